This design comes from an exercise in tuning for small area on the open sky130 flow, not from production work. Where RTL was checked, it was by simulation tests only, not by an equivalence proof against the original. The runs stand in the order in which they began. Some may have run side by side, so a run need not build on the results above it, and the first need not be the original design. Some runs may be left out. An edit can pass the tests and still lose a function that they never use. For runs 2 to 6, only the layout was checked, not whether the RTL still works. In runs 9, 11 to 15 and 17 the design's own scripts or RTL, not TritonCTS, make the clock network. The clock port is modelled as an ideal driver, which makes a skipped or thinned clock tree look cheaper than it is; a real chip needs a root buffer or a tree.

--- flow/run.sh ---
#!/bin/bash
# synth_recipe.tcl (not shown) runs the flow's synth.tcl, then flattens the netlist and writes it again
# the make line also repeats each setting of config.mk as NAME=value (left out here)
make -C /OpenROAD-flow-scripts/flow DESIGN_CONFIG=/design/flow/config.mk WORK_HOME=/design/flow/orfs CLKGATE_MAP_FILE= SYNTH_SCRIPT=/design/flow/synth_recipe.tcl finish
--- flow/design.v ---
`timescale 1ns / 1ps
module uart (
    input        clk,
    input        reset,
    input        br_tick,
    output       tx,
    output [7:0] rx_data,
    output       rx_done,
    input        rx
);
    reg [7:0] p;
    reg [7:0] rd;
    wire r_idle = (p == 8'd0);
    assign rx_done = (p == 8'd160);
    assign rx_data = rd;
    wire r_sample = br_tick & (p[3:0] == 4'hf) & (p[7:4] != 4'd0) & (p[7:4] != 4'd9);
    always @(posedge clk, posedge reset) begin
        if (reset) begin
            p <= 8'd0;
        end else if (r_idle | rx_done) begin
            p <= rx ? 8'd0 : 8'd8;
        end else if (br_tick) begin
            p <= p + 8'd1;
        end
    end
    always @(posedge clk) begin
        if ((r_idle | rx_done) & ~rx) rd <= 8'd0;
        else if (r_sample) rd <= {rx, rd[7:1]};
    end
    localparam T_DONE = 8'd160, T_IDLE = 8'd161, T_LOAD = 8'd255;
    reg [7:0] q;
    reg [7:0] td;
    wire t_frame = (q < 8'd160);
    wire t_shift = br_tick & (q[3:0] == 4'hf) & (q[7:4] != 4'd0) & (q[7:4] != 4'd9);
    always @(posedge clk, posedge reset) begin
        if (reset) begin
            q <= T_IDLE;
        end else if (q == T_IDLE) begin
            if (rx_done) q <= T_LOAD;
        end else if (q == T_LOAD) begin
            q <= 8'd0;
        end else if (q == T_DONE) begin
            q <= T_IDLE;
        end else if (br_tick) begin
            q <= q + 8'd1;
        end
    end
    always @(posedge clk) begin
        if (q == T_LOAD) td <= rd;
        else if (t_shift) td <= {1'b0, td[7:1]};
    end
    assign tx = (q[7:4] == 4'd0) ? 1'b0 : t_frame ? (q[7:4] == 4'd9 ? 1'b1 : td[0]) : 1'b1;
endmodule
`timescale 1ns / 1ps
module top_counter_up_down (
    input        clk,
    input        reset,
    output [3:0] fndCom,
    output [7:0] fndFont,
    output       tx,
    input        rx
);
    wire        br_tick, scan_tick;
    wire [7:0]  rx_data;
    wire        rx_done;
    wire        en, clear, mode;
    wire [15:0] bcd;
    tick_gen U_TickGen (
        .clk      (clk),
        .reset    (reset),
        .br_tick  (br_tick),
        .scan_tick(scan_tick)
    );
    uart U_uart (
        .clk    (clk),
        .reset  (reset),
        .br_tick(br_tick),
        .tx     (tx),
        .rx_data(rx_data),
        .rx_done(rx_done),
        .rx     (rx)
    );
    control_unit U_ControlUnit (
        .clk    (clk),
        .reset  (reset),
        .rx_data(rx_data),
        .rx_done(rx_done),
        .en     (en),
        .clear  (clear),
        .mode   (mode)
    );
    counter_bcd U_Counter (
        .clk  (clk),
        .reset(reset),
        .en   (en),
        .clear(clear),
        .mode (mode),
        .bcd  (bcd)
    );
    fndController U_FndController (
        .clk      (clk),
        .reset    (reset),
        .scan_tick(scan_tick),
        .bcd      (bcd),
        .fndCom   (fndCom),
        .fndFont  (fndFont)
    );
endmodule
module control_unit (
    input            clk,
    input            reset,
    input      [7:0] rx_data,
    input            rx_done,
    output           en,
    output           clear,
    output reg       mode
);
    localparam STOP = 2'd0, RUN = 2'd1, CLEAR = 2'd2;
    reg [1:0] state;
    wire hi  = (rx_data[7:6] == 2'b01);
    wire is_r = hi && (rx_data[4:0] == 5'b10010);
    wire is_c = hi && (rx_data[4:0] == 5'b00011);
    wire is_m = hi && (rx_data[4:0] == 5'b01101);
    assign en    = (state == RUN);
    assign clear = (state == CLEAR);
    always @(posedge clk, posedge reset) begin
        if (reset) begin
            state <= STOP;
            mode  <= 1'b0;
        end else begin
            if (rx_done && is_m) mode <= ~mode;
            case (state)
                STOP: begin
                    if (rx_done && is_r) state <= RUN;
                    else if (rx_done && is_c) state <= CLEAR;
                end
                RUN: if (rx_done && is_r) state <= STOP;
                default: state <= STOP;
            endcase
        end
    end
endmodule
module counter_bcd (
    input             clk,
    input             reset,
    input             en,
    input             clear,
    input             mode,
    output reg [15:0] bcd
);
    reg [4:0] div;
    wire tick = (div == 5'd25);
    always @(posedge clk, posedge reset) begin
        if (reset) begin
            div <= 5'd0;
        end else if (clear) begin
            div <= 5'd0;
        end else if (en) begin
            div <= tick ? 5'd1 : div + 5'd1;
        end
    end
    wire step = en & tick;
    wire [3:0] d0 = bcd[3:0], d1 = bcd[7:4], d2 = bcd[11:8], d3 = bcd[15:12];
    wire l0 = mode ? (d0 == 4'd0) : (d0 == 4'd9);
    wire l1 = mode ? (d1 == 4'd0) : (d1 == 4'd9);
    wire l2 = mode ? (d2 == 4'd0) : (d2 == 4'd9);
    function [3:0] nxt(input [3:0] d, input dn);
        if (dn) nxt = (d == 4'd0) ? 4'd9 : d - 4'd1;
        else    nxt = (d == 4'd9) ? 4'd0 : d + 4'd1;
    endfunction
    always @(posedge clk, posedge reset) begin
        if (reset) begin
            bcd <= 16'd0;
        end else if (clear) begin
            bcd <= 16'd0;
        end else if (step) begin
            bcd[3:0] <= nxt(d0, mode);
            if (l0) bcd[7:4] <= nxt(d1, mode);
            if (l0 & l1) bcd[11:8] <= nxt(d2, mode);
            if (l0 & l1 & l2) bcd[15:12] <= nxt(d3, mode);
        end
    end
endmodule
`timescale 1ns / 1ps
module tick_gen (
    input  clk,
    input  reset,
    output br_tick,
    output scan_tick
);
    reg [3:0] c;
    always @(posedge clk, posedge reset) begin
        if (reset) c <= 4'd15;
        else if (c == 4'd9) c <= 4'd0;
        else if (c == 4'd15) c <= 4'd1;
        else c <= c + 4'd1;
    end
    assign scan_tick = (c == 4'd0);
    assign br_tick   = (c == 4'd0) | (c == 4'd5);
endmodule
module fndController (
    input         clk,
    input         reset,
    input         scan_tick,
    input  [15:0] bcd,
    output [ 3:0] fndCom,
    output [ 7:0] fndFont
);
    reg [1:0] sel;
    always @(posedge clk, posedge reset) begin
        if (reset) sel <= 2'd0;
        else if (scan_tick) sel <= sel + 2'd1;
    end
    assign fndCom = ~(4'b0001 << sel);
    reg [3:0] dig;
    always @(*) begin
        case (sel)
            2'd0: dig = bcd[3:0];
            2'd1: dig = bcd[7:4];
            2'd2: dig = bcd[11:8];
            default: dig = bcd[15:12];
        endcase
    end
    wire w = dig[3], x = dig[2], y = dig[1], z = dig[0];
    wire a_off = (~w & ~x & ~y & z) | (x & ~y & ~z);
    wire b_off = x & (y ^ z);
    wire c_off = ~x & y & ~z;
    wire d_off = a_off | (x & y & z);
    wire e_off = z | (x & ~y);
    wire f_off = (y & z) | (~w & ~x & (y | z));
    wire g_off = (~w & ~x & ~y) | (x & y & z);
    wire ones_lt5 = ~bcd[3] & ~(bcd[2] & (bcd[1] | bcd[0]));
    wire dp = ~((sel == 2'd1) & ones_lt5);
    assign fndFont = {dp, g_off, f_off, e_off, d_off, c_off, b_off, a_off};
endmodule
--- flow/config.mk ---
export PLATFORM = sky130hd
export DESIGN_NAME = top_counter_up_down
export DESIGN_NICKNAME = top_counter_up_down
export VERILOG_FILES = /design/flow/design.v
export SDC_FILE = /design/flow/constraint.sdc
export NUM_CORES = 4
export LEC_CHECK = 0
export CAP_MARGIN = 20
export CORE_MARGIN = 2
export CORE_UTILIZATION = 40
export SLEW_MARGIN = 20
--- flow/constraint.sdc ---
create_clock -name core_clock -period 90.0 [get_ports {clk}]
set_input_delay 18.0000 -clock core_clock [delete_from_list [all_inputs] [get_ports {clk}]]
set_output_delay 18.0000 -clock core_clock [all_outputs]
set_load 0.01 [all_outputs]
==> parameters.txt, run 1 <==
Parameter                              Value

Timing
  RSZ-0062 raised after global routing    no
  Post-route clock period utilization    23.06%
  Max Clk Rate    48.18 MHz
  Final number of hold-violating endpoints    0
  Worst clock skew on the final layout    10.94 ps
  Pins over their slew limit    0
  Fin crit period    20760 ps
  Tightest slew margin relative to the limit    29.25%
  Transition time at the pin with the least slew margin    1052 ps
  Setup TNS after final layout    0 ps
  Final setup violation count    0

Global routing
  Total global-route track usage    15.43%
  Largest net degree at the start of global routing    47
  Number of global-route vias before repair    2981
  Number of antenna violations at the first check in global routing    0
  Global-route wire length before repair    13.97 mm
  Total global routing overflow    0

Logic synthesis
  Post-synthesis instance area    0.004058 mm²
  Number of flip-flops and latches in the synthesized netlist    62
  Top flip-flop cell by instance count after synthesis    dfrtp_1
  Number of enable flip-flop cells after synthesis    8
  Syn_nets    464
  Dominant cells by area after synthesis    dfrtp_1, ha_1, edfxtp_1
  Cell count after synthesis    440
  Cell type with the highest aggregate area in the netlist    dfrtp_1
  Avg Synthesized Cell Area    9.222 µm²
  Top post-synthesis cells by count    dfrtp_1, nor2_1, inv_1, a21oi_1, o21ai_0
  Async set-or-reset flop fraction in the synthesized netlist    74.19%
  Seq/Total Area, Yosys    38.45%
  Area share of the largest cell type after synthesis    24.05%
  Synth unique cells    66
  Number of warnings printed during yosys synthesis    5

Setup path
  Arrival time at the worst endpoint    2760 ps
  Data required time at the worst endpoint    72000 ps
  Worst r2r path cells    5
  CP endpoint kind    primary output
  CP startpoint kind    flop
  Endpoint of the most critical register-to-register path    U_Counter.bcd[13]
  Start-to-end type of the worst setup path    flop to primary output
  Top fanout value on the critical path    5
  Reg2Reg Launch Point    U_ControlUnit.mode
  Flop-to-flop setup slack    87080 ps

Clock tree
  PostCTS Resize Cnt    0
  Buffer type at the clock tree root    clkbuf_8
  Clock insertion delay at the later pin of the skew report    340 ps
  CTS tree    built
  CTS Buf Count    9
  Clk buf depth    2
  Clock Sinks    62
  # hold bufs at CTS    0
  Clock-pin slew on the worst setup and hold paths    70 ps
  # H-tree levels    3
  Post-CTS Setup Bufs    0

Route
  Starting DRT DRC Count    154
  Vias after detailed routing    3113
  Via density per instance    5.461
  Antenna Violating Nets Remaining    0
  TritonRoute pass-1 iters    5
  Final routed wire length divided by cell count    13.99 µm
  WL final    7.974 mm
  Total DRC errors in the routed layout    0

Min path
  Origin of the worst min-delay path    U_uart.rd[7]
  Worst Hold Endpoint    U_uart.rd[7]
  Worst Hold Path Cells    2
  Type of the most critical hold path    flop to flop

Die
  Floorplan Core Area    0.009819 mm²
  Initial Utilization    41.32%
  # rows    36
  Horizontal die dimension    104.7 µm
  Die Height    104.7 µm
  Boundary Pins    16
  Die Footprint    0.01097 mm²

Place
  Half-perimeter wire length of the detailed placement result    5.485 mm
  Count of input and output buffers    15
  GP Congestion    0.7968

Run
  Max-Cap Viols    0

Status
  Outcome    complete, no violations

Cells and area
  Finished Core Util    44.75%
  Multi-input gate area    0.002210 mm²
  Final antenna diode count    0
  Layout Area Growth over Synthesis    8.295%
  Final-layout fill cell count    967
  Fraction of final layout cells sized beyond drive strength 1    11.21%
  Final nets    456
  Total area of sequential cells    0.001560 mm²
==> critical path: stages, from the launching register on <==
cell and delay [ps]:
dfrtp_1 400, inv_1 90, ha_1 240, a222oi_1 400
and3b_1 220, a21oi_1 60, or2_2 300, a31oi_1 160
clkdlybuf4s50_1 550
==> how the worst max path moves through the flow <==
stage                                 startpoint          to  slack (ps)  cells after the start
after floorplan           U_FndController.sel[1]  fndFont[3]       70180                      8
after CTS                 U_FndController.sel[1]  fndFont[3]       69220                      8
final                     U_FndController.sel[1]  fndFont[3]       69240                      8
after global placement    U_FndController.sel[1]  fndFont[3]       69670                      8
after detailed placement  U_FndController.sel[1]  fndFont[3]       69610                      8
after global routing      U_FndController.sel[0]  fndFont[5]       68990                      8
==> cell usage in the layout (no fill, tap or decap), drive strengths merged, types with 5 or more instances in the layout <==
cell type	instances
a21oi	27
a31oi	5
and3	5
clkbuf	9
clkdlybuf4s50	15
dfrtp	39
dfstp	7
dfxtp	8
edfxtp	8
ha	21
inv	29
mux2	10
mux2i	12
nand2	23
nand2b	10
nand3	9
nand4	6
nor2	41
nor2b	6
nor3	9
o21a	5
o21ai	25
o31ai	6
or2	5
xnor2	11
xor2	11
==> logic make-up after synthesis <==
family                     after synthesis  share of synthesized area [%]
AOI/OAI and AO/OA                      100                          16.44
muxes                                   22                          5.828
buffers and inverters                   63                          7.092
xor gates and xnor gates                22                          4.749
and+or+nand+nor                        149                          20.72
DFF                                     62                          38.45
adders and majority gates               22                          6.722
==> through the flow <==
step	setup WS, ps	hold slack (ps)	area (µm²)	std cells
after global placement	69670	475.1	4195	554
after global routing	68990	533.9	4394	570
final	69240	497.2	4394	570
after detailed placement	69610	485.4	4195	554
after CTS	69220	496.0	4393	570
after floorplan	70180	453.0	4058	440
==> cell type report <==
cell class,instances,area share (%)
flip-flops and latches,62,35.51
multi-input cells,315,50.28
clock buffers,9,2.819
well taps,133,3.787
inverters,29,2.506
repair buffers,15,3.417
clock inverters,7,1.680
==> routing by layer <==
layer | vias to the layer above | GRT usage [%] | part of all wire [%] | wire length (µm)
li1 | 1542 | - | - | -
met1 | 1510 | 20.23 | 49 | 3928
met2 | 48 | 24.60 | 46 | 3676
met3 | 13 | 3.119 | 2.9 | 235
met4 | 0 | 6.952 | 1.7 | 133
met5 | - | 0 | 0 | 0
==> sequential cells by signal (all words and copies together) (netlist names) <==
name and count:
U_TickGen.c 4, U_uart.p 8, U_ControlUnit.state 2, U_FndController.sel 2
U_uart.td 8, U_Counter.div 5, U_uart.rd 8, U_Counter.bcd 16
U_uart.q 8, U_ControlUnit.mode 1
Power of run 1 is not shown: the default activity estimate is doubtful for this run.
==> run 2, diff against run 1 <==
--- a/flow/design.v
+++ b/flow/design.v
@@ -9,46 +9,39 @@
     input        rx
 );
+    localparam R_IDLE = 8'h14, R_START = 8'h78;
     reg [7:0] p;
     reg [7:0] rd;
-    wire r_idle = (p == 8'd0);
-    assign rx_done = (p == 8'd160);
+    wire [3:0] pb = p[7:4];
+    wire r_wait = (pb == 4'd1);            
+    assign rx_done = r_wait & ~p[2];
     assign rx_data = rd;
-    wire r_sample = br_tick & (p[3:0] == 4'hf) & (p[7:4] != 4'd0) & (p[7:4] != 4'd9);
-    always @(posedge clk, posedge reset) begin
-        if (reset) begin
-            p <= 8'd0;
-        end else if (r_idle | rx_done) begin
-            p <= rx ? 8'd0 : 8'd8;
-        end else if (br_tick) begin
-            p <= p + 8'd1;
-        end
+    always @(posedge clk, posedge reset) begin
+        if (reset) p <= R_IDLE;
+        else if (r_wait) p <= rx ? R_IDLE : R_START;
+        else if (br_tick) p <= p + 8'd1;
     end
     always @(posedge clk) begin
-        if ((r_idle | rx_done) & ~rx) rd <= 8'd0;
-        else if (r_sample) rd <= {rx, rd[7:1]};
-    end
-    localparam T_DONE = 8'd160, T_IDLE = 8'd161, T_LOAD = 8'd255;
+        if (br_tick & pb[3] & (p[3:0] == 4'hf)) rd <= {rx, rd[7:1]};
+    end
+    localparam T_DONE = 8'h10, T_IDLE = 8'h11, T_LOAD = 8'h6f;
     reg [7:0] q;
     reg [7:0] td;
-    wire t_frame = (q < 8'd160);
-    wire t_shift = br_tick & (q[3:0] == 4'hf) & (q[7:4] != 4'd0) & (q[7:4] != 4'd9);
-    always @(posedge clk, posedge reset) begin
-        if (reset) begin
-            q <= T_IDLE;
-        end else if (q == T_IDLE) begin
+    reg       z;
+    wire [3:0] qb = q[7:4];
+    wire t_idle = (q == T_IDLE);
+    wire t_load = t_idle & rx_done;
+    always @(posedge clk, posedge reset) begin
+        if (reset) q <= T_IDLE;
+        else if (t_idle) begin
             if (rx_done) q <= T_LOAD;
-        end else if (q == T_LOAD) begin
-            q <= 8'd0;
-        end else if (q == T_DONE) begin
-            q <= T_IDLE;
-        end else if (br_tick) begin
-            q <= q + 8'd1;
-        end
+        end else if (q == T_LOAD || q == T_DONE || br_tick) q <= q + 8'd1;
     end
     always @(posedge clk) begin
-        if (q == T_LOAD) td <= rd;
-        else if (t_shift) td <= {1'b0, td[7:1]};
-    end
-    assign tx = (q[7:4] == 4'd0) ? 1'b0 : t_frame ? (q[7:4] == 4'd9 ? 1'b1 : td[0]) : 1'b1;
+        if (t_load) begin
+            td <= rd;
+            z  <= ~rx;
+        end
+    end
+    assign tx = (qb == 4'd7) ? 1'b0 : qb[3] ? (td[qb[2:0]] & ~z) : 1'b1;
 endmodule
 `timescale 1ns / 1ps
@@ -150,23 +143,21 @@
 );
     reg [4:0] div;
-    wire tick = (div == 5'd25);
+    wire tick = &div;
     always @(posedge clk, posedge reset) begin
         if (reset) begin
-            div <= 5'd0;
+            div <= 5'd6;
         end else if (clear) begin
-            div <= 5'd0;
+            div <= 5'd6;
         end else if (en) begin
-            div <= tick ? 5'd1 : div + 5'd1;
+            div <= (div + 5'd1) | {2'b00, {3{tick}}};
         end
     end
     wire step = en & tick;
-    wire [3:0] d0 = bcd[3:0], d1 = bcd[7:4], d2 = bcd[11:8], d3 = bcd[15:12];
-    wire l0 = mode ? (d0 == 4'd0) : (d0 == 4'd9);
-    wire l1 = mode ? (d1 == 4'd0) : (d1 == 4'd9);
-    wire l2 = mode ? (d2 == 4'd0) : (d2 == 4'd9);
-    function [3:0] nxt(input [3:0] d, input dn);
-        if (dn) nxt = (d == 4'd0) ? 4'd9 : d - 4'd1;
-        else    nxt = (d == 4'd9) ? 4'd0 : d + 4'd1;
-    endfunction
+    wire [3:0] t0, t1, t2, t3;
+    wire c1, c2, c3, c4;
+    bcd_digit_t U_D0 (.d(bcd[3:0]),   .dn(mode), .ci(step), .t(t0), .co(c1));
+    bcd_digit_t U_D1 (.d(bcd[7:4]),   .dn(mode), .ci(c1),   .t(t1), .co(c2));
+    bcd_digit_t U_D2 (.d(bcd[11:8]),  .dn(mode), .ci(c2),   .t(t2), .co(c3));
+    bcd_digit_t U_D3 (.d(bcd[15:12]), .dn(mode), .ci(c3),   .t(t3), .co(c4));
     always @(posedge clk, posedge reset) begin
         if (reset) begin
@@ -174,11 +165,23 @@
         end else if (clear) begin
             bcd <= 16'd0;
-        end else if (step) begin
-            bcd[3:0] <= nxt(d0, mode);
-            if (l0) bcd[7:4] <= nxt(d1, mode);
-            if (l0 & l1) bcd[11:8] <= nxt(d2, mode);
-            if (l0 & l1 & l2) bcd[15:12] <= nxt(d3, mode);
-        end
-    end
+        end else begin
+            bcd <= bcd ^ {t3, t2, t1, t0};
+        end
+    end
+endmodule
+module bcd_digit_t (
+    input  [3:0] d,
+    input        dn,
+    input        ci,
+    output [3:0] t,
+    output       co
+);
+    wire [2:0] e = d[2:0] ^ {3{dn}};
+    wire term = dn ? ~(d[3] | d[2] | d[1] | d[0]) : (d[3] & d[0]);
+    assign co   = ci & term;
+    assign t[0] = ci;
+    assign t[1] = ci & e[0] & ~term;
+    assign t[2] = ci & e[0] & e[1] & ~term;
+    assign t[3] = ci & ((e[0] & e[1] & e[2]) | term);
 endmodule
 `timescale 1ns / 1ps
--- a/flow/config.mk
+++ b/flow/config.mk
@@ -6,6 +6,7 @@
 export NUM_CORES = 4
 export LEC_CHECK = 0
+export ABC_AREA = 1
 export CAP_MARGIN = 20
 export CORE_MARGIN = 2
-export CORE_UTILIZATION = 40
+export CORE_UTILIZATION = 60
 export SLEW_MARGIN = 20
==> run 2 against run 1 <==
- first-iteration DRC count decreased by 7.8%
- largest cell class unchanged
- sequential cell count is 1 higher
- via count is 4.4% lower
- synthesized area down 8.6%
- die area shrank 38%
- highest routed layer unchanged
- routed wire length fell by 12%
- synthesized cell count grew 3.4%
==> parameters.txt, run 2 <==
Parameter                              Value

Clock tree
  Clk buf depth    2
  # hold bufs at CTS    0
  Clock insertion delay at the later pin of the skew report    340 ps
  Clock Sinks    63
  Buffer type at the clock tree root    clkbuf_8
  CTS Buf Count    9
  Post-CTS Setup Bufs    0
  Clock-pin slew on the worst setup and hold paths    80 ps
  PostCTS Resize Cnt    0
  CTS tree    built
  # H-tree levels    3

Place
  Half-perimeter wire length of the detailed placement result    5.043 mm
  Count of input and output buffers    15
  GP Congestion    0.8422

Cells and area
  Most common library cell in the layout ignoring fill and taps    nand2_1
  Final antenna diode count    0
  Final nets    490
  Fraction of final layout cells sized beyond drive strength 1    9.091%
  Largest register FFs    16
  Largest register by flop count    U_Counter.bcd
  Layout Area Growth over Synthesis    10.02%
  Final-layout fill cell count    522
  Top library cells by usage in the layout, fill and taps aside    nand2_1, inv_1, nor2_1

Route
  Starting DRT DRC Count    142
  WL final    7.024 mm
  Total DRC errors in the routed layout    0
  Final routed wire length divided by cell count    12.82 µm
  Via density per instance    5.432
  TritonRoute pass-1 iters    4
  Antenna Violating Nets Remaining    0
  Vias after detailed routing    2977

Logic synthesis
  Synth unique cells    42
  Cell type with the highest aggregate area in the netlist    dfrtp_1
  Async set-or-reset flop fraction in the synthesized netlist    73.02%
  Area share of the largest cell type after synthesis    24.30%
  Post-synthesis share of cell area spent on full adders, half adders and majority gates    6.412%
  Seq/Total Area, Yosys    45.16%
  Dominant cells by area after synthesis    dfrtp_1, edfxtp_1, nand2_1
  Number of enable flip-flop cells after synthesis    17
  Largest family of logic cells by synthesized area    simple AND/OR/NAND/NOR gates
  Syn_nets    477
  Avg Synthesized Cell Area    8.148 µm²
  Number of flip-flops and latches in the synthesized netlist    63
  Post-synthesis share of cell area spent on and, or, nand and nor gates    25.38%
  Multiplexer share of the synthesized area    0%
  Most repeated cell in the gate-level netlist after synthesis    nand2_1
  Post-synthesis compound-gate area fraction    11.07%
  Top flip-flop cell by instance count after synthesis    dfrtp_1
  Number of warnings printed during yosys synthesis    5
  Cell count after synthesis    455
  Post-synthesis instance area    0.003707 mm²
  Xor and xnor fraction of the mapped netlist area    2.599%
  Top post-synthesis cells by count    nand2_1, inv_1, nor2_1, nand3_1, dfrtp_1

Setup path
  Standard cell with the maximum stage delay on the critical path    clkdlybuf4s50_1
  Total buffers and inverters traversed by the critical path    5
  Flop-to-flop setup slack    87880 ps
  Reg2Reg Launch Point    U_Counter.div[1]
  CP endpoint kind    primary output
  Crit. Startpoint    U_FndController.sel[0]
  Worst r2r path cells    12
  Cell seen most often among critical-path stages    inv_1
  Arrival time at the worst endpoint    2730 ps
  Path length in cells of the critical path    10
  Endpoint of the most critical register-to-register path    U_Counter.bcd[14]
  CP delay by family, top    buffers and inverters
  Start-to-end type of the worst setup path    flop to primary output
  CP startpoint kind    flop
  Top fanout value on the critical path    5
  Worst Setup EP    fndFont[1]
  Crit path cell chain    inv_1 -> ha_1 -> inv_1 -> o22ai_1 -> o22ai_1 -> inv_1 -> ha_1 -> inv_1 -> nor2_1 -> clkdlybuf4s50_1
  Data required time at the worst endpoint    72000 ps
  Delay of the slowest cell on the worst path    530 ps

Timing
  Post-route worst hold slack    471.3 ps
  Final setup violation count    0
  Pins over their slew limit    0
  Fin crit period    20730 ps
  Transition time at the pin with the least slew margin    814.3 ps
  RSZ-0062 raised after global routing    no
  Tightest slew margin relative to the limit    45.65%
  Setup TNS after final layout    0 ps
  Final number of hold-violating endpoints    0
  Max Clk Rate    48.24 MHz
  Worst clock skew on the final layout    10.65 ps
  Post-route clock period utilization    23.03%

Global routing
  Global-route wire length before repair    11.66 mm
  Number of antenna violations at the first check in global routing    0
  Number of global-route vias before repair    2731
  Total global routing overflow    0
  Largest net degree at the start of global routing    47
  Total global-route track usage    22.65%

Die
  Boundary Pins    16
  # rows    28
  Die Height    82.61 µm
  Floorplan Core Area    0.005956 mm²
  Horizontal die dimension    82.61 µm
  Die Footprint    0.006824 mm²
  Initial Utilization    62.25%

Min path
  Type of the most critical hold path    flop to flop

Run
  Max-Cap Viols    0

Status
  Outcome    complete, no violations
run 2: how the worst min path moves through the flow:
stage	start	to	slack, ps	cells past startpoint
6_report	U_uart.rd[5]	U_uart.td[5]	470	0
5_1_grt	U_uart.rd[3]	U_uart.rd[2]	500	0
4_1_cts	U_uart.p[7]	U_uart.p[7]	480	1
3_5_place_dp	U_uart.p[7]	U_uart.p[7]	460	1
3_3_place_gp	U_uart.rd[5]	U_uart.td[5]	440	0
2_1_floorplan	U_uart.rd[5]	U_uart.rd[4]	420	0
run 2: routing by layer:
layer,wire length (µm),GRT usage [%],up-vias
met5,0,0,-
met4,137,11.15,0
met3,203,3.913,12
met2,3313,36.94,38
met1,3369,29.19,1404
li1,-,-,1523
run 2: stage by stage:
| stage | utilization (%) | setup WS [ps] | std cells | cell area, µm² |
|---|---|---|---|---|
| finish | 68.49 | 69270 | 548 | 4079 |
| CTS | 68.47 | 69280 | 548 | 4078 |
| global placement | 64.79 | 69750 | 532 | 3859 |
| detailed placement | 64.79 | 69650 | 532 | 3859 |
| floorplan | - | 70210 | 455 | 3707 |
| global route | 68.49 | 69000 | 548 | 4079 |
run 2: layout make-up:
cell class | instances | area (µm²) | share of cell area [%]
Tap cell | 75 | 93.84 | 2.301
Multi-Input combinational cell | 311 | 1685 | 41.32
Clock inverter | 7 | 95.09 | 2.331
Timing Repair Buffer | 15 | 150.1 | 3.681
Sequential cell | 63 | 1674 | 41.04
Inverter | 68 | 256.5 | 6.288
Clock buffer | 9 | 123.9 | 3.037
run 2: cell families (layout without fill, tap and decap cells):
| family | Yosys count | count (layout) |
|---|---|---|
| AND/OR/NAND/NOR | 206 | 206 |
| AO/OA/AOI/OAI | 75 | 75 |
| adder cells (fa/ha/maj) | 19 | 19 |
| flip-flops | 63 | 63 |
| XOR/XNOR | 11 | 11 |
| buffers and inverters | 81 | 99 |
run 2: worst reg2reg max path, cell delays in order (launching register included):
cell	delay [ps]
dfstp_2	540
ha_1	180
nand2_1	60
nor2_1	90
ha_1	190
nand2_1	110
inv_1	80
nand3_2	170
nor2_4	240
nand4_1	150
nand2_1	90
nand2_1	50
nor2_1	100
Power of run 2 is not shown: the default activity estimate is doubtful for this run.
==> run 3, diff against run 2 <==
--- a/flow/config.mk
+++ b/flow/config.mk
@@ -9,4 +9,4 @@
 export CAP_MARGIN = 20
 export CORE_MARGIN = 2
-export CORE_UTILIZATION = 60
+export CORE_UTILIZATION = 80
 export SLEW_MARGIN = 20
==> run 3 against run 2 <==
- non-clock buffer count is 1 higher
- sequential cell count unchanged
- cell count is 4.0% lower
- cell area fell by 0.71%
- maximum frequency down 0.44%
- die area fell by 24%
- synthesized cell count stayed put
- critical path type unchanged
==> parameters.txt, run 3 <==
Parameter                              Value

Timing
  Fin crit period    20820 ps
  Final setup violation count    0
  Worst clock skew on the final layout    9.939 ps
  Max Clk Rate    48.03 MHz
  Pins over their slew limit    0
  Post-route clock period utilization    23.13%
  Tightest slew margin relative to the limit    57.71%
  RSZ-0062 raised after global routing    no
  Transition time at the pin with the least slew margin    632.0 ps
  Setup TNS after final layout    0 ps
  Final number of hold-violating endpoints    0

Setup path
  Top fanout value on the critical path    5
  Cell seen most often among critical-path stages    inv_1
  CP startpoint kind    flop
  Total buffers and inverters traversed by the critical path    5
  CP endpoint kind    primary output
  Data required time at the worst endpoint    72000 ps
  Flop-to-flop setup slack    87520 ps
  CP delay by family, top    buffers and inverters
  Delay of the slowest cell on the worst path    540 ps
  Start-to-end type of the worst setup path    flop to primary output
  Arrival time at the worst endpoint    2820 ps
  Standard cell with the maximum stage delay on the critical path    clkdlybuf4s50_1
  Crit path cell chain    inv_1 -> ha_1 -> inv_1 -> o21ai_0 -> o22ai_1 -> inv_1 -> ha_1 -> inv_1 -> nor2_1 -> clkdlybuf4s50_1

Die
  Die Height    72.08 µm
  Boundary Pins    16
  Die Footprint    0.005195 mm²
  # rows    24
  Horizontal die dimension    72.08 µm
  Floorplan Core Area    0.004414 mm²
  Initial Utilization    83.99%

Clock tree
  Clock Sinks    63
  Post-CTS Setup Bufs    0
  Clock insertion delay at the later pin of the skew report    360 ps
  # hold bufs at CTS    0
  CTS tree    built
  PostCTS Resize Cnt    0
  Clock-pin slew on the worst setup and hold paths    70 ps
  Clk buf depth    2
  CTS Buf Count    9
  # H-tree levels    3
  Buffer type at the clock tree root    clkbuf_8

Cells and area
  Largest register FFs    16
  Fraction of final layout cells sized beyond drive strength 1    8.861%
  Multi-input gate area    0.001685 mm²
  Layout Area Growth over Synthesis    9.247%
  Top library cells by usage in the layout, fill and taps aside    nand2_1, inv_1, nor2_1
  Final antenna diode count    0
  Total area of sequential cells    0.001674 mm²
  Largest register by flop count    U_Counter.bcd
  Final nets    491
  Final-layout fill cell count    173
  Most common library cell in the layout ignoring fill and taps    nand2_1

Logic synthesis
  Syn_nets    477
  Number of warnings printed during yosys synthesis    5
  Most repeated cell in the gate-level netlist after synthesis    nand2_1
  Number of enable flip-flop cells after synthesis    17
  Top post-synthesis cells by count    nand2_1, inv_1, nor2_1, nand3_1, dfrtp_1
  Number of flip-flops and latches in the synthesized netlist    63
  Avg Synthesized Cell Area    8.148 µm²
  Cell count after synthesis    455
  Top flip-flop cell by instance count after synthesis    dfrtp_1
  Async set-or-reset flop fraction in the synthesized netlist    73.02%
  Seq/Total Area, Yosys    45.16%
  Cell type with the highest aggregate area in the netlist    dfrtp_1
  Post-synthesis instance area    0.003707 mm²
  Area share of the largest cell type after synthesis    24.30%
  Dominant cells by area after synthesis    dfrtp_1, edfxtp_1, nand2_1
  Synth unique cells    42

Place
  Count of input and output buffers    15
  Half-perimeter wire length of the detailed placement result    5.518 mm
  GP Congestion    0.9078

Global routing
  Number of global-route vias before repair    3512
  Largest net degree at the start of global routing    47
  Total global-route track usage    42.54%
  Total global routing overflow    0
  Number of antenna violations at the first check in global routing    0
  Global-route wire length before repair    16.70 mm

Route
  WL final    10.03 mm
  Total DRC errors in the routed layout    0
  Vias after detailed routing    3517
  Via density per instance    6.686
  Starting DRT DRC Count    630
  Antenna Violating Nets Remaining    0
  TritonRoute pass-1 iters    5
  Final routed wire length divided by cell count    19.06 µm

Status
  Outcome    complete, no violations

Min path
  Type of the most critical hold path    flop to flop

Run
  Max-Cap Viols    0
-- run 3: cell counts after synthesis --
Identical to the previous run, type by type.
-- run 3: through the flow --
stage / cells / cell area, µm² / hold slack, ps / setup WS, ps / util, %
2_1_floorplan: 455 / 3707 / 421.5 / 70210 / -
3_3_place_gp: 510 / 3837 / 437.0 / 69760 / 86.93
3_5_place_dp: 510 / 3837 / 441.9 / 69660 / 86.93
4_1_cts: 526 / 4050 / 489.4 / 69230 / 91.75
5_1_grt: 526 / 4050 / 491.8 / 68960 / 91.75
6_report: 526 / 4050 / 479.8 / 69180 / 91.75
-- run 3: path summary, 6_finish.rpt --
kind / start / to / depth (start not counted)
worst max-delay path: U_FndController.sel[0] / fndFont[1] / 10
worst min-delay path: U_uart.rd[5] / U_uart.rd[4] / 0
worst max register to register: U_Counter.div[1] / U_Counter.bcd[10] / 11
worst min register to register: U_uart.rd[5] / U_uart.rd[4] / 0
max in group asynchronous: reset / U_Counter.div[3] / 3
min in group asynchronous: reset / U_uart.q[2] / 3
-- run 3: final cells by class --
cell class | count | area share [%]
multi-input combinational | 311 | 41.61
clock buffer | 10 | 3.151
sequential | 63 | 41.33
inverter | 68 | 6.302
clock inverter | 6 | 2.101
timing repair buffer | 16 | 3.892
tap | 52 | 1.606
-- run 3: logic make-up after synthesis --
logic type      synth area share (%)
xor+xnor                       2.599
compound gates                 11.07
buf+inv                        9.382
flops                          45.16
simple gates                   25.38
fa+ha+maj                      6.412
-- run 3: worst reg2reg max path, cell delays in order, from the launching register on --
cell and delay [ps]:
dfstp_2 560, ha_1 220, nand2_1 70, nor2_1 110, ha_1 220, nand2_1 120, inv_1 90, nand3_2 190
nor2_4 250, nand3_1 160, o21ai_0 300, nor2_1 70
-- run 3: routing by layer --
| layer | vias up | global-route usage (%) | wire (µm) |
|---|---|---|---|
| met1 | 1625 | 52.37 | 3637 |
| li1 | 1528 | - | - |
| met5 | - | 0 | 0 |
| met4 | 0 | 20.13 | 521 |
| met3 | 69 | 10.97 | 949 |
| met2 | 295 | 70.34 | 4918 |
Power of run 3 is not shown: the default activity estimate is doubtful for this run.
==> run 4, diff against run 3 <==
--- a/flow/design.v
+++ b/flow/design.v
@@ -4,4 +4,5 @@
     input        reset,
     input        br_tick,
+    input        ph2,
     output       tx,
     output [7:0] rx_data,
@@ -24,16 +25,16 @@
         if (br_tick & pb[3] & (p[3:0] == 4'hf)) rd <= {rx, rd[7:1]};
     end
-    localparam T_DONE = 8'h10, T_IDLE = 8'h11, T_LOAD = 8'h6f;
+    localparam T_IDLE = 8'h11, T_START = 8'h70;
     reg [7:0] q;
     reg [7:0] td;
     reg       z;
     wire [3:0] qb = q[7:4];
-    wire t_idle = (q == T_IDLE);
+    wire t_idle = (qb == 4'd1) & q[0];
     wire t_load = t_idle & rx_done;
     always @(posedge clk, posedge reset) begin
         if (reset) q <= T_IDLE;
         else if (t_idle) begin
-            if (rx_done) q <= T_LOAD;
-        end else if (q == T_LOAD || q == T_DONE || br_tick) q <= q + 8'd1;
+            if (rx_done) q <= T_START;
+        end else if (br_tick) q <= q + 8'd1;
     end
     always @(posedge clk) begin
@@ -43,5 +44,5 @@
         end
     end
-    assign tx = (qb == 4'd7) ? 1'b0 : qb[3] ? (td[qb[2:0]] & ~z) : 1'b1;
+    assign tx = (qb == 4'd7) ? (ph2 & (q[3:0] == 4'd0)) : qb[3] ? (td[qb[2:0]] & ~z) : 1'b1;
 endmodule
 `timescale 1ns / 1ps
@@ -54,8 +55,8 @@
     input        rx
 );
-    wire        br_tick, scan_tick;
+    wire        br_tick, scan_tick, ph2;
     wire [7:0]  rx_data;
     wire        rx_done;
-    wire        en, clear, mode;
+    wire        en, clear_cmd, mode;
     wire [15:0] bcd;
     tick_gen U_TickGen (
@@ -63,5 +64,6 @@
         .reset    (reset),
         .br_tick  (br_tick),
-        .scan_tick(scan_tick)
+        .scan_tick(scan_tick),
+        .ph2      (ph2)
     );
     uart U_uart (
@@ -69,4 +71,5 @@
         .reset  (reset),
         .br_tick(br_tick),
+        .ph2    (ph2),
         .tx     (tx),
         .rx_data(rx_data),
@@ -79,14 +82,14 @@
         .rx_data(rx_data),
         .rx_done(rx_done),
-        .en     (en),
-        .clear  (clear),
-        .mode   (mode)
+        .en       (en),
+        .clear_cmd(clear_cmd),
+        .mode     (mode)
     );
     counter_bcd U_Counter (
         .clk  (clk),
         .reset(reset),
-        .en   (en),
-        .clear(clear),
-        .mode (mode),
+        .en       (en),
+        .clear_cmd(clear_cmd),
+        .mode     (mode),
         .bcd  (bcd)
     );
@@ -105,30 +108,20 @@
     input      [7:0] rx_data,
     input            rx_done,
-    output           en,
-    output           clear,
+    output reg       en,
+    output           clear_cmd,
     output reg       mode
 );
-    localparam STOP = 2'd0, RUN = 2'd1, CLEAR = 2'd2;
-    reg [1:0] state;
-    wire hi  = (rx_data[7:6] == 2'b01);
+    wire hi   = (rx_data[7:6] == 2'b01);
     wire is_r = hi && (rx_data[4:0] == 5'b10010);
     wire is_c = hi && (rx_data[4:0] == 5'b00011);
     wire is_m = hi && (rx_data[4:0] == 5'b01101);
-    assign en    = (state == RUN);
-    assign clear = (state == CLEAR);
+    assign clear_cmd = rx_done & is_c & ~en;
     always @(posedge clk, posedge reset) begin
         if (reset) begin
-            state <= STOP;
-            mode  <= 1'b0;
+            en   <= 1'b0;
+            mode <= 1'b0;
         end else begin
             if (rx_done && is_m) mode <= ~mode;
-            case (state)
-                STOP: begin
-                    if (rx_done && is_r) state <= RUN;
-                    else if (rx_done && is_c) state <= CLEAR;
-                end
-                RUN: if (rx_done && is_r) state <= STOP;
-                default: state <= STOP;
-            endcase
+            if (rx_done && is_r) en <= ~en;
         end
     end
@@ -138,10 +131,11 @@
     input             reset,
     input             en,
-    input             clear,
+    input             clear_cmd,
     input             mode,
     output reg [15:0] bcd
 );
     reg [4:0] div;
-    wire tick = &div;
+    wire tick  = &div;
+    wire clear = (div == 5'd0);
     always @(posedge clk, posedge reset) begin
         if (reset) begin
@@ -149,4 +143,6 @@
         end else if (clear) begin
             div <= 5'd6;
+        end else if (clear_cmd) begin
+            div <= 5'd0;
         end else if (en) begin
             div <= (div + 5'd1) | {2'b00, {3{tick}}};
@@ -190,5 +186,6 @@
     input  reset,
     output br_tick,
-    output scan_tick
+    output scan_tick,
+    output ph2
 );
     reg [3:0] c;
@@ -201,4 +198,5 @@
     assign scan_tick = (c == 4'd0);
     assign br_tick   = (c == 4'd0) | (c == 4'd5);
+    assign ph2       = (c == 4'd2) | (c == 4'd7);
 endmodule
 module fndController (
--- a/flow/config.mk
+++ b/flow/config.mk
@@ -9,4 +9,6 @@
 export CAP_MARGIN = 20
 export CORE_MARGIN = 2
-export CORE_UTILIZATION = 80
+export CORE_UTILIZATION = 70
+export CTS_CLUSTER_DIAMETER = 500
+export CTS_CLUSTER_SIZE = 100
 export SLEW_MARGIN = 20
==> run 4 against run 3 <==
- worst hold slack got worse by 14 ps
- via count decreased by 15%
- synthesized area decreased by 2.3%
- clock skew increased by 0.92 ps
- clock-buffer cell count unchanged
- setup slack improved by 100 ps
- largest cell class is now sequential cells
- non-clock buffer count unchanged
==> parameters.txt, run 4 <==
Parameter                              Value

Status
  Outcome    complete, no violations

Logic synthesis
  Cell count after synthesis    450
  Cell type with the highest aggregate area in the netlist    dfrtp_1
  Top flip-flop cell by instance count after synthesis    dfrtp_1
  Async set-or-reset flop fraction in the synthesized netlist    72.58%
  Area share of the largest cell type after synthesis    24.18%
  Seq/Total Area, Yosys    45.53%
  Number of flip-flops and latches in the synthesized netlist    62
  Avg Synthesized Cell Area    8.049 µm²
  Top post-synthesis cells by count    nand2_1, inv_1, nor2_1, o21ai_0, dfrtp_1
  Syn_nets    470
  Synth unique cells    35
  Most repeated cell in the gate-level netlist after synthesis    nand2_1
  Post-synthesis instance area    0.003622 mm²
  Dominant cells by area after synthesis    dfrtp_1, edfxtp_1, nand2_1
  Number of enable flip-flop cells after synthesis    17
  Number of warnings printed during yosys synthesis    5

Clock tree
  Post-CTS Setup Bufs    0
  PostCTS Resize Cnt    0
  CTS Buf Count    9
  Clock Sinks    62
  Clock-pin slew on the worst setup and hold paths    70 ps
  # H-tree levels    3
  CTS tree    built
  Buffer type at the clock tree root    clkbuf_8
  Clk buf depth    2
  Clock insertion delay at the later pin of the skew report    350 ps
  # hold bufs at CTS    0

Place
  Half-perimeter wire length of the detailed placement result    5.170 mm
  GP Congestion    0.8867
  Count of input and output buffers    15
  Post-placement cell area    0.003791 mm²

Cells and area
  Final nets    486
  Finished Core Util    79.31%
  Final antenna diode count    0
  Final-layout fill cell count    357
  Total area of sequential cells    0.001649 mm²
  Largest register FFs    16
  Final design instance area without fill    0.003999 mm²
  Multi-input gate area    0.001627 mm²
  Most common library cell in the layout ignoring fill and taps    nand2_1
  Largest register by flop count    U_Counter.bcd
  Layout Area Growth over Synthesis    10.40%
  Top library cells by usage in the layout, fill and taps aside    nand2_1, inv_1, nor2_1
  Fraction of final layout cells sized beyond drive strength 1    8.705%

Min path
  Worst Hold Endpoint    U_uart.td[5]
  Type of the most critical hold path    flop to flop
  Origin of the worst min-delay path    U_uart.rd[5]
  Worst Hold Path Cells    0

Timing
  RSZ-0062 raised after global routing    no
  Setup TNS after final layout    0 ps
  Fin crit period    20720 ps
  Final number of hold-violating endpoints    0
  Worst clock skew on the final layout    10.86 ps
  Transition time at the pin with the least slew margin    724.4 ps
  Post-route clock period utilization    23.02%
  Final setup violation count    0
  Max Clk Rate    48.27 MHz
  Tightest slew margin relative to the limit    51.53%
  Post-route worst hold slack    465.3 ps
  Pins over their slew limit    0

Setup path
  Data required time at the worst endpoint    72000 ps
  CP startpoint kind    flop
  CP endpoint kind    primary output
  Top fanout value on the critical path    7
  Worst r2r path cells    7
  Arrival time at the worst endpoint    2720 ps
  Reg2Reg Launch Point    U_TickGen.c[0]
  Flop-to-flop setup slack    87800 ps
  Endpoint of the most critical register-to-register path    U_uart.rd[5]
  Start-to-end type of the worst setup path    flop to primary output
  Crit. Startpoint    U_FndController.sel[0]

Die
  Horizontal die dimension    75.94 µm
  Floorplan Core Area    0.005042 mm²
  Die Height    75.94 µm
  Die Footprint    0.005766 mm²
  Boundary Pins    16
  Initial Utilization    71.84%
  # rows    26

Route
  Vias after detailed routing    3004
  Final routed wire length divided by cell count    13.55 µm
  Starting DRT DRC Count    167
  Total DRC errors in the routed layout    0
  Via density per instance    5.553
  Antenna Violating Nets Remaining    0
  WL final    7.328 mm
  TritonRoute pass-1 iters    5

Run
  Max-Cap Viols    0

Global routing
  Number of antenna violations at the first check in global routing    0
  Total global-route track usage    27.56%
  Largest net degree at the start of global routing    46
  Number of global-route vias before repair    2953
  Global-route wire length before repair    12.86 mm
  Total global routing overflow    0
[run 4: cell count changes after synthesis, sizes merged, moves of 3 or more]
cell   before  now
nor2       43   64
nand3      40   23
o21ai      32   44
a21oi      28   18
nand2      97   89
inv        68   72
xor2       10   13
[run 4: final cells by class]
| cell class | count | area share, % |
|---|---|---|
| Sequential cell | 62 | 41.24 |
| Inverter | 72 | 6.758 |
| Timing Repair Buffer | 16 | 3.942 |
| Tap cell | 70 | 2.190 |
| Clock buffer | 10 | 3.442 |
| Clock inverter | 6 | 1.752 |
| Multi-Input combinational cell | 305 | 40.68 |
[run 4: worst max-delay path by stage]
stage,end
floorplan,fndFont[1]
global placement,fndFont[1]
detailed placement,fndFont[1]
CTS,fndFont[1]
global route,fndFont[1]
finish,fndFont[1]
[run 4: cells by family after synthesis]
kind of cell / synth area share (%)
compound gates: 11.02
xor+xnor: 3.869
fa+ha+maj: 5.872
buf+inv: 9.568
flops: 45.53
simple gates: 24.15
[run 4: critical path, stage by stage (launching register included)]
cell and delay, ps:
dfrtp_1 420, ha_1 240, inv_1 150, o21ai_0 120, o22ai_1 350, inv_1 150
ha_1 300, inv_1 30, nor2_1 80, clkdlybuf4s50_1 540
[run 4: stage by stage]
step,setup slack (ps),instances
3_5_place_dp,69660,525
4_1_cts,69280,541
3_3_place_gp,69740,525
5_1_grt,69060,541
2_1_floorplan,70210,450
6_report,69280,541
[run 4: routing by layer]
metal / wire [µm] / global-route usage [%] / part of all wire (%) / vias up
met5: 0 / 0 / 0 / -
met4: 111 / 8.727 / 1.5 / 0
met3: 282 / 5.833 / 3.8 / 13
met2: 3812 / 49.02 / 52 / 71
met1: 3121 / 33.68 / 43 / 1430
li1: - / - / - / 1490
Power of run 4 is not shown: the default activity estimate is doubtful for this run.
==> run 5, diff against run 4 <==
--- a/flow/config.mk
+++ b/flow/config.mk
@@ -10,5 +10,3 @@
 export CORE_MARGIN = 2
 export CORE_UTILIZATION = 70
-export CTS_CLUSTER_DIAMETER = 500
-export CTS_CLUSTER_SIZE = 100
 export SLEW_MARGIN = 20
==> run 5 against run 4 <==
- global-route usage unchanged
- die area unchanged
- sequential share of layout area unchanged
- non-clock buffer count unchanged
- worst hold slack unchanged
- cell area unchanged
- still clean on timing, DRC and antenna
- clock skew unchanged
==> parameters.txt, run 5 <==
Parameter                              Value

Status
  Outcome    complete, no violations

Die
  Boundary Pins    16
  Floorplan Core Area    0.005042 mm²
  Die Footprint    0.005766 mm²
  # rows    26
  Die Height    75.94 µm
  Horizontal die dimension    75.94 µm
  Initial Utilization    71.84%

Timing
  Fin crit period    20720 ps
  Transition time at the pin with the least slew margin    724.4 ps
  Pins over their slew limit    0
  Max Clk Rate    48.27 MHz
  Final number of hold-violating endpoints    0
  Final setup violation count    0
  RSZ-0062 raised after global routing    no
  Setup TNS after final layout    0 ps
  Tightest slew margin relative to the limit    51.53%
  Post-route clock period utilization    23.02%
  Worst clock skew on the final layout    10.86 ps

Min path
  Worst Hold Path Cells    0
  Type of the most critical hold path    flop to flop

Route
  Total DRC errors in the routed layout    0
  Vias after detailed routing    3004
  Final routed wire length divided by cell count    13.55 µm
  WL final    7.328 mm
  Antenna Violating Nets Remaining    0
  TritonRoute pass-1 iters    5
  Via density per instance    5.553
  Starting DRT DRC Count    167

Setup path
  CP endpoint kind    primary output
  CP startpoint kind    flop
  Data required time at the worst endpoint    72000 ps
  Top fanout value on the critical path    7
  Start-to-end type of the worst setup path    flop to primary output
  Worst r2r path cells    7
  Cell seen most often among critical-path stages    inv_1
  Arrival time at the worst endpoint    2720 ps
  Flop-to-flop setup slack    87800 ps
  Crit path cell chain    ha_1 -> inv_1 -> o21ai_0 -> o22ai_1 -> inv_1 -> ha_1 -> inv_1 -> nor2_1 -> clkdlybuf4s50_1
  Standard cell with the maximum stage delay on the critical path    clkdlybuf4s50_1
  Delay of the slowest cell on the worst path    540 ps

Clock tree
  Clock insertion delay at the later pin of the skew report    350 ps
  Clock-pin slew on the worst setup and hold paths    70 ps
  CTS tree    built
  # H-tree levels    3
  Clock Sinks    62
  # hold bufs at CTS    0
  Clk buf depth    2
  Post-CTS Setup Bufs    0
  PostCTS Resize Cnt    0
  CTS Buf Count    9
  Buffer type at the clock tree root    clkbuf_8

Logic synthesis
  Async set-or-reset flop fraction in the synthesized netlist    72.58%
  Cell type with the highest aggregate area in the netlist    dfrtp_1
  Syn_nets    470
  Seq/Total Area, Yosys    45.53%
  Post-synthesis instance area    0.003622 mm²
  Number of enable flip-flop cells after synthesis    17
  Dominant cells by area after synthesis    dfrtp_1, edfxtp_1, nand2_1
  Number of flip-flops and latches in the synthesized netlist    62
  Cell count after synthesis    450
  Most repeated cell in the gate-level netlist after synthesis    nand2_1
  Top flip-flop cell by instance count after synthesis    dfrtp_1
  Area share of the largest cell type after synthesis    24.18%
  Top post-synthesis cells by count    nand2_1, inv_1, nor2_1, o21ai_0, dfrtp_1
  Number of warnings printed during yosys synthesis    5
  Synth unique cells    35
  Avg Synthesized Cell Area    8.049 µm²

Cells and area
  Most common library cell in the layout ignoring fill and taps    nand2_1
  Final nets    486
  Top library cells by usage in the layout, fill and taps aside    nand2_1, inv_1, nor2_1
  Fraction of final layout cells sized beyond drive strength 1    8.705%
  Largest register FFs    16
  Final antenna diode count    0
  Largest register by flop count    U_Counter.bcd
  Layout Area Growth over Synthesis    10.40%

Global routing
  Total global-route track usage    27.56%
  Total global routing overflow    0
  Global-route wire length before repair    12.86 mm
  Number of global-route vias before repair    2953
  Largest net degree at the start of global routing    46
  Number of antenna violations at the first check in global routing    0

Place
  Count of input and output buffers    15
  Half-perimeter wire length of the detailed placement result    5.170 mm
  GP Congestion    0.8867

Run
  Max-Cap Viols    0
==> run 5: cell counts in the layout (fill, tap and decap cells not counted) <==
Identical to the previous run, type by type.
==> run 5: metal layers <==
layer | GRT usage [%] | vias up | share of wire [%]
met1 | 33.68 | 1430 | 43
met3 | 5.833 | 13 | 3.8
li1 | - | 1490 | -
met2 | 49.02 | 71 | 52
met4 | 8.727 | 0 | 1.5
met5 | 0 | - | 0
==> run 5: cells by family after synthesis <==
family | share of synthesized area (%)
buffers and inverters | 9.568
flip-flops | 45.53
AND/OR/NAND/NOR | 24.15
XOR/XNOR | 3.869
AO/OA/AOI/OAI | 11.02
adder cells (fa/ha/maj) | 5.872
==> run 5: worst paths after layout <==
| path | start | end |
|---|---|---|
| setup / recovery | U_FndController.sel[0] | fndFont[1] |
| hold / removal | U_uart.rd[5] | U_uart.td[5] |
| setup reg to reg | U_TickGen.c[0] | U_uart.rd[5] |
| hold reg to reg | U_uart.rd[5] | U_uart.td[5] |
| max in group asynchronous | reset | U_Counter.bcd[1] |
| min in group asynchronous | reset | U_FndController.sel[0] |
==> run 5: stage by stage <==
stage | utilization, % | cells | setup WS (ps) | instance area, µm² | hold slack (ps)
floorplan | - | 450 | 70210 | 3622 | 421.5
global placement | 75.19 | 525 | 69740 | 3791 | 436.2
detailed placement | 75.19 | 525 | 69660 | 3791 | 455.8
CTS | 79.31 | 541 | 69280 | 3999 | 473.9
global route | 79.31 | 541 | 69060 | 3999 | 485.5
finish | 79.31 | 541 | 69280 | 3999 | 465.3
==> run 5: cell type report <==
| class | instances | area (µm²) |
|---|---|---|
| clock buffers | 10 | 137.6 |
| clock inverters | 6 | 70.07 |
| fillers | 357 | 1044 |
| inverters | 72 | 270.3 |
| multi-input cells | 305 | 1627 |
| flip-flops and latches | 62 | 1649 |
| well taps | 70 | 87.58 |
| repair buffers | 16 | 157.7 |
==> run 5: worst max-delay path: cells and delay by family (launching register included) <==
family,cells,cell delay (ps)
adders and majority gates,2,540
AOI/OAI and AO/OA,2,470
DFF,1,420
and+or+nand+nor,1,80
buffers and inverters,4,870
Power of run 5 is not shown: the default activity estimate is doubtful for this run.
==> run 6, diff against run 5 <==
--- a/flow/config.mk
+++ b/flow/config.mk
@@ -10,3 +10,4 @@
 export CORE_MARGIN = 2
 export CORE_UTILIZATION = 70
+export CTS_BUF_LIST = sky130_fd_sc_hd__clkbuf_4
 export SLEW_MARGIN = 20
==> run 6 against run 5 <==
- still clean on timing, DRC and antenna
- register-to-register slack got worse by 20 ps
- synthesized area unchanged
- routed wire length increased by 0.31%
- worst hold slack improved by 7.6 ps
- setup slack got worse by 80 ps
- clock-buffer cell count decreased by 1
- sequential cell count unchanged
- via count decreased by 0.13%
- synthesized cell count unchanged
- first-iteration DRC count increased by 20%
- critical endpoint unchanged
- highest routed layer unchanged
==> parameters.txt, run 6 <==
Parameter                              Value

Setup path
  CP endpoint kind    primary output
  Start-to-end type of the worst setup path    flop to primary output
  Flop-to-flop setup slack    87780 ps
  Arrival time at the worst endpoint    2800 ps
  Data required time at the worst endpoint    72000 ps
  CP startpoint kind    flop
  Top fanout value on the critical path    7

Clock tree
  PostCTS Resize Cnt    0
  Clock-pin slew on the worst setup and hold paths    110 ps
  Post-CTS Setup Bufs    0
  Clock insertion delay at the later pin of the skew report    420 ps
  Clock Sinks    62
  CTS Buf Count    9
  CTS tree    built
  Buffer type at the clock tree root    clkbuf_4
  # H-tree levels    3
  Clk buf depth    2
  # hold bufs at CTS    0

Route
  Antenna Violating Nets Remaining    0
  Total DRC errors in the routed layout    0
  TritonRoute pass-1 iters    5
  Starting DRT DRC Count    200
  WL final    7.351 mm
  Final routed wire length divided by cell count    13.59 µm
  Via density per instance    5.545
  Vias after detailed routing    3000

Logic synthesis
  Async set-or-reset flop fraction in the synthesized netlist    72.58%
  Top flip-flop cell by instance count after synthesis    dfrtp_1
  Dominant cells by area after synthesis    dfrtp_1, edfxtp_1, nand2_1
  Most repeated cell in the gate-level netlist after synthesis    nand2_1
  Top post-synthesis cells by count    nand2_1, inv_1, nor2_1, o21ai_0, dfrtp_1
  Seq/Total Area, Yosys    45.53%
  Number of warnings printed during yosys synthesis    5
  Number of enable flip-flop cells after synthesis    17
  Synth unique cells    35
  Cell type with the highest aggregate area in the netlist    dfrtp_1
  Cell count after synthesis    450
  Post-synthesis instance area    0.003622 mm²
  Syn_nets    470
  Area share of the largest cell type after synthesis    24.18%
  Number of flip-flops and latches in the synthesized netlist    62
  Avg Synthesized Cell Area    8.049 µm²

Place
  Post-placement cell area    0.003791 mm²
  GP Congestion    0.8867
  Number of cells in the design after placement    525
  Half-perimeter wire length of the detailed placement result    5.170 mm
  Count of input and output buffers    15

Cells and area
  Fraction of final layout cells sized beyond drive strength 1    8.493%
  Final-layout fill cell count    372
  Non-Filler Instances    541
  Final design instance area without fill    0.003933 mm²
  Multi-input gate area    0.001627 mm²
  Layout Area Growth over Synthesis    8.566%
  Most common library cell in the layout ignoring fill and taps    nand2_1
  Largest register by flop count    U_Counter.bcd
  Largest register FFs    16
  Final antenna diode count    0
  Top library cells by usage in the layout, fill and taps aside    nand2_1, inv_1, nor2_1
  Final nets    486
  Total area of sequential cells    0.001649 mm²

Timing
  RSZ-0062 raised after global routing    no
  Post-route clock period utilization    23.11%
  Pins over their slew limit    0
  Transition time at the pin with the least slew margin    731.6 ps
  Final setup violation count    0
  Fin crit period    20800 ps
  Max Clk Rate    48.08 MHz
  Final number of hold-violating endpoints    0
  Worst clock skew on the final layout    17.46 ps
  Tightest slew margin relative to the limit    51.04%
  Setup TNS after final layout    0 ps

Status
  Outcome    complete, no violations

Global routing
  Number of antenna violations at the first check in global routing    0
  Largest net degree at the start of global routing    46
  Total global-route track usage    27.50%
  Number of global-route vias before repair    2933
  Global-route wire length before repair    12.82 mm
  Total global routing overflow    0

Die
  Die Height    75.94 µm
  Horizontal die dimension    75.94 µm
  Die Footprint    0.005766 mm²
  Initial Utilization    71.84%
  # rows    26
  Floorplan Core Area    0.005042 mm²
  Boundary Pins    16

Run
  Max-Cap Viols    0

Min path
  Type of the most critical hold path    flop to flop
-- run 6: kinds of logic (layout without fill, tap and decap cells) --
family                   Yosys count  in the layout  synth area share, %
AND/OR/NAND/NOR                  198            198                24.15
adder cells (fa/ha/maj)           17             17                5.872
XOR/XNOR                          16             16                3.869
flip-flops                        62             62                45.53
AO/OA/AOI/OAI                     74             74                11.02
buffers and inverters             83            104                9.568
-- run 6: final timing paths --
| check | end | from | cells after the start |
|---|---|---|---|
| worst min register to register | U_uart.td[5] | U_uart.rd[5] | 0 |
| max in group asynchronous | U_Counter.bcd[15] | reset | 3 |
| worst min-delay path | U_uart.td[5] | U_uart.rd[5] | 0 |
| min in group asynchronous | U_Counter.bcd[11] | reset | 3 |
| worst max-delay path | fndFont[1] | U_FndController.sel[0] | 9 |
| worst max register to register | U_Counter.bcd[9] | U_Counter.div[1] | 13 |
-- run 6: cell type report --
class	instances	share of cell area (%)
sequential	62	41.93
multi-input combinational	305	41.36
inverter	72	6.872
timing repair buffer	16	4.009
tap	70	2.227
clock inverter	7	1.877
clock buffer	9	1.718
-- run 6: critical path: stages (launching register included) --
cell	delay [ps]
dfrtp_1	430
ha_1	240
inv_1	150
o21ai_0	110
o22ai_1	350
inv_1	150
ha_1	300
inv_1	30
nor2_1	80
clkdlybuf4s50_1	530
-- run 6: routing by layer --
layer | GRT usage (%) | routed length (µm)
met5 | 0 | 0
met4 | 8.545 | 134
met3 | 6.071 | 327
met2 | 49.29 | 3758
met1 | 33.17 | 3130
-- run 6: stage by stage --
step / worst slack [ps] / hold slack [ps] / util [%]
6_report: 69200 / 472.8 / 77.99
5_1_grt: 68970 / 502.6 / 77.99
4_1_cts: 69190 / 482.9 / 77.99
3_5_place_dp: 69660 / 455.8 / 75.19
3_3_place_gp: 69740 / 436.2 / 75.19
2_1_floorplan: 70210 / 421.5 / -
Power of run 6 is not shown: the default activity estimate is doubtful for this run.
==> run 7, diff against run 6 <==
--- a/flow/design.v
+++ b/flow/design.v
@@ -213,14 +213,8 @@
         else if (scan_tick) sel <= sel + 2'd1;
     end
-    assign fndCom = ~(4'b0001 << sel);
-    reg [3:0] dig;
-    always @(*) begin
-        case (sel)
-            2'd0: dig = bcd[3:0];
-            2'd1: dig = bcd[7:4];
-            2'd2: dig = bcd[11:8];
-            default: dig = bcd[15:12];
-        endcase
-    end
+    wire [3:0] on = 4'b0001 << sel;
+    assign fndCom = ~on;
+    wire [3:0] dig = ({4{on[0]}} & bcd[3:0]) | ({4{on[1]}} & bcd[7:4]) |
+                     ({4{on[2]}} & bcd[11:8]) | ({4{on[3]}} & bcd[15:12]);
     wire w = dig[3], x = dig[2], y = dig[1], z = dig[0];
     wire a_off = (~w & ~x & ~y & z) | (x & ~y & ~z);
--- a/flow/config.mk
+++ b/flow/config.mk
@@ -10,4 +10,3 @@
 export CORE_MARGIN = 2
 export CORE_UTILIZATION = 70
-export CTS_BUF_LIST = sky130_fd_sc_hd__clkbuf_4
 export SLEW_MARGIN = 20
==> run 7 against run 6 <==
- via count decreased by 3.2%
- cell count down 1.8%
- core utilization grew 0.42 points
- sequential share of layout area down 0.23 points
- cell area rose by 0.54%
- highest routed layer unchanged
==> parameters.txt, run 7 <==
Parameter                              Value

Min path
  Worst Hold Path Cells    0
  Origin of the worst min-delay path    U_uart.rd[5]
  Worst Hold Endpoint    U_uart.td[5]
  Type of the most critical hold path    flop to flop

Logic synthesis
  Most repeated cell in the gate-level netlist after synthesis    nand2_1
  Top flip-flop cell by instance count after synthesis    dfrtp_1
  Number of enable flip-flop cells after synthesis    17
  Avg Synthesized Cell Area    8.165 µm²
  Number of flip-flops and latches in the synthesized netlist    62
  Area share of the largest cell type after synthesis    24.32%
  Seq/Total Area, Yosys    45.80%
  Cell type with the highest aggregate area in the netlist    dfrtp_1
  Dominant cells by area after synthesis    dfrtp_1, edfxtp_1, nand2_1
  Top post-synthesis cells by count    nand2_1, inv_1, nor2_1, dfrtp_1, o21ai_0
  Async set-or-reset flop fraction in the synthesized netlist    72.58%
  Cell count after synthesis    441
  Synth unique cells    37
  Number of warnings printed during yosys synthesis    5
  Post-synthesis instance area    0.003601 mm²
  Syn_nets    460

Cells and area
  Largest register FFs    16
  Largest register by flop count    U_Counter.bcd
  Fraction of final layout cells sized beyond drive strength 1    8.677%
  Layout Area Growth over Synthesis    9.798%
  Final antenna diode count    0
  Top library cells by usage in the layout, fill and taps aside    nand2_1, inv_1, nor2_1
  Most common library cell in the layout ignoring fill and taps    nand2_1
  Final nets    475
  Final-layout fill cell count    353
  Non-Filler Instances    531

Timing
  RSZ-0062 raised after global routing    no
  Fin crit period    20620 ps
  Post-route clock period utilization    22.92%
  Setup TNS after final layout    0 ps
  Worst clock skew on the final layout    10.84 ps
  Final setup violation count    0
  Pins over their slew limit    0
  Max Clk Rate    48.49 MHz
  Final number of hold-violating endpoints    0
  Tightest slew margin relative to the limit    44.64%
  Transition time at the pin with the least slew margin    827.9 ps

Place
  GP Congestion    0.8206
  Number of cells in the design after placement    515
  Count of input and output buffers    15
  Half-perimeter wire length of the detailed placement result    5.152 mm

Setup path
  Worst r2r path cells    7
  Arrival time at the worst endpoint    2620 ps
  Start-to-end type of the worst setup path    flop to primary output
  Reg2Reg Launch Point    U_TickGen.c[0]
  CP startpoint kind    flop
  Top fanout value on the critical path    5
  CP endpoint kind    primary output
  Endpoint of the most critical register-to-register path    U_uart.rd[2]
  Flop-to-flop setup slack    87720 ps
  Data required time at the worst endpoint    72000 ps

Die
  Boundary Pins    16
  Die Footprint    0.005734 mm²
  Die Height    75.73 µm
  Initial Utilization    71.41%
  Horizontal die dimension    75.73 µm
  Floorplan Core Area    0.005042 mm²
  # rows    26

Route
  Final routed wire length divided by cell count    13.56 µm
  WL final    7.200 mm
  Total DRC errors in the routed layout    0
  Antenna Violating Nets Remaining    0
  Vias after detailed routing    2903
  TritonRoute pass-1 iters    4
  Via density per instance    5.467
  Starting DRT DRC Count    154

Clock tree
  Post-CTS Setup Bufs    0
  PostCTS Resize Cnt    0
  Clock-pin slew on the worst setup and hold paths    90 ps
  Clk buf depth    2
  Buffer type at the clock tree root    clkbuf_8
  # hold bufs at CTS    0
  Clock insertion delay at the later pin of the skew report    350 ps
  CTS tree    built
  Clock Sinks    62
  CTS Buf Count    9
  # H-tree levels    3

Status
  Outcome    complete, no violations

Global routing
  Largest net degree at the start of global routing    46
  Total global routing overflow    0
  Number of global-route vias before repair    2643
  Number of antenna violations at the first check in global routing    0
  Global-route wire length before repair    11.59 mm
  Total global-route track usage    26.90%

Run
  Max-Cap Viols    0
[run 7: changes by cell type after synthesis, moves of 3 or more]
cell	before	now
nand2_1	84	80
nand3_1	21	31
o211ai_1	0	3
nor2_1	60	47
o21ai_0	42	32
a21oi_1	17	24
[run 7: cells by family (layout without fill, tap and decap cells)]
family | Yosys count | count (layout) | share of synthesized area (%)
flops | 62 | 62 | 45.80
buf+inv | 86 | 106 | 9.972
simple gates | 188 | 188 | 23.66
compound gates | 74 | 74 | 11.36
fa+ha+maj | 16 | 16 | 5.559
xor+xnor | 15 | 15 | 3.648
[run 7: stage by stage]
stage / setup slack (ps) / instance area [µm²] / hold slack (ps) / util [%]
after floorplan: 70330 / 3601 / 421.5 / -
after global placement: 69890 / 3765 / 440.4 / 74.67
after detailed placement: 69810 / 3765 / 448.9 / 74.67
after CTS: 69410 / 3954 / 478.6 / 78.41
after global routing: 69200 / 3954 / 491.7 / 78.41
final: 69380 / 3954 / 470.6 / 78.41
[run 7: critical path, stage by stage, from the launching register on]
cell             delay [ps]
dfrtp_1                 380
inv_1                    80
ha_1                    230
inv_1                   120
o22ai_1                  90
nor2_1                  270
inv_1                   140
ha_1                    300
inv_1                    30
nor2_1                   90
clkdlybuf4s50_1         530
[run 7: layer usage]
metal	GRT usage, %	part of all wire [%]	vias up
li1	-	-	1469
met1	34.33	46	1378
met2	45.02	49	46
met3	4.497	3.5	10
met4	12.09	1.6	0
met5	0	0	-
[run 7: area by class of cell]
| type | count | area, µm² | area share (%) |
|---|---|---|---|
| Inverter | 74 | 277.8 | 7.025 |
| Multi-Input combinational cell | 293 | 1593 | 40.28 |
| Clock inverter | 7 | 65.06 | 1.646 |
| Sequential cell | 62 | 1649 | 41.71 |
| Tap cell | 70 | 87.58 | 2.215 |
| Clock buffer | 9 | 123.9 | 3.133 |
| Timing Repair Buffer | 16 | 157.7 | 3.987 |
[run 7: worst max-delay path by stage]
| stage | start | to | slack [ps] | depth (start not counted) |
|---|---|---|---|---|
| 2_1_floorplan | U_FndController.sel[0] | fndFont[1] | 70330 | 10 |
| 3_3_place_gp | U_FndController.sel[0] | fndFont[1] | 69890 | 10 |
| 3_5_place_dp | U_FndController.sel[1] | fndFont[1] | 69810 | 10 |
| 4_1_cts | U_FndController.sel[1] | fndFont[1] | 69410 | 10 |
| 5_1_grt | U_FndController.sel[1] | fndFont[1] | 69200 | 10 |
| 6_report | U_FndController.sel[1] | fndFont[1] | 69380 | 10 |
Power of run 7 is not shown: the default activity estimate is doubtful for this run.
==> run 8, diff against run 7 <==
==> flow/flow/run.sh (new file) <==
#!/bin/bash
# Own layout flow: the standard synthesis, then the combinational logic is
# re-mapped for area with a stronger ABC script (flip-flops kept as they are,
# checked by name, type and a combinational equivalence proof), then the standard flow's
# standard layout steps with smaller port buffers and no CTS dummy loads.
set -uo pipefail
W=$(pwd)
F=$W/flow
R=$W/orfs/results/$FLOW_PLATFORM/top_counter_up_down/base
LIB=$FLOW_HOME/platforms/$FLOW_PLATFORM/lib/sky130_fd_sc_hd__tt_025C_1v80.lib
DU=$(sed -n '/DONT_USE_CELLS +=/,/^#/p' $FLOW_HOME/platforms/$FLOW_PLATFORM/config.mk | tr -d '\\' | tr ' ' '\n' | grep '^sky130' | sed 's/^/-dont_use /' | tr '\n' ' ')

bash standard.sh synth > log_std_synth.txt 2>&1 || exit 1
cp $R/1_2_yosys.v $W/std_1_2_yosys.v

remap() { # in out abc_script
  cat > $2.ys <<EOC
read_liberty -ignore_miss_func $LIB
blackbox sky130_fd_sc_hd__df* sky130_fd_sc_hd__edf* sky130_fd_sc_hd__sdf* sky130_fd_sc_hd__dl*
read_verilog $1
hierarchy -top $FLOW_TOP
flatten
rename -hide w:_*
opt -purge
abc -script $3 -liberty $LIB $DU -D 90000
opt_clean -purge
hilomap -singleton -hicell sky130_fd_sc_hd__conb_1 HI -locell sky130_fd_sc_hd__conb_1 LO
tee -q -o $2.stat stat -liberty $LIB
select $FLOW_TOP
write_verilog -selected -noattr -noexpr -nohex -nodec $2
EOC
  yosys -q $2.ys > $2.log 2>&1
}

ffs() { grep -oE 'sky130_fd_sc_hd__(df|edf|sdf|dl)[a-z0-9_]*\s+\S+' $1 | awk '{print $1, $2}' | sort; }

check() { # candidate netlist: same flip-flops, combinationally equivalent
  ffs $W/std_1_2_yosys.v > $1.ffs_std
  ffs $1 > $1.ffs
  cmp -s $1.ffs_std $1.ffs || return 1
  python3 $F/cutff.py $W/std_1_2_yosys.v $1.gold_cut.v || return 1
  python3 $F/cutff.py $1 $1.gate_cut.v || return 1
  cat > $1.eq.ys <<EOC
read_liberty -ignore_miss_func $LIB
read_verilog $1.gold_cut.v
rename $FLOW_TOP gold
read_verilog $1.gate_cut.v
rename $FLOW_TOP gate
miter -equiv -flatten -make_assert gold gate m
hierarchy -top m
sat -verify -prove-asserts m
EOC
  yosys -q $1.eq.ys > $1.eq.log 2>&1
}

BEST=$W/std_1_2_yosys.v
if remap $W/std_1_2_yosys.v $W/remap1.v $F/remap1.abc && check $W/remap1.v; then
  BEST=$W/remap1.v
  if remap $W/remap1.v $W/remap2.v $F/remap2.abc && check $W/remap2.v; then
    a1=$(grep -oE "Chip area for module[^:]*: [0-9.]+" $W/remap1.v.stat | awk '{print $NF}')
    a2=$(grep -oE "Chip area for module[^:]*: [0-9.]+" $W/remap2.v.stat | awk '{print $NF}')
    if python3 -c "import sys; sys.exit(0 if float('$a2') < float('$a1') else 1)"; then BEST=$W/remap2.v; fi
  fi
fi
echo "netlist used: $BEST" > log_remap_choice.txt
if [[ $BEST != $W/std_1_2_yosys.v ]]; then
  cp $BEST $R/1_2_yosys.v
  rm -f $R/1_synth.odb $R/1_synth.sdc
fi

export BUFFER_PORTS_ARGS="-buffer_cell sky130_fd_sc_hd__buf_1"
export CTS_ARGS="-sink_clustering_enable -repair_clock_nets -dont_use_dummy_load"
bash standard.sh finish > log_std_finish.txt 2>&1
==> flow/flow/cutff.py (new file) <==
import re,sys
# cutff.py IN OUT: replace flip-flop instances by ports (Q -> input, other pins -> outputs)
v=open(sys.argv[1]).read()
ports=[];decl=[];assigns=[]
def repl(m):
    typ,name,body=m.group(1),m.group(2),m.group(3)
    key=re.sub(r'[^A-Za-z0-9_]','_',name.strip().lstrip('\\'))
    for p,n in re.findall(r'\.(\w+)\(([^()]*)\)',body):
        n=n.strip()
        if p=='CLK': continue
        pn=f'ff_{key}_{p}'
        ports.append(pn)
        if p in('Q','Q_N'):
            decl.append(f'  input {pn};'); assigns.append(f'  assign {n} = {pn} ;')
        else:
            decl.append(f'  output {pn};'); assigns.append(f'  assign {pn} = {n} ;')
    return ''
v=re.sub(r'(sky130_fd_sc_hd__(?:df|edf|sdf)\w*)\s+(\\\S+\s|\S+)\s*\((.*?)\);',repl,v,flags=re.S)
m=re.search(r'module\s+(\w+)\s*\(',v)
v=v[:m.end()]+', '.join(ports)+', '+v[m.end():]
i=v.index(';',m.end())+1
v=v[:i]+'\n'+'\n'.join(decl)+'\n'+v[i:]
j=v.rindex('endmodule')
v=v[:j]+'\n'.join(assigns)+'\n'+v[j:]
open(sys.argv[2],'w').write(v)
==> flow/flow/remap1.abc (new file) <==
strash
&get -n
&deepsyn -T 30
&put
dch -f
map -a
topo
==> flow/flow/remap2.abc (new file) <==
strash
dch -f
amap
topo
==> flow/standard.sh (new file) <==
#!/bin/bash
# synth_recipe.tcl (not shown) runs the flow's synth.tcl, then flattens the netlist and writes it again
# the make line also repeats each setting of config.mk as NAME=value (left out here)
make -C /OpenROAD-flow-scripts/flow DESIGN_CONFIG=/design/flow/config.mk WORK_HOME=/design/flow/orfs CLKGATE_MAP_FILE= SYNTH_SCRIPT=/design/flow/synth_recipe.tcl "${@:-finish}"
removed: flow/run.sh
==> run 8 against run 7 <==
- sequential share of layout area rose by 9.7 points
- global-route usage grew 2.7 points
- core utilization grew 1.3 points
- register-to-register slack got worse by 2300 ps
- cell count shrank 25%
- maximum frequency is 0.95% higher
- first-iteration DRC count grew 69%
- die area is 17% lower
- critical path type unchanged
- highest routed layer unchanged
==> parameters.txt, run 8 <==
Parameter                              Value

Timing
  Final number of hold-violating endpoints    0
  Worst clock skew on the final layout    15.46 ps
  RSZ-0062 raised after global routing    no
  Final setup violation count    0
  Tightest slew margin relative to the limit    51.32%
  Post-route clock period utilization    22.70%
  Pins over their slew limit    0
  Setup TNS after final layout    0 ps
  Fin crit period    20430 ps
  Max Clk Rate    48.95 MHz
  Worst-case setup margin in the final layout    69570 ps
  Transition time at the pin with the least slew margin    727.5 ps

Place
  Worst slack at placement    69980 ps
  Number of cells in the design after placement    391
  Count of input and output buffers    15
  Post-placement cell area    0.003087 mm²
  Half-perimeter wire length of the detailed placement result    4.587 mm
  GP Congestion    0.9633

Cells and area
  Layout Area Growth over Synthesis    9.006%
  Top library cells by usage in the layout, fill and taps aside    nor2_1, clkinv_1, dfrtp_1
  Most common library cell in the layout ignoring fill and taps    nor2_1
  Non-Filler Instances    400
  Largest register by flop count    U_Counter.bcd
  Final nets    355
  Final design instance area without fill    0.003211 mm²
  Largest register FFs    16
  Fraction of final layout cells sized beyond drive strength 1    6.286%
  Final antenna diode count    0

Clock tree
  Clk buf depth    2
  PostCTS Resize Cnt    0
  Clock insertion delay at the later pin of the skew report    330 ps
  CTS Buf Count    9
  CTS tree    built
  Clock Sinks    62
  Clock-pin slew on the worst setup and hold paths    50 ps
  # hold bufs at CTS    0
  # H-tree levels    3
  Buffer type at the clock tree root    clkbuf_8
  Post-CTS Setup Bufs    0

Route
  WL final    6.217 mm
  Final routed wire length divided by cell count    15.54 µm
  Starting DRT DRC Count    260
  TritonRoute pass-1 iters    6
  Total DRC errors in the routed layout    0
  Via density per instance    6.143
  Antenna Violating Nets Remaining    0
  Vias after detailed routing    2457

Setup path
  Data required time at the worst endpoint    72000 ps
  CP endpoint kind    primary output
  CP startpoint kind    flop
  Cell seen most often among critical-path stages    nor2_1
  CP delay by family, top    simple AND/OR/NAND/NOR gates
  Top fanout value on the critical path    7
  Start-to-end type of the worst setup path    flop to primary output
  Delay of the slowest cell on the worst path    430 ps
  Arrival time at the worst endpoint    2430 ps
  Crit path cell chain    clkinv_1 -> nand2_1 -> o22ai_1 -> nor2_1 -> nor2_1 -> nor4_1 -> a21oi_1 -> a32o_1 -> buf_1
  Standard cell with the maximum stage delay on the critical path    dfrtp_1
  Total buffers and inverters traversed by the critical path    2

Die
  # rows    23
  Die Height    68.87 µm
  Initial Utilization    73.11%
  Die Footprint    0.004742 mm²
  Floorplan Core Area    0.004029 mm²
  Horizontal die dimension    68.87 µm
  Boundary Pins    16

Logic synthesis
  Post-synthesis instance area    0.002945 mm²
  Cell count after synthesis    323
  Number of warnings printed during yosys synthesis    5
  Avg Synthesized Cell Area    9.119 µm²
  Syn_nets    326

Global routing
  Number of antenna violations at the first check in global routing    0
  Number of global-route vias before repair    2270
  Largest net degree at the start of global routing    34
  Total global routing overflow    0
  Global-route wire length before repair    10.06 mm
  Total global-route track usage    29.56%

Status
  Outcome    complete, no violations

Run
  Max-Cap Viols    0

Min path
  Type of the most critical hold path    flop to flop
run 8: worst register-to-register path, stage by stage, from the launching register on:
cell      delay, ps
dfrtp_1         400
and2_0          260
and3_1          220
and2_0          200
nand2_1         130
nor3_1          230
nor3_1          110
nor3_1          470
clkinv_1        170
or3_1           390
nor2_1          140
nand2_1         140
nor3_1          310
clkinv_1        140
nor2_1          150
nand2_1         110
o21ai_0         350
o21ai_0         220
nor3_1          230
a21oi_1          60
nor2_1          110
run 8: stage by stage:
step	utilization, %	hold WS [ps]
final	79.69	471.3
after detailed placement	76.61	467.5
after floorplan	-	421.5
after global placement	76.61	454.9
after global routing	79.69	498.0
after CTS	79.69	474.3
run 8: worst paths after layout:
path | from | endpoint | cells after the start | slack (ps)
max | U_FndController.sel[0] | fndFont[0] | 9 | 69570
min | U_uart.q[1] | U_uart.q[1] | 1 | 470
max reg2reg | U_ControlUnit.en | U_Counter.bcd[14] | 20 | 85390
min reg2reg | U_uart.q[1] | U_uart.q[1] | 1 | 470
max in group asynchronous | reset | U_uart.p[2] | 3 | 71620
min in group asynchronous | reset | U_Counter.bcd[3] | 2 | 17590
run 8: cell type report:
cell class / count / area [µm²]
clock buffers: 9 / 123.9
fillers: 274 / 818.3
inverters: 47 / 176.4
multi-input cells: 214 / 1120
flip-flops and latches: 62 / 1649
well taps: 50 / 62.56
repair buffers: 18 / 78.83
run 8: metal layers:
layer	GRT usage (%)	vias to the layer above	wire length, µm
li1	-	1208	-
met1	39.18	1131	2675
met2	46.51	93	2895
met3	5.682	25	412
met4	15.44	0	233
met5	0	-	0
Power of run 8 is not shown: the default activity estimate is doubtful for this run.
==> run 9, diff against run 8 <==
--- a/flow/flow/run.sh
+++ b/flow/flow/run.sh
@@ -71,3 +71,19 @@
 export BUFFER_PORTS_ARGS="-buffer_cell sky130_fd_sc_hd__buf_1"
 export CTS_ARGS="-sink_clustering_enable -repair_clock_nets -dont_use_dummy_load"
+bash standard.sh cts > log_std_cts.txt 2>&1 || exit 1
+
+# Clock distribution: NCLUST buffers fed by the clock port, each driving one
+# cluster of flip-flops; kept only if the estimated clock-pin slew is low.
+cp $R/4_cts.odb $W/4_cts_orfs.odb
+PLATFORM_DIR=$FLOW_HOME/platforms/$FLOW_PLATFORM IN_ODB=$R/4_cts.odb IN_SDC=$R/4_cts.sdc \
+  OUT_ODB=$W/4_cts_recluster.odb NCLUST=${NCLUST:-3} LEAF_CELL=${LEAF_CELL:-sky130_fd_sc_hd__clkbuf_16} \
+  openroad -no_init -exit $F/recluster.tcl > log_recluster.txt 2>&1
+slew=$(grep -oE "RECLUSTER: worst clock pin slew [0-9.e-]+" log_recluster.txt | awk '{print $NF}')
+if [[ -f $W/4_cts_recluster.odb && -n "$slew" ]] && python3 -c "import sys; sys.exit(0 if float('$slew') < 0.105 else 1)"; then
+  cp $W/4_cts_recluster.odb $R/4_cts.odb
+  echo "recluster used, slew $slew" >> log_remap_choice.txt
+else
+  echo "recluster not used ($slew)" >> log_remap_choice.txt
+fi
+
 bash standard.sh finish > log_std_finish.txt 2>&1
==> flow/flow/recluster.tcl (new file) <==
# Rebuild the clock distribution as K buffers fed by the clock port, each
# driving one cluster of clock sinks (k-means on sink locations).
set P $::env(PLATFORM_DIR)
read_lef $P/lef/sky130_fd_sc_hd.tlef
read_lef $P/lef/sky130_fd_sc_hd_merged.lef
read_liberty $P/lib/sky130_fd_sc_hd__tt_025C_1v80.lib
read_db $::env(IN_ODB)
read_sdc $::env(IN_SDC)
source $P/setRC.tcl
set K $::env(NCLUST)
set BUF $::env(LEAF_CELL)
set block [ord::get_db_block]
set clknet [$block findNet clk]
# collect the clock buffers (driven from clk, transitively) and the sinks
set bufs {}
set sinks {}
set front [list $clknet]
while {[llength $front]} {
  set n [lindex $front 0]; set front [lrange $front 1 end]
  foreach it [$n getITerms] {
    if {[$it isOutputSignal]} continue
    set inst [$it getInst]
    set m [[$inst getMaster] getName]
    if {[string match sky130_fd_sc_hd__clkbuf_* $m] || [string match sky130_fd_sc_hd__buf_* $m]} {
      lappend bufs $inst
      lappend front [[$inst findITerm X] getNet]
    } else {
      lappend sinks $it
    }
  }
}
puts "RECLUSTER: [llength $bufs] buffers, [llength $sinks] sinks"
# remove the old buffers and their nets
foreach it $sinks { $it disconnect }
foreach b $bufs {
  set on [[$b findITerm X] getNet]
  foreach it [$b getITerms] { if {[$it getNet] != "NULL"} { $it disconnect } }
  odb::dbInst_destroy $b
  if {$on != $clknet} { catch { odb::dbNet_destroy $on } }
}
# k-means on sink locations
set xs {}; set ys {}
foreach it $sinks { set bb [[$it getInst] getBBox]; lappend xs [expr {([$bb xMin]+[$bb xMax])/2.0}]; lappend ys [expr {([$bb yMin]+[$bb yMax])/2.0}] }
set n [llength $sinks]
set cx {}; set cy {}
set idx [lsort -real -indices $xs]
for {set k 0} {$k < $K} {incr k} { set j [lindex $idx [expr {int(($k+0.5)*$n/$K)}]]; lappend cx [lindex $xs $j]; lappend cy [lindex $ys $j] }
for {set iter 0} {$iter < 50} {incr iter} {
  set asg {}
  for {set i 0} {$i < $n} {incr i} {
    set best 0; set bd 1e30
    for {set k 0} {$k < $K} {incr k} { set d [expr {abs([lindex $xs $i]-[lindex $cx $k])+abs([lindex $ys $i]-[lindex $cy $k])}]; if {$d < $bd} {set bd $d; set best $k} }
    lappend asg $best
  }
  for {set k 0} {$k < $K} {incr k} { set sx 0; set sy 0; set c 0
    for {set i 0} {$i < $n} {incr i} { if {[lindex $asg $i]==$k} { set sx [expr {$sx+[lindex $xs $i]}]; set sy [expr {$sy+[lindex $ys $i]}]; incr c } }
    if {$c} { lset cx $k [expr {$sx/$c}]; lset cy $k [expr {$sy/$c}] } }
}
set master [[ord::get_db] findMaster $BUF]
for {set k 0} {$k < $K} {incr k} {
  set b [odb::dbInst_create $block $master "clkbuf_leaf_$k"]
  set net [odb::dbNet_create $block "clknet_leaf_$k"]
  $net setSigType CLOCK
  [$b findITerm A] connect $clknet
  [$b findITerm X] connect $net
  $b setLocation [expr {int([lindex $cx $k])}] [expr {int([lindex $cy $k])}]
  $b setPlacementStatus PLACED
  set c 0
  for {set i 0} {$i < $n} {incr i} { if {[lindex $asg $i]==$k} { [lindex $sinks $i] connect $net; incr c } }
  puts "RECLUSTER: buffer $k drives $c sinks"
}
detailed_placement
check_placement
set_propagated_clock [all_clocks]
estimate_parasitics -placement
set worst 0
foreach pin [get_pins */CLK] { set s [get_property $pin slew_max]; if {$s > $worst} {set worst $s} }
puts "RECLUSTER: worst clock pin slew $worst"
report_worst_slack -max
report_worst_slack -min
write_db $::env(OUT_ODB)
==> run 9 against run 8 <==
- global-route usage decreased by 1.5 points
- routed wire length decreased by 2.4%
- critical path depth unchanged
- die area unchanged
- synthesized cell count unchanged
- register-to-register slack about the same
- sequential cell count unchanged
- core utilization decreased by 1.2 points
- sequential share of layout area increased by 0.79 points
- first-iteration DRC count decreased by 20%
- synthesized area unchanged
==> parameters.txt, run 9 <==
Parameter                              Value

Timing
  Transition time at the pin with the least slew margin    731.1 ps
  Post-route clock period utilization    22.47%
  Final number of hold-violating endpoints    0
  Pins over their slew limit    0
  Final setup violation count    0
  Tightest slew margin relative to the limit    51.08%
  Fin crit period    20230 ps
  Setup TNS after final layout    0 ps
  Max Clk Rate    49.44 MHz
  Worst clock skew on the final layout    20.73 ps
  RSZ-0062 raised after global routing    no

Status
  Outcome    complete, no violations

Min path
  Origin of the worst min-delay path    U_uart.q[1]
  Worst Hold Endpoint    U_uart.q[1]
  Type of the most critical hold path    flop to flop
  Worst Hold Path Cells    1

Cells and area
  Final antenna diode count    0
  Layout Area Growth over Synthesis    7.349%
  Multi-input gate area    0.001120 mm²
  Finished Core Util    78.48%
  Fraction of final layout cells sized beyond drive strength 1    4.651%
  Largest register FFs    16
  Total area of sequential cells    0.001649 mm²
  Top library cells by usage in the layout, fill and taps aside    nor2_1, clkinv_1, dfrtp_1
  Final-layout fill cell count    275
  Most common library cell in the layout ignoring fill and taps    nor2_1
  Largest register by flop count    U_Counter.bcd
  Final nets    349

Die
  Boundary Pins    16
  Die Height    68.87 µm
  Horizontal die dimension    68.87 µm
  Floorplan Core Area    0.004029 mm²
  Die Footprint    0.004742 mm²
  # rows    23
  Initial Utilization    73.11%

Global routing
  Number of global-route vias before repair    2230
  Total global routing overflow    0
  Total global-route track usage    28.08%
  Largest net degree at the start of global routing    34
  Global-route wire length before repair    9.825 mm
  Number of antenna violations at the first check in global routing    0

Logic synthesis
  Syn_nets    326
  Cell count after synthesis    323
  Number of warnings printed during yosys synthesis    5
  Avg Synthesized Cell Area    9.119 µm²
  Post-synthesis instance area    0.002945 mm²

Route
  TritonRoute pass-1 iters    6
  Starting DRT DRC Count    208
  Via density per instance    6.173
  Total DRC errors in the routed layout    0
  WL final    6.065 mm
  Vias after detailed routing    2432
  Antenna Violating Nets Remaining    0
  Final routed wire length divided by cell count    15.39 µm

Setup path
  Standard cell with the maximum stage delay on the critical path    dfrtp_1
  Arrival time at the worst endpoint    2230 ps
  Crit path cell chain    clkinv_1 -> nand2_1 -> o22ai_1 -> nor2_1 -> nor2_1 -> nor4_1 -> a21oi_1 -> a32o_1 -> buf_1
  Reg2Reg Launch Point    U_ControlUnit.en
  Top fanout value on the critical path    7
  Data required time at the worst endpoint    72000 ps
  Delay of the slowest cell on the worst path    430 ps
  Flop-to-flop setup slack    85380 ps
  Start-to-end type of the worst setup path    flop to primary output
  CP startpoint kind    flop
  CP delay by family, top    simple AND/OR/NAND/NOR gates
  Endpoint of the most critical register-to-register path    U_Counter.bcd[14]
  Total buffers and inverters traversed by the critical path    2
  CP endpoint kind    primary output
  Cell seen most often among critical-path stages    nor2_1
  Worst r2r path cells    20

Clock tree
  # hold bufs at CTS    0
  Clock Sinks    62
  PostCTS Resize Cnt    0
  Clock insertion delay at the later pin of the skew report    150 ps
  Post-CTS Setup Bufs    0
  Clock-pin slew on the worst setup and hold paths    90 ps

Run
  Max-Cap Viols    0

Place
  Count of input and output buffers    15
  Half-perimeter wire length of the detailed placement result    4.587 mm
  GP Congestion    0.9633
[run 9: how the worst max path moves through the flow]
stage,startpoint,endpoint,slack (ps),cells past startpoint
6_report,U_FndController.sel[0],fndFont[0],69770,9
5_1_grt,U_FndController.sel[0],fndFont[0],69590,10
4_1_cts,U_FndController.sel[0],fndFont[0],69630,9
3_5_place_dp,U_FndController.sel[0],fndFont[0],69980,9
3_3_place_gp,U_FndController.sel[0],fndFont[0],70160,10
2_1_floorplan,U_FndController.sel[0],fndFont[0],70170,9
[run 9: worst reg2reg max path, delay by kind of cell, from the launching register on]
| family | cells | cell delay (ps) |
|---|---|---|
| buf+inv | 2 | 310 |
| flops | 1 | 410 |
| simple gates | 15 | 3200 |
| compound gates | 3 | 630 |
[run 9: final cells by class]
type                            instances  area share (%)
Multi-Input combinational cell        214           35.42
Timing Repair Buffer                   18           2.493
Sequential cell                        62           52.16
Buffer                                  3           2.374
Tap cell                               50           1.979
Inverter                               47           5.580
[run 9: stage by stage]
stage	cells	hold slack (ps)	area (µm²)	setup WS, ps
floorplan	323	421.5	2945	70170
global placement	391	454.9	3087	70160
detailed placement	391	467.5	3087	69980
CTS	400	474.3	3211	69630
global route	394	503.6	3162	69590
finish	394	476.1	3162	69770
[run 9: routing by layer]
| layer | part of all wire [%] | vias up | track usage [%] |
|---|---|---|---|
| li1 | - | 1191 | - |
| met1 | 44 | 1127 | 37.31 |
| met2 | 48 | 91 | 46.15 |
| met3 | 5.2 | 23 | 4.383 |
| met4 | 2.9 | 0 | 12.01 |
| met5 | 0 | - | 0 |
Power of run 9 is not shown: the default activity estimate is doubtful for this run.
==> run 10, diff against run 9 <==
--- a/flow/config.mk
+++ b/flow/config.mk
@@ -9,4 +9,4 @@
 export CAP_MARGIN = 20
 export CORE_MARGIN = 2
-export CORE_UTILIZATION = 70
+export CORE_UTILIZATION = 85
 export SLEW_MARGIN = 20
==> run 10 against run 9 <==
- the flow now stops in 3_3_place_gp
- synthesized cell count unchanged
- synthesized area unchanged
==> parameters.txt, run 10 <==
Parameter                              Value

Die
  Die Height    62.87 µm
  Initial Utilization    88.26%
  Horizontal die dimension    62.87 µm
  # rows    21
  Boundary Pins    16

Status
  Terminating stage of the flow    3_3_place_gp
  Error that stopped the run    [ERROR GPL-0301] Utilization 101.062 % exceeds 100%.
  Outcome    stopped before the end

Logic synthesis
  Number of warnings printed during yosys synthesis    5
  Avg Synthesized Cell Area    9.119 µm²
  Syn_nets    326
  Cell count after synthesis    323
  Post-synthesis instance area    0.002945 mm²

Place
  Count of input and output buffers    15
==> run 11, diff against run 10 <==
--- a/flow/config.mk
+++ b/flow/config.mk
@@ -7,6 +7,7 @@
 export LEC_CHECK = 0
 export ABC_AREA = 1
-export CAP_MARGIN = 20
+export CAP_MARGIN = 0
 export CORE_MARGIN = 2
-export CORE_UTILIZATION = 85
-export SLEW_MARGIN = 20
+export CORE_UTILIZATION = 75
+export GPL_TIMING_DRIVEN = 0
+export SLEW_MARGIN = 0
==> run 11 against run 10 <==
- now clean on timing, DRC and antenna
- synthesized area unchanged
- synthesized cell count is the same
==> parameters.txt, run 11 <==
Parameter                              Value

Die
  Die Footprint    0.004444 mm²
  Boundary Pins    16
  # rows    22
  Initial Utilization    79.26%
  Horizontal die dimension    66.67 µm
  Floorplan Core Area    0.003716 mm²
  Die Height    66.67 µm

Logic synthesis
  Post-synthesis instance area    0.002945 mm²
  Avg Synthesized Cell Area    9.119 µm²
  Cell count after synthesis    323
  Syn_nets    326
  Number of warnings printed during yosys synthesis    5

Setup path
  Worst r2r path cells    17
  Start-to-end type of the worst setup path    flop to primary output
  Worst Setup EP    fndFont[0]
  Top fanout value on the critical path    7
  Crit. Startpoint    U_FndController.sel[0]
  CP startpoint kind    flop
  Endpoint of the most critical register-to-register path    U_Counter.bcd[14]
  Standard cell with the maximum stage delay on the critical path    dfrtp_1
  Arrival time at the worst endpoint    2390 ps
  Crit path cell chain    clkinv_1 -> nand2_1 -> o22ai_1 -> nor2_1 -> nor2_1 -> nor4_1 -> a21oi_1 -> a32o_1 -> buf_1
  Reg2Reg Launch Point    U_Counter.div[4]
  Flop-to-flop setup slack    85480 ps
  Delay of the slowest cell on the worst path    460 ps
  Cell seen most often among critical-path stages    nor2_1
  Data required time at the worst endpoint    72000 ps
  CP endpoint kind    primary output

Global routing
  Global-route wire length before repair    11.01 mm
  Total global routing overflow    0
  Largest net degree at the start of global routing    46
  Number of antenna violations at the first check in global routing    0
  Total global-route track usage    33.03%
  Number of global-route vias before repair    2380

Clock tree
  Clock-pin slew on the worst setup and hold paths    90 ps
  # hold bufs at CTS    0
  Clock Sinks    62
  Post-CTS Setup Bufs    0
  PostCTS Resize Cnt    0
  Clock insertion delay at the later pin of the skew report    150 ps

Min path
  Type of the most critical hold path    flop to flop

Cells and area
  Fraction of final layout cells sized beyond drive strength 1    4.692%
  Final antenna diode count    0
  Layout Area Growth over Synthesis    6.882%
  Final nets    346
  Top library cells by usage in the layout, fill and taps aside    nor2_1, clkinv_1, dfrtp_1
  Most common library cell in the layout ignoring fill and taps    nor2_1
  Largest register FFs    16
  Largest register by flop count    U_Counter.bcd

Timing
  Final number of hold-violating endpoints    0
  Fin crit period    20390 ps
  Final setup violation count    0
  Pins over their slew limit    0
  Tightest slew margin relative to the limit    44.09%
  Max Clk Rate    49.05 MHz
  Worst clock skew on the final layout    18.17 ps
  Transition time at the pin with the least slew margin    834.1 ps
  Setup TNS after final layout    0 ps
  RSZ-0062 raised after global routing    no
  Post-route clock period utilization    22.65%

Route
  TritonRoute pass-1 iters    5
  Final routed wire length divided by cell count    16.25 µm
  Via density per instance    6.311
  Antenna Violating Nets Remaining    0
  WL final    6.320 mm
  Vias after detailed routing    2455
  Starting DRT DRC Count    311
  Total DRC errors in the routed layout    0

Place
  GP Congestion    0.8962
  Half-perimeter wire length of the detailed placement result    4.336 mm
  Count of input and output buffers    15

Run
  Max-Cap Viols    0

Status
  Outcome    complete, no violations
==> run 11: worst max-delay path: cells and delay by family, from the launching register on <==
| kind | cells | cell delay, ps |
|---|---|---|
| AO/OA/AOI/OAI | 3 | 530 |
| buffers and inverters | 2 | 260 |
| flip-flops | 1 | 460 |
| AND/OR/NAND/NOR | 4 | 1000 |
==> run 11: through the flow <==
step / worst slack (ps) / std cells / util (%) / hold WS, ps / instance area [µm²]
finish: 69610 / 389 / 84.71 / 474.2 / 3148
global route: 69400 / 389 / 84.71 / 480.3 / 3148
CTS: 69500 / 395 / 85.76 / 444.2 / 3187
detailed placement: 69860 / 386 / 82.42 / 438.5 / 3063
global placement: 69950 / 386 / 82.39 / 439.9 / 3062
floorplan: 70170 / 323 / - / 421.5 / 2945
==> run 11: cell type report <==
cell class / count / area [µm²]
Buffer: 3 / 75.07
Fill cell: 184 / 568.0
Inverter: 47 / 177.7
Multi-Input combinational cell: 214 / 1130
Sequential cell: 62 / 1649
Tap cell: 48 / 60.06
Timing Repair Buffer: 15 / 56.30
==> run 11: routing by layer <==
metal | track usage, % | wire (µm)
met1 | 44.53 | 2706
met2 | 55.38 | 3091
met3 | 4.054 | 406
met4 | 11.99 | 116
met5 | 0 | 0
==> run 11: worst min-delay path by stage <==
stage | end | cells past startpoint | slack, ps | start
3_3_place_gp | U_uart.td[5] | 0 | 440 | U_uart.rd[5]
4_1_cts | U_uart.rd[4] | 0 | 440 | U_uart.rd[5]
5_1_grt | U_TickGen.c[0] | 1 | 480 | U_TickGen.c[0]
3_5_place_dp | U_uart.rd[4] | 0 | 440 | U_uart.rd[5]
2_1_floorplan | U_uart.rd[4] | 0 | 420 | U_uart.rd[5]
6_report | U_uart.rd[4] | 0 | 470 | U_uart.rd[5]
Power of run 11 is not shown: the default activity estimate is doubtful for this run.
==> run 12, diff against run 11 <==
--- a/flow/design.v
+++ b/flow/design.v
@@ -14,5 +14,5 @@
     reg [7:0] rd;
     wire [3:0] pb = p[7:4];
-    wire r_wait = (pb == 4'd1);            
+    wire r_wait = ~pb[3] & ~pb[1] & pb[0];    
     assign rx_done = r_wait & ~p[2];
     assign rx_data = rd;
@@ -30,5 +30,5 @@
     reg       z;
     wire [3:0] qb = q[7:4];
-    wire t_idle = (qb == 4'd1) & q[0];
+    wire t_idle = ~qb[3] & ~qb[1] & qb[0] & q[0];
     wire t_load = t_idle & rx_done;
     always @(posedge clk, posedge reset) begin
@@ -44,5 +44,5 @@
         end
     end
-    assign tx = (qb == 4'd7) ? (ph2 & (q[3:0] == 4'd0)) : qb[3] ? (td[qb[2:0]] & ~z) : 1'b1;
+    assign tx = (~qb[3] & qb[1]) ? (ph2 & (q[3:0] == 4'd0)) : qb[3] ? (td[qb[2:0]] & ~z) : 1'b1;
 endmodule
 `timescale 1ns / 1ps
@@ -137,5 +137,5 @@
     reg [4:0] div;
     wire tick  = &div;
-    wire clear = (div == 5'd0);
+    wire clear = ~(div[4] | div[3] | div[1]);    
     always @(posedge clk, posedge reset) begin
         if (reset) begin
@@ -190,13 +190,13 @@
 );
     reg [3:0] c;
-    always @(posedge clk, posedge reset) begin
-        if (reset) c <= 4'd15;
-        else if (c == 4'd9) c <= 4'd0;
-        else if (c == 4'd15) c <= 4'd1;
+    wire c10 = c[3] & c[1];
+    always @(posedge clk, posedge reset) begin
+        if (reset) c <= 4'd0;
+        else if (c10) c <= 4'd1;
         else c <= c + 4'd1;
     end
-    assign scan_tick = (c == 4'd0);
-    assign br_tick   = (c == 4'd0) | (c == 4'd5);
-    assign ph2       = (c == 4'd2) | (c == 4'd7);
+    assign scan_tick = c10;
+    assign br_tick   = c10 | (c[2] & ~c[1] & c[0]);           
+    assign ph2       = ~c[3] & c[1] & ~(c[2] ^ c[0]);        
 endmodule
 module fndController (
==> run 12 against run 11 <==
- sequential share of layout area up 0.88 points
- largest cell class unchanged
- register-to-register slack better by 270 ps
- critical path depth rose by 2
- worst hold slack improved by 7.5 ps
- cell count is 3.3% lower
==> parameters.txt, run 12 <==
Parameter                              Value

Die
  Floorplan Core Area    0.003689 mm²
  # rows    22
  Die Height    66.07 µm
  Initial Utilization    78.32%
  Die Footprint    0.004365 mm²
  Horizontal die dimension    66.07 µm
  Boundary Pins    16

Setup path
  Endpoint of the most critical register-to-register path    U_Counter.bcd[13]
  Data required time at the worst endpoint    72000 ps
  Reg2Reg Launch Point    U_Counter.div[4]
  CP endpoint kind    primary output
  Top fanout value on the critical path    5
  Worst r2r path cells    17
  CP startpoint kind    flop
  Flop-to-flop setup slack    85750 ps
  Start-to-end type of the worst setup path    flop to primary output
  Arrival time at the worst endpoint    2650 ps

Place
  Count of input and output buffers    15
  GP Congestion    0.8556
  Half-perimeter wire length of the detailed placement result    4.125 mm
  Post-placement cell area    0.003012 mm²

Global routing
  Number of global-route vias before repair    2200
  Number of antenna violations at the first check in global routing    0
  Largest net degree at the start of global routing    46
  Total global-route track usage    28.76%
  Global-route wire length before repair    9.584 mm
  Total global routing overflow    0

Route
  Via density per instance    6.176
  Final routed wire length divided by cell count    15.05 µm
  Starting DRT DRC Count    200
  WL final    5.657 mm
  Vias after detailed routing    2322
  Total DRC errors in the routed layout    0
  Antenna Violating Nets Remaining    0
  TritonRoute pass-1 iters    5

Timing
  Setup TNS after final layout    0 ps
  Worst clock skew on the final layout    17.32 ps
  Post-route clock period utilization    22.94%
  Max Clk Rate    48.44 MHz
  Tightest slew margin relative to the limit    39.43%
  Final number of hold-violating endpoints    0
  Final setup violation count    0
  Transition time at the pin with the least slew margin    903.6 ps
  Fin crit period    20650 ps
  RSZ-0062 raised after global routing    no
  Pins over their slew limit    0

Cells and area
  Largest register by flop count    U_Counter.bcd
  Top library cells by usage in the layout, fill and taps aside    nor2_1, clkinv_1, dfrtp_1
  Final-layout fill cell count    189
  Total area of sequential cells    0.001644 mm²
  Layout Area Growth over Synthesis    6.843%
  Most common library cell in the layout ignoring fill and taps    nor2_1
  Fraction of final layout cells sized beyond drive strength 1    3.354%
  Final design instance area without fill    0.003087 mm²
  Multi-input gate area    0.001074 mm²
  Final nets    333
  Final antenna diode count    0
  Largest register FFs    16

Clock tree
  # hold bufs at CTS    0
  Clock insertion delay at the later pin of the skew report    150 ps
  Clock Sinks    62
  Clock-pin slew on the worst setup and hold paths    90 ps
  PostCTS Resize Cnt    0
  Post-CTS Setup Bufs    0

Logic synthesis
  Cell count after synthesis    310
  Avg Synthesized Cell Area    9.319 µm²
  Number of warnings printed during yosys synthesis    5
  Post-synthesis instance area    0.002889 mm²
  Syn_nets    313

Status
  Outcome    complete, no violations

Min path
  Worst Hold Endpoint    U_uart.rd[4]
  Worst Hold Path Cells    0
  Origin of the worst min-delay path    U_uart.rd[5]
  Type of the most critical hold path    flop to flop

Run
  Max-Cap Viols    0
## run 12: how the worst max path moves through the flow
| stage | startpoint | end | slack (ps) |
|---|---|---|---|
| final | U_FndController.sel[0] | fndFont[0] | 69350 |
| after global routing | U_FndController.sel[0] | fndFont[0] | 69100 |
| after CTS | U_FndController.sel[0] | fndFont[0] | 69200 |
| after detailed placement | U_FndController.sel[0] | fndFont[0] | 69600 |
| after global placement | U_FndController.sel[0] | fndFont[0] | 69780 |
| after floorplan | U_FndController.sel[0] | fndFont[0] | 69880 |
## run 12: routing by layer
layer	global-route usage, %	wire [µm]
met5	0	0
met4	6.378	81
met3	4.600	301
met2	48.86	2769
met1	39.50	2505
## run 12: cell type report
class | count | share of cell area (%)
Multi-Input combinational cell | 201 | 34.78
Sequential cell | 62 | 53.26
Tap cell | 48 | 1.946
Inverter | 47 | 5.756
Timing Repair Buffer | 15 | 1.824
Buffer | 3 | 2.432
## run 12: worst max-delay path: stages, from the launching register on
cell	delay (ps)
dfrtp_1	400
clkinv_1	120
nor2_1	270
clkinv_1	220
o221ai_1	460
clkinv_1	170
nor2_1	190
a21oi_1	80
a21oi_1	180
o21ai_0	140
nor2_1	110
buf_1	160
## run 12: stage by stage
| step | hold WS [ps] | utilization [%] | setup slack (ps) | instances |
|---|---|---|---|---|
| floorplan | 421.5 | - | 69880 | 310 |
| global placement | 435.8 | 81.48 | 69780 | 373 |
| detailed placement | 451.1 | 81.65 | 69600 | 373 |
| CTS | 456.2 | 85.01 | 69200 | 382 |
| global route | 501.4 | 83.68 | 69100 | 376 |
| finish | 481.7 | 83.68 | 69350 | 376 |
Power of run 12 is not shown: the default activity estimate is doubtful for this run.
==> run 13, diff against run 12 <==
--- a/flow/flow/run.sh
+++ b/flow/flow/run.sh
@@ -54,13 +54,17 @@
 }
 
+# deepsyn with a few seeds in parallel, each followed by an area re-mapping;
+# the smallest netlist that passes the checks is used
 BEST=$W/std_1_2_yosys.v
-if remap $W/std_1_2_yosys.v $W/remap1.v $F/remap1.abc && check $W/remap1.v; then
-  BEST=$W/remap1.v
-  if remap $W/remap1.v $W/remap2.v $F/remap2.abc && check $W/remap2.v; then
-    a1=$(grep -oE "Chip area for module[^:]*: [0-9.]+" $W/remap1.v.stat | awk '{print $NF}')
-    a2=$(grep -oE "Chip area for module[^:]*: [0-9.]+" $W/remap2.v.stat | awk '{print $NF}')
-    if python3 -c "import sys; sys.exit(0 if float('$a2') < float('$a1') else 1)"; then BEST=$W/remap2.v; fi
-  fi
-fi
+for S in 1 2 3 4; do
+  printf 'strash\n&get -n\n&deepsyn -T 30 -S %s\n&put\ndch -f\nmap -a\ntopo\n' $S > $W/deepsyn$S.abc
+  ( remap $W/std_1_2_yosys.v $W/remap_s$S.v $W/deepsyn$S.abc && remap $W/remap_s$S.v $W/remap_s${S}_a.v $F/amap.abc ) &
+done
+wait
+for cand in $(for f in $W/remap_s?.v $W/remap_s?_a.v; do
+                [[ -f $f.stat ]] && echo "$(grep -oE 'Chip area for module[^:]*: [0-9.]+' $f.stat | awk '{print $NF}') $f"
+              done | sort -n | awk '{print $2}'); do
+  if check $cand; then BEST=$cand; break; fi
+done
 echo "netlist used: $BEST" > log_remap_choice.txt
 if [[ $BEST != $W/std_1_2_yosys.v ]]; then
==> flow/flow/amap.abc (new file) <==
strash
dch -f
amap
topo
removed: flow/flow/remap1.abc
removed: flow/flow/remap2.abc
==> run 13 against run 12 <==
- first-iteration DRC count grew 28%
- worst hold slack lost 19 ps
- routed wire length grew 9.4%
- synthesized area shrank 0.61%
- via count grew 4.1%
- die area shrank 0.57%
==> parameters.txt, run 13 <==
Parameter                              Value

Timing
  Final number of hold-violating endpoints    0
  Tightest slew margin relative to the limit    43.74%
  RSZ-0062 raised after global routing    no
  Pins over their slew limit    0
  Post-route clock period utilization    22.69%
  Post-route worst hold slack    462.7 ps
  Worst clock skew on the final layout    13.74 ps
  Transition time at the pin with the least slew margin    839.3 ps
  Max Clk Rate    48.96 MHz
  Fin crit period    20420 ps
  Final setup violation count    0
  Setup TNS after final layout    0 ps

Setup path
  Arrival time at the worst endpoint    2420 ps
  Flop-to-flop setup slack    85650 ps
  Top fanout value on the critical path    5
  CP startpoint kind    flop
  Data required time at the worst endpoint    72000 ps
  CP endpoint kind    primary output
  Start-to-end type of the worst setup path    flop to primary output

Global routing
  Largest net degree at the start of global routing    46
  Total global routing overflow    0
  Number of global-route vias before repair    2213
  Global-route wire length before repair    10.27 mm
  Total global-route track usage    31.12%
  Number of antenna violations at the first check in global routing    0

Die
  Horizontal die dimension    65.88 µm
  Die Footprint    0.004340 mm²
  Boundary Pins    16
  # rows    22
  Die Height    65.88 µm
  Floorplan Core Area    0.003661 mm²
  Initial Utilization    78.43%

Cells and area
  Fraction of final layout cells sized beyond drive strength 1    3.313%
  Most common library cell in the layout ignoring fill and taps    clkinv_1
  Top library cells by usage in the layout, fill and taps aside    clkinv_1, nor2_1, dfrtp_1
  Largest register FFs    16
  Final nets    337
  Final antenna diode count    0
  Layout Area Growth over Synthesis    6.884%
  Largest register by flop count    U_Counter.bcd
  Final design instance area without fill    0.003069 mm²

Clock tree
  Clock insertion delay at the later pin of the skew report    150 ps
  Clock-pin slew on the worst setup and hold paths    90 ps
  PostCTS Resize Cnt    0
  Post-CTS Setup Bufs    0
  # hold bufs at CTS    0
  Clock Sinks    62

Route
  Vias after detailed routing    2417
  Starting DRT DRC Count    255
  TritonRoute pass-1 iters    5
  WL final    6.186 mm
  Final routed wire length divided by cell count    16.28 µm
  Antenna Violating Nets Remaining    0
  Total DRC errors in the routed layout    0
  Via density per instance    6.361

Logic synthesis
  Avg Synthesized Cell Area    9.145 µm²
  Number of warnings printed during yosys synthesis    5
  Syn_nets    317
  Post-synthesis instance area    0.002872 mm²
  Cell count after synthesis    314

Place
  Post-placement cell area    0.002989 mm²
  Half-perimeter wire length of the detailed placement result    4.209 mm
  Count of input and output buffers    15
  GP Congestion    0.8844

Run
  Max-Cap Viols    0

Status
  Outcome    complete, no violations

Min path
  Type of the most critical hold path    flop to flop
==> run 13: per-stage QoR <==
step	setup WS [ps]	utilization [%]	cells
4_1_cts	69480	85.03	386
6_report	69580	83.83	380
5_1_grt	69360	83.83	380
3_3_place_gp	70030	81.61	377
3_5_place_dp	69820	81.65	377
2_1_floorplan	70090	-	314
==> run 13: area by class of cell <==
class                   instances  area [µm²]
inverters                      59       222.7
flip-flops and latches         62        1644
repair buffers                 15       56.30
fillers                       197       591.8
well taps                      48       60.06
multi-input cells             193        1011
plain buffers                   3       75.07
==> run 13: final timing paths <==
check / from / end / depth (start not counted)
hold / removal: U_uart.rd[5] / U_uart.td[5] / 0
hold reg to reg: U_uart.rd[5] / U_uart.td[5] / 0
max in group asynchronous: reset / U_TickGen.c[2] / 2
setup / recovery: U_FndController.sel[0] / fndFont[3] / 10
setup reg to reg: U_ControlUnit.en / U_Counter.bcd[11] / 28
min in group asynchronous: reset / U_FndController.sel[0] / 2
==> run 13: per-layer routing <==
layer  wire [µm]  share of wire (%)  global-route usage, %  up-vias
li1            -                  -                      -     1133
met1        2558                 41                  42.76     1153
met2        3132                 51                  52.78      116
met3         382                6.2                  3.918       15
met4         112                1.8                  8.333        0
met5           0                  0                      0        -
==> run 13: critical path, stage by stage (launching register included) <==
cell and delay, ps:
dfrtp_1 410, clkinv_1 110, nand2_1 170, o22ai_1 110
a221oi_1 410, clkinv_1 240, a21oi_1 250, a21oi_1 80
o21ai_0 260, clkinv_1 100, buf_1 130
Power of run 13 is not shown: the default activity estimate is doubtful for this run.
==> run 14, diff against run 13 <==
--- a/flow/flow/run.sh
+++ b/flow/flow/run.sh
@@ -77,17 +77,21 @@
 bash standard.sh cts > log_std_cts.txt 2>&1 || exit 1
 
-# Clock distribution: NCLUST buffers fed by the clock port, each driving one
-# cluster of flip-flops; kept only if the estimated clock-pin slew is low.
 cp $R/4_cts.odb $W/4_cts_orfs.odb
-PLATFORM_DIR=$FLOW_HOME/platforms/$FLOW_PLATFORM IN_ODB=$R/4_cts.odb IN_SDC=$R/4_cts.sdc \
-  OUT_ODB=$W/4_cts_recluster.odb NCLUST=${NCLUST:-3} LEAF_CELL=${LEAF_CELL:-sky130_fd_sc_hd__clkbuf_16} \
-  openroad -no_init -exit $F/recluster.tcl > log_recluster.txt 2>&1
-slew=$(grep -oE "RECLUSTER: worst clock pin slew [0-9.e-]+" log_recluster.txt | awk '{print $NF}')
-if [[ -f $W/4_cts_recluster.odb && -n "$slew" ]] && python3 -c "import sys; sys.exit(0 if float('$slew') < 0.105 else 1)"; then
-  cp $W/4_cts_recluster.odb $R/4_cts.odb
-  echo "recluster used, slew $slew" >> log_remap_choice.txt
-else
-  echo "recluster not used ($slew)" >> log_remap_choice.txt
-fi
+: > log_recluster.txt
+for cfg in "4 sky130_fd_sc_hd__buf_6" "3 sky130_fd_sc_hd__buf_8" "4 sky130_fd_sc_hd__buf_8" "3 sky130_fd_sc_hd__clkbuf_16"; do
+  set -- $cfg
+  rm -f $W/4_cts_recluster.odb
+  echo "== $cfg" >> log_recluster.txt
+  PLATFORM_DIR=$FLOW_HOME/platforms/$FLOW_PLATFORM IN_ODB=$W/4_cts_orfs.odb IN_SDC=$R/4_cts.sdc \
+    OUT_ODB=$W/4_cts_recluster.odb NCLUST=$1 LEAF_CELL=$2 \
+    openroad -no_init -exit $F/recluster.tcl >> log_recluster.txt 2>&1
+  slew=$(grep -oE "RECLUSTER: worst clock pin slew [0-9.e-]+" log_recluster.txt | tail -1 | awk '{print $NF}')
+  if [[ -f $W/4_cts_recluster.odb && -n "$slew" ]] && python3 -c "import sys; sys.exit(0 if float('$slew') < 0.108 else 1)"; then
+    cp $W/4_cts_recluster.odb $R/4_cts.odb
+    echo "recluster used: $cfg, slew $slew" >> log_remap_choice.txt
+    break
+  fi
+  echo "recluster $cfg not used ($slew)" >> log_remap_choice.txt
+done
 
 bash standard.sh finish > log_std_finish.txt 2>&1
--- a/flow/flow/recluster.tcl
+++ b/flow/flow/recluster.tcl
@@ -46,10 +46,19 @@
 set idx [lsort -real -indices $xs]
 for {set k 0} {$k < $K} {incr k} { set j [lindex $idx [expr {int(($k+0.5)*$n/$K)}]]; lappend cx [lindex $xs $j]; lappend cy [lindex $ys $j] }
-for {set iter 0} {$iter < 50} {incr iter} {
-  set asg {}
+set cap [expr {int(ceil(double($n)/$K))}]
+for {set iter 0} {$iter < 30} {incr iter} {
+  # balanced assignment: nearest free centre, closest pairs first
+  set pairs {}
   for {set i 0} {$i < $n} {incr i} {
-    set best 0; set bd 1e30
-    for {set k 0} {$k < $K} {incr k} { set d [expr {abs([lindex $xs $i]-[lindex $cx $k])+abs([lindex $ys $i]-[lindex $cy $k])}]; if {$d < $bd} {set bd $d; set best $k} }
-    lappend asg $best
+    for {set k 0} {$k < $K} {incr k} {
+      set dx [expr {[lindex $xs $i]-[lindex $cx $k]}]; set dy [expr {[lindex $ys $i]-[lindex $cy $k]}]
+      lappend pairs [list [expr {$dx*$dx+$dy*$dy}] $i $k]
+    }
+  }
+  set asg [lrepeat $n -1]; set cnt [lrepeat $K 0]
+  foreach pr [lsort -real -index 0 $pairs] {
+    lassign $pr d i k
+    if {[lindex $asg $i] >= 0 || [lindex $cnt $k] >= $cap} continue
+    lset asg $i $k; lset cnt $k [expr {[lindex $cnt $k]+1}]
   }
   for {set k 0} {$k < $K} {incr k} { set sx 0; set sy 0; set c 0
==> run 14 against run 13 <==
- routed wire length fell by 4.0%
- synthesized cell count did not move
- sequential cell count did not move
- still clean on timing, DRC and antenna
- maximum frequency rose by 0.11%
- highest routed layer unchanged
- first-iteration DRC count fell by 24%
- cell area fell by 0.98%
- via count fell by 1.3%
==> parameters.txt, run 14 <==
Parameter                              Value

Status
  Outcome    complete, no violations

Setup path
  Flop-to-flop setup slack    85690 ps
  Standard cell with the maximum stage delay on the critical path    a221oi_1
  Arrival time at the worst endpoint    2400 ps
  CP endpoint kind    primary output
  Total buffers and inverters traversed by the critical path    4
  Cell seen most often among critical-path stages    clkinv_1
  Delay of the slowest cell on the worst path    410 ps
  Data required time at the worst endpoint    72000 ps
  CP startpoint kind    flop
  Crit path cell chain    clkinv_1 -> nand2_1 -> o22ai_1 -> a221oi_1 -> clkinv_1 -> a21oi_1 -> a21oi_1 -> o21ai_0 -> clkinv_1 -> buf_1
  CP delay by family, top    compound AO/OA/AOI/OAI gates
  Top fanout value on the critical path    5
  Start-to-end type of the worst setup path    flop to primary output

Timing
  RSZ-0062 raised after global routing    no
  Setup TNS after final layout    0 ps
  Tightest slew margin relative to the limit    42.80%
  Final setup violation count    0
  Fin crit period    20400 ps
  Post-route clock period utilization    22.67%
  Pins over their slew limit    0
  Transition time at the pin with the least slew margin    853.4 ps
  Max Clk Rate    49.02 MHz
  Final number of hold-violating endpoints    0
  Worst clock skew on the final layout    5.664 ps

Route
  Via density per instance    6.260
  Vias after detailed routing    2385
  Antenna Violating Nets Remaining    0
  Total DRC errors in the routed layout    0
  WL final    5.941 mm
  Final routed wire length divided by cell count    15.59 µm
  Starting DRT DRC Count    193
  TritonRoute pass-1 iters    5

Global routing
  Global-route wire length before repair    10.03 mm
  Number of global-route vias before repair    2246
  Number of antenna violations at the first check in global routing    0
  Largest net degree at the start of global routing    46
  Total global-route track usage    30.71%
  Total global routing overflow    0

Clock tree
  Clock Sinks    62
  PostCTS Resize Cnt    0
  Clock-pin slew on the worst setup and hold paths    100 ps
  Clock insertion delay at the later pin of the skew report    130 ps
  Post-CTS Setup Bufs    0
  # hold bufs at CTS    0

Place
  Half-perimeter wire length of the detailed placement result    4.209 mm
  Number of cells in the design after placement    377
  Count of input and output buffers    15
  GP Congestion    0.8844

Logic synthesis
  Cell count after synthesis    314
  Syn_nets    317
  Post-synthesis instance area    0.002872 mm²
  Avg Synthesized Cell Area    9.145 µm²
  Number of warnings printed during yosys synthesis    5

Die
  Die Footprint    0.004340 mm²
  Horizontal die dimension    65.88 µm
  Die Height    65.88 µm
  Floorplan Core Area    0.003661 mm²
  Initial Utilization    78.43%
  Boundary Pins    16
  # rows    22

Cells and area
  Non-Filler Instances    381
  Most common library cell in the layout ignoring fill and taps    clkinv_1
  Final nets    338
  Largest register FFs    16
  Top library cells by usage in the layout, fill and taps aside    clkinv_1, nor2_1, dfrtp_1
  Fraction of final layout cells sized beyond drive strength 1    3.604%
  Largest register by flop count    U_Counter.bcd
  Final antenna diode count    0
  Layout Area Growth over Synthesis    5.839%

Run
  Max-Cap Viols    0

Min path
  Type of the most critical hold path    flop to flop
-- run 14: cell types whose count changed in the layout (fill, tap and decap cells not counted) --
cell,before,now
buf_6,0,4
clkbuf_16,3,0
-- run 14: per-stage QoR --
step | util [%] | worst slack [ps] | hold WS, ps | instance area (µm²)
after global routing | 83.01 | 69380 | 479.8 | 3039
after detailed placement | 81.65 | 69820 | 443.2 | 2989
after CTS | 85.03 | 69480 | 441.4 | 3113
final | 83.01 | 69600 | 462.8 | 3039
after floorplan | - | 70090 | 421.5 | 2872
after global placement | 81.61 | 70030 | 431.1 | 2988
-- run 14: area by class of cell --
class                   count  area, µm²
fillers                   203      621.8
repair buffers             15      56.30
inverters                  59      222.7
flip-flops and latches     62       1644
plain buffers               4      45.04
multi-input cells         193       1011
well taps                  48      60.06
-- run 14: worst reg2reg max path: cells and delay by family (launching register included) --
kind / cells / cell delay, ps
simple gates: 16 / 2230
compound gates: 6 / 810
buf+inv: 6 / 760
flops: 1 / 410
-- run 14: final timing paths --
kind | startpoint | end | depth (start not counted)
worst min-delay path | U_uart.rd[5] | U_uart.rd[4] | 0
max in group asynchronous | reset | U_uart.p[6] | 2
min in group asynchronous | reset | U_uart.q[1] | 2
worst max register to register | U_ControlUnit.en | U_Counter.bcd[11] | 28
worst max-delay path | U_FndController.sel[0] | fndFont[3] | 10
worst min register to register | U_uart.rd[5] | U_uart.rd[4] | 0
-- run 14: routing by layer --
metal  up-vias  global-route usage (%)  wire length (µm)
met4         0                   10.42               108
met5         -                       0                 0
met3        16                   5.792               391
li1       1128                       -                 -
met2       105                   50.38              2897
met1      1136                   41.45              2544
Power of run 14 is not shown: the default activity estimate is doubtful for this run.
==> run 15, diff against run 14 <==
--- a/flow/design.v
+++ b/flow/design.v
@@ -11,5 +11,6 @@
 );
     localparam R_IDLE = 8'h14, R_START = 8'h78;
-    reg [7:0] p;
+    reg [7:0] ps;                           
+    wire [7:0] p = ps ^ R_IDLE;
     reg [7:0] rd;
     wire [3:0] pb = p[7:4];
@@ -18,7 +19,7 @@
     assign rx_data = rd;
     always @(posedge clk, posedge reset) begin
-        if (reset) p <= R_IDLE;
-        else if (r_wait) p <= rx ? R_IDLE : R_START;
-        else if (br_tick) p <= p + 8'd1;
+        if (reset) ps <= 8'd0;
+        else if (r_wait) ps <= rx ? 8'd0 : (R_START ^ R_IDLE);
+        else if (br_tick) ps <= (p + 8'd1) ^ R_IDLE;
     end
     always @(posedge clk) begin
@@ -26,5 +27,6 @@
     end
     localparam T_IDLE = 8'h11, T_START = 8'h70;
-    reg [7:0] q;
+    reg [7:0] qs;                           
+    wire [7:0] q = qs ^ T_IDLE;
     reg [7:0] td;
     reg       z;
@@ -33,8 +35,8 @@
     wire t_load = t_idle & rx_done;
     always @(posedge clk, posedge reset) begin
-        if (reset) q <= T_IDLE;
+        if (reset) qs <= 8'd0;
         else if (t_idle) begin
-            if (rx_done) q <= T_START;
-        end else if (br_tick) q <= q + 8'd1;
+            if (rx_done) qs <= T_START ^ T_IDLE;
+        end else if (br_tick) qs <= (q + 8'd1) ^ T_IDLE;
     end
     always @(posedge clk) begin
@@ -135,16 +137,17 @@
     output reg [15:0] bcd
 );
-    reg [4:0] div;
+    reg [4:0] ds;                           
+    wire [4:0] div = ds ^ 5'd6;
     wire tick  = &div;
     wire clear = ~(div[4] | div[3] | div[1]);    
     always @(posedge clk, posedge reset) begin
         if (reset) begin
-            div <= 5'd6;
+            ds <= 5'd0;
         end else if (clear) begin
-            div <= 5'd6;
+            ds <= 5'd0;
         end else if (clear_cmd) begin
-            div <= 5'd0;
+            ds <= 5'd6;
         end else if (en) begin
-            div <= (div + 5'd1) | {2'b00, {3{tick}}};
+            ds <= ((div + 5'd1) | {2'b00, {3{tick}}}) ^ 5'd6;
         end
     end
--- a/flow/flow/run.sh
+++ b/flow/flow/run.sh
@@ -57,9 +57,11 @@
 # the smallest netlist that passes the checks is used
 BEST=$W/std_1_2_yosys.v
-for S in 1 2 3 4; do
-  printf 'strash\n&get -n\n&deepsyn -T 30 -S %s\n&put\ndch -f\nmap -a\ntopo\n' $S > $W/deepsyn$S.abc
-  ( remap $W/std_1_2_yosys.v $W/remap_s$S.v $W/deepsyn$S.abc && remap $W/remap_s$S.v $W/remap_s${S}_a.v $F/amap.abc ) &
+for G in "1 2 3 4" "5 6 7 8"; do
+  for S in $G; do
+    printf 'strash\n&get -n\n&deepsyn -T 30 -S %s\n&put\ndch -f\nmap -a\ntopo\n' $S > $W/deepsyn$S.abc
+    ( remap $W/std_1_2_yosys.v $W/remap_s$S.v $W/deepsyn$S.abc && remap $W/remap_s$S.v $W/remap_s${S}_a.v $F/amap.abc ) &
+  done
+  wait
 done
-wait
 for cand in $(for f in $W/remap_s?.v $W/remap_s?_a.v; do
                 [[ -f $f.stat ]] && echo "$(grep -oE 'Chip area for module[^:]*: [0-9.]+' $f.stat | awk '{print $NF}') $f"
==> run 15 against run 14 <==
- critical path depth stayed put
- cell count shrank 2.9%
- synthesized area shrank 1.3%
- core utilization shrank 0.72 points
- sequential cell count unchanged
- largest cell class unchanged
==> parameters.txt, run 15 <==
Parameter                              Value

Status
  Outcome    complete, no violations

Clock tree
  Post-CTS Setup Bufs    0
  PostCTS Resize Cnt    0
  Clock-pin slew on the worst setup and hold paths    90 ps
  Clock Sinks    62
  Clock insertion delay at the later pin of the skew report    120 ps
  # hold bufs at CTS    0

Die
  Initial Utilization    77.44%
  Floorplan Core Area    0.003661 mm²
  Boundary Pins    16
  Die Height    65.49 µm
  Die Footprint    0.004288 mm²
  # rows    22
  Horizontal die dimension    65.49 µm

Route
  WL final    5.456 mm
  Via density per instance    6.086
  Final routed wire length divided by cell count    14.75 µm
  TritonRoute pass-1 iters    5
  Starting DRT DRC Count    242
  Total DRC errors in the routed layout    0
  Vias after detailed routing    2252
  Antenna Violating Nets Remaining    0

Timing
  Final number of hold-violating endpoints    0
  Final setup violation count    0
  Pins over their slew limit    0
  RSZ-0062 raised after global routing    no
  Tightest slew margin relative to the limit    25.80%
  Post-route clock period utilization    22.63%
  Transition time at the pin with the least slew margin    1105 ps
  Fin crit period    20370 ps
  Worst clock skew on the final layout    13.12 ps
  Max Clk Rate    49.09 MHz
  Setup TNS after final layout    0 ps

Setup path
  Top fanout value on the critical path    7
  Arrival time at the worst endpoint    2370 ps
  Start-to-end type of the worst setup path    flop to primary output
  Reg2Reg Launch Point    U_ControlUnit.en
  Data required time at the worst endpoint    72000 ps
  CP endpoint kind    primary output
  Crit. Startpoint    U_FndController.sel[1]
  CP startpoint kind    flop

Min path
  Origin of the worst min-delay path    U_uart.rd[5]
  Type of the most critical hold path    flop to flop

Run
  Max-Cap Viols    0

Logic synthesis
  Avg Synthesized Cell Area    9.357 µm²
  Number of warnings printed during yosys synthesis    5
  Cell count after synthesis    303
  Syn_nets    306
  Post-synthesis instance area    0.002835 mm²

Place
  Half-perimeter wire length of the detailed placement result    3.849 mm
  Count of input and output buffers    15
  GP Congestion    0.8621

Cells and area
  Most common library cell in the layout ignoring fill and taps    dfrtp_1
  Layout Area Growth over Synthesis    6.267%
  Largest register FFs    16
  Final nets    327
  Final-layout fill cell count    205
  Fraction of final layout cells sized beyond drive strength 1    1.553%
  Top library cells by usage in the layout, fill and taps aside    dfrtp_1, clkinv_1, nor2_1
  Total area of sequential cells    0.001637 mm²
  Final antenna diode count    0
  Multi-input gate area    0.001030 mm²
  Largest register by flop count    U_Counter.bcd
  Finished Core Util    82.30%

Global routing
  Global-route wire length before repair    9.356 mm
  Number of antenna violations at the first check in global routing    0
  Number of global-route vias before repair    2159
  Total global-route track usage    29.03%
  Largest net degree at the start of global routing    46
  Total global routing overflow    0
## run 15: cell types whose count changed in the layout (fill, tap and decap cells not counted), moves of 4 or more
cell | previous run | this run
buf_8 | 0 | 4
nor2_1 | 49 | 44
buf_6 | 4 | 0
nand3_1 | 10 | 3
a211oi_1 | 5 | 1
dfrtp_1 | 39 | 45
a221oi_1 | 10 | 2
nor2b_1 | 0 | 5
dfstp_2 | 6 | 0
nor3_1 | 14 | 25
clkinv_1 | 58 | 44
a21oi_1 | 12 | 16
## run 15: final timing paths
path,end,slack [ps],cells after the start
worst max-delay path,fndFont[0],69630,10
worst min-delay path,U_uart.rd[4],470,0
worst max register to register,U_Counter.bcd[15],86230,15
worst min register to register,U_uart.rd[4],470,0
max in group asynchronous,U_ControlUnit.mode,71590,2
min in group asynchronous,U_Counter.bcd[8],17950,2
## run 15: worst max-delay path: stages (launching register included)
cell and delay [ps]:
dfrtp_1 440, clkinv_1 170, nand2_1 260, o22ai_1 120, a311oi_1 420, nor2b_1 120
a21oi_1 170, a21oi_1 70, o21ai_0 250, nor2_1 70, buf_1 150
## run 15: final cells by class
type / count / share of cell area [%]
Multi-Input combinational cell: 196 / 34.18
Sequential cell: 62 / 54.32
Inverter: 45 / 5.648
Tap cell: 48 / 1.993
Timing Repair Buffer: 15 / 1.869
Buffer: 4 / 1.993
## run 15: metrics by stage
stage	instances	instance area [µm²]	hold slack, ps	worst slack, ps
after global placement	366	2952	434.0	69940
after floorplan	303	2835	421.5	70080
after CTS	375	3077	465.1	69500
after detailed placement	366	2953	436.0	69900
final	370	3013	465.8	69630
after global routing	370	3013	497.5	69410
## run 15: layer usage
layer  wire (µm)  share of wire (%)  vias up  track usage [%]
li1            -                  -     1117                -
met1        2524                 46     1054            38.68
met2        2632                 48       77            48.98
met3         261                4.8        4            7.021
met4          38               0.70        0            6.250
met5           0                  0        -                0
Power of run 15 is not shown: the default activity estimate is doubtful for this run.
==> run 16, diff against run 15 <==
--- a/flow/flow/run.sh
+++ b/flow/flow/run.sh
@@ -89,5 +89,5 @@
     openroad -no_init -exit $F/recluster.tcl >> log_recluster.txt 2>&1
   slew=$(grep -oE "RECLUSTER: worst clock pin slew [0-9.e-]+" log_recluster.txt | tail -1 | awk '{print $NF}')
-  if [[ -f $W/4_cts_recluster.odb && -n "$slew" ]] && python3 -c "import sys; sys.exit(0 if float('$slew') < 0.108 else 1)"; then
+  if [[ -f $W/4_cts_recluster.odb && -n "$slew" ]] && python3 -c "import sys; sys.exit(0 if float('$slew') < 0.112 else 1)"; then
     cp $W/4_cts_recluster.odb $R/4_cts.odb
     echo "recluster used: $cfg, slew $slew" >> log_remap_choice.txt
--- a/flow/config.mk
+++ b/flow/config.mk
@@ -8,6 +8,8 @@
 export ABC_AREA = 1
 export CAP_MARGIN = 0
+export CELL_PAD_IN_SITES_DETAIL_PLACEMENT = 0
+export CELL_PAD_IN_SITES_GLOBAL_PLACEMENT = 0
 export CORE_MARGIN = 2
-export CORE_UTILIZATION = 75
+export CORE_UTILIZATION = 85
 export GPL_TIMING_DRIVEN = 0
 export SLEW_MARGIN = 0
==> run 16 against run 15 <==
- the flow now stops in 3_1_place_gp_skip_io
- synthesized area did not move
- synthesized cell count unchanged
==> parameters.txt, run 16 <==
Parameter                              Value

Logic synthesis
  Number of warnings printed during yosys synthesis    5
  Cell count after synthesis    303
  Avg Synthesized Cell Area    9.357 µm²
  Post-synthesis instance area    0.002835 mm²
  Syn_nets    306

Status
  Error that stopped the run    [ERROR GPL-0301] Utilization 102.099 % exceeds 100%.
  Terminating stage of the flow    3_1_place_gp_skip_io
  Outcome    stopped before the end

Die
  # rows    20
  Die Height    61.76 µm
  Initial Utilization    91.37%
  Horizontal die dimension    61.76 µm
==> run 17, diff against run 16 <==
--- a/flow/config.mk
+++ b/flow/config.mk
@@ -11,5 +11,5 @@
 export CELL_PAD_IN_SITES_GLOBAL_PLACEMENT = 0
 export CORE_MARGIN = 2
-export CORE_UTILIZATION = 85
+export CORE_UTILIZATION = 80
 export GPL_TIMING_DRIVEN = 0
 export SLEW_MARGIN = 0
==> run 17 against run 16 <==
- the run now finishes clean
- synthesized area is the same
- synthesized cell count is the same
==> parameters.txt, run 17 <==
Parameter                              Value

Status
  Outcome    complete, no violations

Die
  Initial Utilization    84.30%
  Die Height    63.53 µm
  Boundary Pins    16
  Floorplan Core Area    0.003363 mm²
  Horizontal die dimension    63.53 µm
  # rows    21
  Die Footprint    0.004036 mm²

Logic synthesis
  Post-synthesis instance area    0.002835 mm²
  Cell count after synthesis    303
  Avg Synthesized Cell Area    9.357 µm²
  Number of warnings printed during yosys synthesis    5
  Syn_nets    306

Cells and area
  Most common library cell in the layout ignoring fill and taps    dfrtp_1
  Largest register by flop count    U_Counter.bcd
  Fraction of final layout cells sized beyond drive strength 1    1.553%
  Largest register FFs    16
  Layout Area Growth over Synthesis    5.649%
  Final antenna diode count    0
  Final nets    327
  Top library cells by usage in the layout, fill and taps aside    dfrtp_1, clkinv_1, nor2_1

Setup path
  Top fanout value on the critical path    7
  Reg2Reg Launch Point    U_ControlUnit.en
  Start-to-end type of the worst setup path    flop to primary output
  CP endpoint kind    primary output
  Worst r2r path cells    15
  CP startpoint kind    flop
  Flop-to-flop setup slack    86020 ps
  Arrival time at the worst endpoint    2650 ps
  Endpoint of the most critical register-to-register path    U_Counter.bcd[15]
  Data required time at the worst endpoint    72000 ps

Timing
  Pins over their slew limit    0
  Tightest slew margin relative to the limit    21.40%
  Max Clk Rate    48.42 MHz
  Setup TNS after final layout    0 ps
  Final setup violation count    0
  Final number of hold-violating endpoints    0
  Post-route clock period utilization    22.95%
  Transition time at the pin with the least slew margin    1170 ps
  RSZ-0062 raised after global routing    no
  Fin crit period    20650 ps
  Worst clock skew on the final layout    15.68 ps

Route
  Total DRC errors in the routed layout    0
  Uppermost layer routed    met4
  Amount of wire on met3 after detailed routing    500 µm
  Length of routed met2 wiring    3.180 mm
  Via density per instance    6.734
  TritonRoute pass-1 iters    7
  WL final    6.455 mm
  Antenna Violating Nets Remaining    0
  Starting DRT DRC Count    360
  Final routed wire length divided by cell count    17.54 µm
  Vias after detailed routing    2478
  Met1 wire length    2.497 mm

Clock tree
  # hold bufs at CTS    0
  Clock-pin slew on the worst setup and hold paths    110 ps
  Post-CTS Setup Bufs    0
  PostCTS Resize Cnt    0
  Clock Sinks    62
  Clock insertion delay at the later pin of the skew report    140 ps

Run
  Max-Cap Viols    0

Place
  Count of input and output buffers    15
  Half-perimeter wire length of the detailed placement result    4.532 mm
  GP Congestion    0.8887

Global routing
  Total global routing overflow    0
  Global-route wire length before repair    10.66 mm
  Number of antenna violations at the first check in global routing    0
  Largest net degree at the start of global routing    46
  Number of global-route vias before repair    2392
  Total global-route track usage    34.27%

Min path
  Worst Hold Path Cells    0
  Origin of the worst min-delay path    U_uart.rd[5]
  Type of the most critical hold path    flop to flop
  Worst Hold Endpoint    U_uart.td[5]
==> run 17: area by class of cell <==
cell class                 count  area, µm²
fill                         162      367.9
timing repair buffer          15      56.30
inverter                      45      170.2
multi-input combinational    196       1030
sequential                    62       1637
buffer                         4      45.04
tap                           46      57.56
==> run 17: stage by stage <==
step	utilization [%]	setup slack, ps	std cells	hold WS [ps]	cell area [µm²]
after global routing	89.06	69140	368	499.4	2995
after CTS	89.73	69220	373	471.6	3018
after global placement	87.69	69950	364	437.9	2949
after detailed placement	87.72	69770	364	459.5	2950
final	89.06	69350	368	463.6	2995
after floorplan	-	70080	303	421.5	2835
==> run 17: how the worst max path moves through the flow <==
stage                      startpoint    endpoint  slack (ps)  cells past startpoint
3_3_place_gp   U_FndController.sel[1]  fndFont[3]       69950                     10
4_1_cts        U_FndController.sel[1]  fndFont[3]       69220                     10
3_5_place_dp   U_FndController.sel[1]  fndFont[3]       69770                     10
5_1_grt        U_FndController.sel[1]  fndFont[3]       69140                     10
6_report       U_FndController.sel[1]  fndFont[3]       69350                     10
2_1_floorplan  U_FndController.sel[1]  fndFont[0]       70080                      8
==> run 17: routing by layer <==
metal	up-vias	GRT usage, %
met1	1154	43.09
met2	164	58.82
met3	41	6.250
met4	0	13.86
met5	-	0
li1	1119	-
==> run 17: worst max-delay path, stage by stage, from the launching register on <==
cell,delay [ps]
dfrtp_1,460
clkinv_1,170
nand2_1,240
o22ai_1,110
a311oi_1,550
nor2b_1,190
a21oi_1,220
a21oi_1,90
o21ai_0,260
clkinv_1,90
buf_1,130
Power of run 17 is not shown: the default activity estimate is doubtful for this run.

-- re-timing with driven ports --
In the flow no input, the clock included, has a driving cell. The finished layouts below were timed again as built, in two steps.
Step 1 sets driving cells, clkbuf_16 on the clock port and buf_2 on the other inputs (assumed; they add their load-dependent delay and slew).
Step 2 moves the port delays by t, midway between the first and last clock arrival at a register: inputs arrive t later, outputs are due t later. That takes back most of the time a late clock gives input paths.
Slacks: no drivers / after step 1 / after step 2; pairs: no drivers / after step 1.
run	t (ns)	setup slack, ns	worst slew at a driven data input, ns
run 1	0.367	69.245 / 69.215 / 69.582	0.03
run 2	0.364	69.272 / 69.240 / 69.604	0.03
run 3	0.382	69.181 / 69.154 / 69.536	0.03
run 4	0.369	69.282 / 69.257 / 69.627	0.03
run 5	0.369	69.282 / 69.257 / 69.627	0.03
run 6	0.437	69.202 / 69.178 / 69.615	0.03
run 7	0.376	69.376 / 69.346 / 69.722	0.03
run 8	0.352	69.570 / 69.542 / 69.894	0.04
run 9	0.200	69.773 / 69.716 / 69.916	0.04
run 11	0.206	69.611 / 69.549 / 69.755	0.03
run 12	0.205	69.354 / 69.294 / 69.499	0.03
run 13	0.201	69.577 / 69.519 / 69.720	0.03
run 14	0.185	69.599 / 69.541 / 69.726	0.03
run 15	0.185	69.631 / 69.563 / 69.748	0.03
run 17	0.185	69.348 / 69.291 / 69.476	0.03
After both steps setup and hold are still met in every run listed.
